From an optimization exercise on the open Yosys and OpenROAD flow, aimed at small area; shortcuts taken in it are not production practice. Function was checked by simulation only, so behaviour that the tests miss may differ from the original. Runs are listed by start time; runs that overlapped did not see each other's results, and the first one shown may already differ from the original design. Some runs may be left out. An edit can pass the tests and still lose a function that they never use. No activity file was given, so power comes from the tool's default toggle rates.

`flow/constraint.sdc`:
```
create_clock -name core_clock -period 25.0 [get_ports {sysclk}]
set_input_delay 5.0000 -clock core_clock [delete_from_list [all_inputs] [get_ports {sysclk}]]
set_output_delay 5.0000 -clock core_clock [all_outputs]
set_load 0.01 [all_outputs]
```
`flow/design.v`:
```
module rtcClkDivider (
	input sys_clk,
	input rst,
	output tick_500Hz,  
	output tick_5s      
);
reg [10:0]counter1;
reg [128:0] counter2;
parameter KEYCHANGE_PERIOD = 5 ;   
localparam [128:0] ctrl = KEYCHANGE_PERIOD*10;
always @(posedge sys_clk) begin
	if (rst) begin
		counter1 <= 0;
		counter2 <= 0;
	end
	else begin
		if (counter1==999) begin
			counter1 <=counter1+1;
		end
		else if (counter1==1999) begin
			counter1 <=0;
		end
		else begin
			counter1<=counter1+1;
		end
		if (counter2==(ctrl/2-1)) begin
			counter2 <=counter2+1;
		end
		else if (counter2==(ctrl-1)) begin
			counter2 <=0;
		end
		else begin
			counter2 <=counter2+1;
		end
	end
end
assign tick_500Hz = !rst && (counter1==999) ;
assign tick_5s = !rst && (counter2==(ctrl/2-1)) ;
endmodule
module timekeeper (
	input clk,     
	input rst,
	input en,
	output[15:0] cur_time	
);
reg [15:0] ct;
always @(posedge clk) begin
	if (rst) begin
		ct <= 0;
	end
	else if (en) begin
		if (ct==16'b1111111111111111) begin
			ct<=0;
		end
		else begin
			ct<=ct+1;
		end
	end
end
assign cur_time =ct ;
endmodule
module hasher (
	input clk,     
	input rst,
	input en,
	input [15:0] cur_time,
	input [15:0] student_id,
	output [15:0] cur_hash	
);
reg [31:0] prev_hash;
reg [15:0] curhash;
always @(*) begin
	prev_hash=cur_hash;
	prev_hash=(cur_time^student_id)-prev_hash;
	prev_hash=prev_hash*prev_hash;
	prev_hash=prev_hash>>8;
	prev_hash=prev_hash & 16'b1111111111111111;
end
always @(posedge clk) begin
	if (rst) begin
		curhash <= 0;
	end
	else if (en) begin
		curhash <= prev_hash[15:0];
	end
end
assign cur_hash = curhash ;
endmodule
module buttonFsm (
	input clk,
	input rst,
	input en,
	input button,    
	output stateful_button
);
reg sb;
reg [1:0] state;
always @(posedge clk) begin
	if (rst) begin
		state <= 0;
	end
	else if (en) begin
	case(state)
	0:
	begin
		if (button) begin
			state <=3;
		end
		else begin
			state <=0;	
		end	
	end
	1:
	begin
		if (button) begin
			state <=2;
		end
		else begin
			state <=1;	
		end	
	end
	2:
	begin
		if (button) begin
			state <=2;
		end
		else begin
			state <=0;	
		end	
	end
	3:
	begin
		if (button) begin
			state <=3;
		end
		else begin
			state <=1;	
		end	
	end
	default: begin
	end
	endcase
	end
end
always @(state or button) begin
	sb=0;
	case(state)
	0:
	begin
		if (button) begin
			sb=1;
		end
		else begin
			sb=0;	
		end	
	end
	1:
	begin
		if (button) begin
			sb=0;
		end
		else begin
			sb=1;	
		end	
	end
	2:
	begin
		if (button) begin
			sb=0;
		end
		else begin
			sb=0;
		end	
	end
	3:
	begin
		if (button) begin
			sb=1;
		end
		else begin
			sb=1;
		end	
	end
	default:
	 begin
	end
	endcase
end
assign stateful_button = sb ;
endmodule
module b16toBCD (
	input [15:0] to_display,
	input enable,
	output [3:0] D5,	
	output [3:0] D4,	
	output [3:0] D3,	
	output [3:0] D2,	
	output [3:0] D1	
);
	reg [15:0] temp;
	reg [3:0] t5;	
	reg [3:0] t4;
	reg [3:0] t3;
	reg [3:0] t2;
	reg [3:0] t1;
	always @(enable or to_display) begin
		temp = to_display ;
		if (enable==0) begin
			t5 = 4'b1111 ;
			t4 = 4'b1111 ;
			t3 = 4'b1111 ;
			t2 = 4'b1111 ;
			t1 = 4'b1111 ;
		end	
		else begin
			t1 = temp % 10 ;
			temp =temp/10 ;
			t2 = temp % 10 ;
			temp =temp/10 ;
			t3 = temp % 10 ;
			temp =temp/10 ;
			t4 = temp % 10 ;
			temp =temp/10 ;
			t5 = temp % 10 ;
		end
	end
	assign D5 =t5 ;
	assign D4 = t4 ;
	assign D3 = t3 ;
	assign D2 =  t2;
	assign D1 = t1 ;
endmodule
module top (
	input sysclk,     
	input rst,        
	input button_in,
	input [15:0] student_id,
	output[3:0] D5_out,	
	output[3:0] D4_out,	
	output[3:0] D3_out,	
	output[3:0] D2_out,	
	output[3:0] D1_out		
);
wire tick500;
wire tick5s;
wire [15:0] curtime;
wire [15:0] curhash;
wire disp;
rtcClkDivider clkd(
	.sys_clk(sysclk),    
	.rst(rst),
	.tick_500Hz(tick500), 
	.tick_5s(tick5s)
	);
timekeeper timekep(
	.clk(sysclk),    
	.rst(rst),
	.en(tick5s),
	.cur_time(curtime)	
	);
hasher hs(
	.clk(sysclk),  
	.rst(rst),
	.en(tick5s),
	.cur_time(curtime),
	.student_id(student_id),
	.cur_hash(curhash)	
	);
buttonFsm button(
	.clk(sysclk),
	.rst(rst),
	.en(tick500),
	.button(button_in),    
	.stateful_button(disp)
	);
b16toBCD display(
	.to_display(curhash),
	.enable(disp),
	.D5(D5_out),	
	.D4(D4_out),
	.D3(D3_out),
	.D2(D2_out),
	.D1(D1_out)
	);
endmodule
```
`flow/config.mk`:
```
export PLATFORM = sky130hd
export DESIGN_NAME = top
export DESIGN_NICKNAME = top
export VERILOG_FILES = /design/flow/design.v
export SDC_FILE = /design/flow/constraint.sdc
export NUM_CORES = 4
export LEC_CHECK = 0
export CAP_MARGIN = 20
export CORE_MARGIN = 2
export CORE_UTILIZATION = 40
export SLEW_MARGIN = 20
```
`flow/run.sh`:
```
#!/bin/bash
# synth_recipe.tcl (not shown) runs the flow's synth.tcl, then flattens the netlist and writes it again
# the make line also repeats each setting of config.mk as NAME=value (left out here)
make -C /OpenROAD-flow-scripts/flow DESIGN_CONFIG=/design/flow/config.mk WORK_HOME=/design/flow/orfs CLKGATE_MAP_FILE= SYNTH_SCRIPT=/design/flow/synth_recipe.tcl finish
```
==> flow_summary.yaml, run 1 <==
outcome:
  outcome: "finished clean"
sta:
  relSlewSlack_pct: 29.15
  whs_ns: 0.4477
  fmax_ghz: 0.04504
  worst-slew-pin-transition_ns: 1.055
  clock-skew-final_ns: 0.02037
  report.final.hold_viol_count: 0
  finalMaxSlewViolations: 0
  final_period_minus_worst_setup_slack_ns: 22.20
  post-route-worst-setup-slack_ns: 2.798
  final.period_utilization_pct: 88.81
  summed_negative_setup_slack_over_all_endpoints_ns: 0
  rsz0062_at_grt: "no"
  number_of_setup_violations_in_the_final_report: 0
worst_setup_path:
  crit_arrival_ns: 17.20
  worstSetupPathType: "flip-flop to output pin"
  critical_path_peak_fanout: 19
  endpoint_kind: "output pin"
  setup_slack_reg_to_reg_ns: 13.41
  slowest_stage: "nor3_2"
  start_kind: "flip-flop"
  worst_path_dominant_cell_family: "simple AND/OR/NAND/NOR gates"
  slowest_delay_ns: 0.88
  timing.critical_path.buf_inv: 6
  ff_to_ff_path_depth: 44
  worstPathRequired_ns: 20.00
  regToRegStartpoint: "hs.curhash[2]"
  r2r_end: "hs.curhash[15]"
floorplan:
  starting_density_pct: 40.36
  core_area_mm2: 0.05748
  die_height_um: 244.8
  placement_rows: 88
  floorplan.die_area_mm2: 0.05993
  floorplan.io_pins: 39
  dieWidth_um: 244.8
cts:
  clk_path_buf_depth: 2
  post_cts_buffers: 0
  numCtsBuffers: 17
  cts_tree: "yes"
  clock-root-buffer: "clkbuf_16"
  postCtsResizedCells: 0
  clkTransAtPathRegs_ns: 0.08
  hold_buffers: 0
  cts_htree_levels: 4
  tritoncts_num_sinks: 174
  clk_latency_ns: 0.45
yosys:
  dominantRegCellSynth: "dfxtp_1"
  synthCells: 3013
  yosysTopAreaCellShare_pct: 16.31
  synthesis.yosys.warnings: 5
  synthesis.nets: 3336
  synth_edf_count: 0
  postSynthAreaPerCell_um2: 7.698
  synth.most_common_cell: "nor2_1"
  ranking_of_synthesized_cells_by_instance_count: "nor2_1 (389), inv_1 (308), nand2_1 (258), fa_1 (189), dfxtp_1 (174)"
  ys_seq_area_share_pct: 15.02
  synth_cell_types: 119
  ys_seq_elements: 174
  cell_taking_the_most_area_after_synthesis: "fa_1"
  synthesis.area_mm2: 0.02319
  synth_area_leaders: "fa_1 (16%), dfxtp_1 (15%), nor2_1 (6.3%)"
  synthArstFlopShare_pct: 0
worst_hold_path:
  hold_start: "clkd.counter1[0]"
  hold-path-cell-count: 1
  hold_path.class: "flip-flop to flip-flop"
  min_to: "clkd.counter1[0]"
placed_design:
  dp.final_hpwl_mm: 50.39
  placement.setup.worst_slack_ns: 3.556
  globalplace.congestion: 0.9290
  placement.io_buffers: 38
  dpl-instance-area_mm2: 0.02424
grt:
  grt_first_pass_wirelength_mm: 107.2
  largest_net_degree_at_the_start_of_global_routing: 78
  globalRoute.totalOverflow: 0
  antenna_found_initial: 2
  gr-usage-all-layers_pct: 21.50
  first_global_vias: 21287
cells_and_area:
  finalInstanceArea_mm2: 0.02483
  drive_gt1_share_pct: 4.813
  num-nets-final: 3302
  antennaDiodeCount: 0
  syn2layout_area_growth_pct: 7.034
drt:
  drt_iter0_markers: 1442
  routed-via-count: 21345
  drt-vias-per-instance: 5.681
  wirelength_mm: 63.78
  antenna_left: 0
  detailedRoute.firstPassIterationCount: 6
  wl_per_cell_um: 16.98
  remaining_drc_errors: 0
power_and_ir_drop:
  cellLeakagePower_nw: 10.91
  max-vdd-ir-drop_uv: 446.6
  power_density_mw_per_mm2: 122.0
job:
  cap_viol_max_count: 0
==> sequential cells by signal (all words and copies together), names as in the netlist <==
signal / cells
button.state: 2
hs.curhash: 16
clkd.counter2: 129
timekep.ct: 16
clkd.counter1: 11
==> metrics by stage <==
step | std cells | util (%) | power (mW)
2_1_floorplan | 3013 | - | 2.145
3_3_place_gp | 3724 | 42.12 | 2.768
3_5_place_dp | 3725 | 42.17 | 2.798
4_1_cts | 3757 | 43.19 | 3.092
5_1_grt | 3757 | 43.19 | 3.452
6_report | 3757 | 43.19 | 3.030
==> routing by layer <==
metal  global-route usage, %  vias up  wire (µm)
li1                        -    10341          -
met5                       0        -         26
met3                   2.056      100       2421
met4                   5.936        4       1365
met1                   27.87    10386      28680
met2                   37.96      514      31280
==> area by class of cell <==
type,count,area [µm²]
multi-input cells,2399,17980
clock inverters,14,147.6
flip-flops and latches,174,3483
inverters,322,1214
clock buffers,18,439.2
fillers,5790,32650
repair buffers,65,603.1
well taps,765,957.2
==> kinds of logic (layout without fill, tap and decap cells) <==
family,Yosys count,after routing,synth area share (%)
AOI/OAI and AO/OA,625,625,18.80
xor gates and xnor gates,249,249,9.402
adders and majority gates,314,314,22.95
buffers and inverters,440,419,7.520
DFF,174,174,15.02
muxes,29,29,1.305
and+or+nand+nor,1182,1182,25.00
==> power breakdown <==
part / internal, mW / switching (mW)
logic: 1.04 / 1.44
clock network: 0.136 / 0.130
registers: 0.278 / 0.000725
==> cells in the final DEF, fill, tap and decap left out, drive strengths merged, types with 17 or more instances in the layout <==
master / instances
nand3b: 17
o22ai: 19
nor2b: 25
a21oi: 147
nand4: 31
clkinv: 17
nor3: 66
a31oi: 27
nor2: 391
clkbuf: 18
clkdlybuf4s50: 38
dfxtp: 174
a21o: 46
nand3: 106
nor4: 53
a211oi: 23
and2: 23
ha: 115
nand2: 258
fa: 189
o21ai: 125
and3: 61
mux2i: 19
o211ai: 30
o31ai: 21
buf: 27
inv: 318
xor2: 139
or2: 18
nand2b: 41
or3: 50
o21a: 20
xnor2: 110
==> worst max-delay path by stage <==
stage | startpoint | to | slack, ns | cells past startpoint
floorplan | hs.curhash[13] | D4_out[2] | 7.68 | 54
global placement | hs.curhash[13] | D4_out[2] | 4.11 | 50
detailed placement | hs.curhash[13] | D4_out[2] | 3.56 | 50
CTS | hs.curhash[13] | D4_out[2] | 2.97 | 50
global route | hs.curhash[13] | D4_out[2] | 1.28 | 50
finish | hs.curhash[13] | D4_out[2] | 2.80 | 50
==> inputs of run 2 (changes only) <==
==> flow/design.v (replaced) <==
module rtcClkDivider (
	input rst,
	input [5:0] r,
	input [5:0] q,
	output [5:0] r_next,
	output [5:0] q_next,
	output tick_500Hz,  
	output tick_5s      
);
wire r_wrap = r[5] & r[4] & r[0];                   
wire q_wrap = r_wrap & q[5] & q[2] & q[1] & q[0];   
assign r_next = (rst | r_wrap) ? 6'd0 : r + 6'd1;
assign q_next = (rst | q_wrap) ? 6'd0 : q + {5'd0, r_wrap};
assign tick_500Hz = !rst && r_wrap && (q == 6'd19);
assign tick_5s = !rst && r[4] && r[3] && !r[2] && !r[1] && !r[0];  
endmodule
module timekeeper (
	input rst,
	input en,
	input [15:0] ct,
	output [15:0] ct_next
);
assign ct_next = rst ? 16'd0 : ct + {15'd0, en};
endmodule
module fa (input a, input b, input c, output s, output co);
	assign s = a ^ b ^ c;
	assign co = (a & b) | (a & c) | (b & c);
endmodule
module ha (input a, input b, output s, output co);
	assign s = a ^ b;
	assign co = a & b;
endmodule
module hasher (
	input [15:0] cur_time,
	input [15:0] student_id,
	input [15:0] h,
	output [15:0] nxt
);
wire [15:0] na = ~(cur_time ^ student_id);
wire s1, c2, s3, c4, s5, c6, s7, c8, s9, c10, s11, c12, s13, c14, s15, c16, s17, c18, s19, c20, s21, c22, s23, c24, s25, c26, s27, c28, s29, c30, s31, c32, c156, c158, s159, c160, c162, s163, c164, c166, s167, c168, s169, c170, c172, s173, c174, s175, c176, s177, c178, s179, c180, s181, c182, s183, c184, s185, c186, s187, c188, s189, c190, s191, c192, s193, c194, s195, c196, s197, c198, s199, c200, s201, c202, s203, c204, s205, c206, s207, c208, s209, c210, s211, c212, s213, c214, s215, c216, s217, c218, s219, c220, s221, c222, s223, c224, s225, c226, s227, c228, s229, c230, s231, c232, s233, c234, s235, c236, s237, c238, s239, c240, s241, c242, s243, c244, s245, c246, s247, c248, s249, c250, s251, c252, s253, c254, s255, c256, s257, c258, s259, c260, s261, c262, s263, c264, s265, c266, s267, c268, s269, c270, s271, c272, s273, c274, s275, c276, s277, c278, s279, c280, s281, c282, s283, c284, s285, c286, s287, c288, s289, c290, s291, c292, s293, c294, s295, c296, s297, c298, s299, c300, s301, c302, s303, c304, s305, c306, s307, c308, s309, c310, s311, c312, s313, c314, s315, c316, s317, c318, s319, c320, s321, c322, s323, c324, s325, c326, s327, c328, s329, c330, s331, c332, s333, c334, s335, c336, s337, c338, s339, c340, s341, c342, s343, c344, s345, c346, s347, c348, s349, c350, s351, c352, s353, c354;
wire p34 = ~(s3 | s1);
wire p35 = ~s5 & s3;
wire p36 = ~(s5 | s3);
wire p37 = ~s7 & s5;
wire p38 = ~(s7 | s5);
wire p39 = ~s9 & s7;
wire p40 = ~(s9 | s7);
wire p41 = ~s11 & s9;
wire p42 = ~(s11 | s9);
wire p43 = ~s13 & s11;
wire p44 = ~(s13 | s11);
wire p45 = ~s15 & s13;
wire p46 = ~(s15 | s13);
wire p47 = ~s17 & s15;
wire p48 = ~(s17 | s15);
wire p49 = ~s19 & s17;
wire p50 = ~(s19 | s17);
wire p51 = ~s21 & s19;
wire p52 = ~(s21 | s19);
wire p53 = ~s23 & s21;
wire p54 = ~(s23 | s21);
wire p55 = ~(s1 | s5);
wire p56 = ~(s1 | s7);
wire p57 = ~(s1 | s9);
wire p58 = ~(s1 | s11);
wire p59 = ~(s1 | s13);
wire p60 = ~(s1 | s15);
wire p61 = ~(s1 | s17);
wire p62 = ~(s1 | s19);
wire p63 = ~(s1 | s21);
wire p64 = ~(s1 | s23);
wire p65 = ~(s1 | s25);
wire p66 = ~(s1 | s27);
wire p67 = ~(s1 | s29);
wire p68 = ~(s1 | s31);
wire p69 = ~(s3 | s7);
wire p70 = ~(s3 | s9);
wire p71 = ~(s3 | s11);
wire p72 = ~(s3 | s13);
wire p73 = ~(s3 | s15);
wire p74 = ~(s3 | s17);
wire p75 = ~(s3 | s19);
wire p76 = ~(s3 | s21);
wire p77 = ~(s3 | s23);
wire p78 = ~(s3 | s25);
wire p79 = ~(s3 | s27);
wire p80 = ~(s3 | s29);
wire p81 = ~(s3 | s31);
wire p82 = ~(s5 | s9);
wire p83 = ~(s5 | s11);
wire p84 = ~(s5 | s13);
wire p85 = ~(s5 | s15);
wire p86 = ~(s5 | s17);
wire p87 = ~(s5 | s19);
wire p88 = ~(s5 | s21);
wire p89 = ~(s5 | s23);
wire p90 = ~(s5 | s25);
wire p91 = ~(s5 | s27);
wire p92 = ~(s5 | s29);
wire p93 = ~(s5 | s31);
wire p94 = ~(s7 | s11);
wire p95 = ~(s7 | s13);
wire p96 = ~(s7 | s15);
wire p97 = ~(s7 | s17);
wire p98 = ~(s7 | s19);
wire p99 = ~(s7 | s21);
wire p100 = ~(s7 | s23);
wire p101 = ~(s7 | s25);
wire p102 = ~(s7 | s27);
wire p103 = ~(s7 | s29);
wire p104 = ~(s7 | s31);
wire p105 = ~(s9 | s13);
wire p106 = ~(s9 | s15);
wire p107 = ~(s9 | s17);
wire p108 = ~(s9 | s19);
wire p109 = ~(s9 | s21);
wire p110 = ~(s9 | s23);
wire p111 = ~(s9 | s25);
wire p112 = ~(s9 | s27);
wire p113 = ~(s9 | s29);
wire p114 = ~(s9 | s31);
wire p115 = ~(s11 | s15);
wire p116 = ~(s11 | s17);
wire p117 = ~(s11 | s19);
wire p118 = ~(s11 | s21);
wire p119 = ~(s11 | s23);
wire p120 = ~(s11 | s25);
wire p121 = ~(s11 | s27);
wire p122 = ~(s11 | s29);
wire p123 = ~(s11 | s31);
wire p124 = ~(s13 | s17);
wire p125 = ~(s13 | s19);
wire p126 = ~(s13 | s21);
wire p127 = ~(s13 | s23);
wire p128 = ~(s13 | s25);
wire p129 = ~(s13 | s27);
wire p130 = ~(s13 | s29);
wire p131 = ~(s13 | s31);
wire p132 = ~(s15 | s19);
wire p133 = ~(s15 | s21);
wire p134 = ~(s15 | s23);
wire p135 = ~(s15 | s25);
wire p136 = ~(s15 | s27);
wire p137 = ~(s15 | s29);
wire p138 = ~(s15 | s31);
wire p139 = ~(s17 | s21);
wire p140 = ~(s17 | s23);
wire p141 = ~(s17 | s25);
wire p142 = ~(s17 | s27);
wire p143 = ~(s17 | s29);
wire p144 = ~(s19 | s23);
wire p145 = ~(s19 | s25);
wire p146 = ~(s19 | s27);
wire p147 = ~(s21 | s25);
wire p148 = c32 & s1;
wire p149 = c32 & s3;
wire p150 = c32 & s5;
wire p151 = c32 & s7;
wire p152 = c32 & s9;
wire p153 = c32 & s11;
wire p154 = c32 & s13;
wire x355 = p54 ^ p147;
wire x356 = x355 ^ p146;
wire x357 = x356 ^ p143;
wire x358 = c344 ^ p154;
wire x359 = x357 ^ p138;
wire x360 = c346 ^ x358;
wire x361 = x359 ^ c348;
wire x362 = x360 ^ x361;
wire x363 = c350 ^ x362;
wire x364 = x363 ^ c352;
wire x365 = x364 ^ c354;
ha u_s1 (.a(na[0]), .b(h[0]), .s(s1), .co(c2));
fa u_s3 (.a(na[1]), .b(h[1]), .c(c2), .s(s3), .co(c4));
fa u_s5 (.a(na[2]), .b(h[2]), .c(c4), .s(s5), .co(c6));
fa u_s7 (.a(na[3]), .b(h[3]), .c(c6), .s(s7), .co(c8));
fa u_s9 (.a(na[4]), .b(h[4]), .c(c8), .s(s9), .co(c10));
fa u_s11 (.a(na[5]), .b(h[5]), .c(c10), .s(s11), .co(c12));
fa u_s13 (.a(na[6]), .b(h[6]), .c(c12), .s(s13), .co(c14));
fa u_s15 (.a(na[7]), .b(h[7]), .c(c14), .s(s15), .co(c16));
fa u_s17 (.a(na[8]), .b(h[8]), .c(c16), .s(s17), .co(c18));
fa u_s19 (.a(na[9]), .b(h[9]), .c(c18), .s(s19), .co(c20));
fa u_s21 (.a(na[10]), .b(h[10]), .c(c20), .s(s21), .co(c22));
fa u_s23 (.a(na[11]), .b(h[11]), .c(c22), .s(s23), .co(c24));
fa u_s25 (.a(na[12]), .b(h[12]), .c(c24), .s(s25), .co(c26));
fa u_s27 (.a(na[13]), .b(h[13]), .c(c26), .s(s27), .co(c28));
fa u_s29 (.a(na[14]), .b(h[14]), .c(c28), .s(s29), .co(c30));
fa u_s31 (.a(na[15]), .b(h[15]), .c(c30), .s(s31), .co(c32));
assign c156 = p34 & p55;
assign c158 = (p35 & c156) | (p35 & p56) | (c156 & p56);
fa u_s159 (.a(p36), .b(p69), .c(p57), .s(s159), .co(c160));
assign c162 = c158 & s159;
fa u_s163 (.a(p37), .b(p70), .c(p58), .s(s163), .co(c164));
assign c166 = (c160 & c162) | (c160 & s163) | (c162 & s163);
fa u_s167 (.a(p38), .b(p82), .c(p71), .s(s167), .co(c168));
fa u_s169 (.a(p59), .b(c164), .c(s167), .s(s169), .co(c170));
assign c172 = c166 & s169;
fa u_s173 (.a(p39), .b(p83), .c(p72), .s(s173), .co(c174));
fa u_s175 (.a(c168), .b(p60), .c(c170), .s(s175), .co(c176));
fa u_s177 (.a(s173), .b(c172), .c(s175), .s(s177), .co(c178));
fa u_s179 (.a(p40), .b(p94), .c(p84), .s(s179), .co(c180));
fa u_s181 (.a(p73), .b(c174), .c(s179), .s(s181), .co(c182));
fa u_s183 (.a(p61), .b(c176), .c(s181), .s(s183), .co(c184));
ha u_s185 (.a(c178), .b(s183), .s(s185), .co(c186));
fa u_s187 (.a(p41), .b(p95), .c(p85), .s(s187), .co(c188));
fa u_s189 (.a(c180), .b(p74), .c(c182), .s(s189), .co(c190));
fa u_s191 (.a(s187), .b(p62), .c(c184), .s(s191), .co(c192));
fa u_s193 (.a(s189), .b(c186), .c(s191), .s(s193), .co(c194));
fa u_s195 (.a(p42), .b(p105), .c(p96), .s(s195), .co(c196));
fa u_s197 (.a(p86), .b(c188), .c(s195), .s(s197), .co(c198));
fa u_s199 (.a(p75), .b(c190), .c(s197), .s(s199), .co(c200));
fa u_s201 (.a(p63), .b(c192), .c(s199), .s(s201), .co(c202));
ha u_s203 (.a(c194), .b(s201), .s(s203), .co(c204));
fa u_s205 (.a(p43), .b(p106), .c(p97), .s(s205), .co(c206));
fa u_s207 (.a(c196), .b(p87), .c(c198), .s(s207), .co(c208));
fa u_s209 (.a(s205), .b(p76), .c(c200), .s(s209), .co(c210));
fa u_s211 (.a(s207), .b(p64), .c(c202), .s(s211), .co(c212));
fa u_s213 (.a(s209), .b(c204), .c(s211), .s(s213), .co(c214));
fa u_s215 (.a(p44), .b(p115), .c(p107), .s(s215), .co(c216));
fa u_s217 (.a(p98), .b(c206), .c(s215), .s(s217), .co(c218));
fa u_s219 (.a(p88), .b(c208), .c(s217), .s(s219), .co(c220));
fa u_s221 (.a(p77), .b(c210), .c(p65), .s(s221), .co(c222));
fa u_s223 (.a(s219), .b(c212), .c(s221), .s(s223), .co(c224));
ha u_s225 (.a(c214), .b(s223), .s(s225), .co(c226));
fa u_s227 (.a(p45), .b(p116), .c(p108), .s(s227), .co(c228));
fa u_s229 (.a(c216), .b(p99), .c(c218), .s(s229), .co(c230));
fa u_s231 (.a(s227), .b(p89), .c(c220), .s(s231), .co(c232));
fa u_s233 (.a(s229), .b(p78), .c(p66), .s(s233), .co(c234));
fa u_s235 (.a(c222), .b(s231), .c(c224), .s(s235), .co(c236));
fa u_s237 (.a(s233), .b(c226), .c(s235), .s(s237), .co(c238));
fa u_s239 (.a(p46), .b(p124), .c(p117), .s(s239), .co(c240));
fa u_s241 (.a(p109), .b(c228), .c(s239), .s(s241), .co(c242));
fa u_s243 (.a(p100), .b(c230), .c(s241), .s(s243), .co(c244));
fa u_s245 (.a(p90), .b(c232), .c(p79), .s(s245), .co(c246));
fa u_s247 (.a(s243), .b(p67), .c(c234), .s(s247), .co(c248));
fa u_s249 (.a(s245), .b(c236), .c(s247), .s(s249), .co(c250));
ha u_s251 (.a(c238), .b(s249), .s(s251), .co(c252));
fa u_s253 (.a(p47), .b(p125), .c(p118), .s(s253), .co(c254));
fa u_s255 (.a(c240), .b(p110), .c(c242), .s(s255), .co(c256));
fa u_s257 (.a(s253), .b(p101), .c(c244), .s(s257), .co(c258));
fa u_s259 (.a(s255), .b(p91), .c(p80), .s(s259), .co(c260));
fa u_s261 (.a(c246), .b(s257), .c(p68), .s(s261), .co(c262));
fa u_s263 (.a(c248), .b(s259), .c(c250), .s(s263), .co(c264));
fa u_s265 (.a(s261), .b(c252), .c(s263), .s(s265), .co(c266));
fa u_s267 (.a(p48), .b(p132), .c(p126), .s(s267), .co(c268));
fa u_s269 (.a(p119), .b(c254), .c(s267), .s(s269), .co(c270));
fa u_s271 (.a(p111), .b(c256), .c(s269), .s(s271), .co(c272));
fa u_s273 (.a(p102), .b(c258), .c(p92), .s(s273), .co(c274));
fa u_s275 (.a(c32), .b(s271), .c(p148), .s(s275), .co(c276));
fa u_s277 (.a(p81), .b(c260), .c(s273), .s(s277), .co(c278));
fa u_s279 (.a(c262), .b(s275), .c(s277), .s(s279), .co(c280));
fa u_s281 (.a(c264), .b(s279), .c(c266), .s(s281), .co(c282));
fa u_s283 (.a(p49), .b(p133), .c(p127), .s(s283), .co(c284));
fa u_s285 (.a(c268), .b(p120), .c(c270), .s(s285), .co(c286));
fa u_s287 (.a(s283), .b(p112), .c(c272), .s(s287), .co(c288));
fa u_s289 (.a(s285), .b(p103), .c(p149), .s(s289), .co(c290));
fa u_s291 (.a(p93), .b(c274), .c(s287), .s(s291), .co(c292));
fa u_s293 (.a(c276), .b(s289), .c(c278), .s(s293), .co(c294));
fa u_s295 (.a(s291), .b(c280), .c(s293), .s(s295), .co(c296));
ha u_s297 (.a(s295), .b(c282), .s(s297), .co(c298));
fa u_s299 (.a(p50), .b(p139), .c(p134), .s(s299), .co(c300));
fa u_s301 (.a(p128), .b(c284), .c(s299), .s(s301), .co(c302));
fa u_s303 (.a(p121), .b(c286), .c(s301), .s(s303), .co(c304));
fa u_s305 (.a(p113), .b(p150), .c(c288), .s(s305), .co(c306));
fa u_s307 (.a(p104), .b(s303), .c(c290), .s(s307), .co(c308));
fa u_s309 (.a(c292), .b(s305), .c(s307), .s(s309), .co(c310));
fa u_s311 (.a(c294), .b(s309), .c(c296), .s(s311), .co(c312));
ha u_s313 (.a(s311), .b(c298), .s(s313), .co(c314));
fa u_s315 (.a(p51), .b(p140), .c(p135), .s(s315), .co(c316));
fa u_s317 (.a(c300), .b(p129), .c(c302), .s(s317), .co(c318));
fa u_s319 (.a(s315), .b(p122), .c(p151), .s(s319), .co(c320));
fa u_s321 (.a(c304), .b(s317), .c(p114), .s(s321), .co(c322));
fa u_s323 (.a(c306), .b(s319), .c(s321), .s(s323), .co(c324));
fa u_s325 (.a(c308), .b(s323), .c(c310), .s(s325), .co(c326));
fa u_s327 (.a(s325), .b(c312), .c(c314), .s(s327), .co(c328));
fa u_s329 (.a(p52), .b(p144), .c(p141), .s(s329), .co(c330));
fa u_s331 (.a(p136), .b(c316), .c(s329), .s(s331), .co(c332));
fa u_s333 (.a(p130), .b(c318), .c(p152), .s(s333), .co(c334));
fa u_s335 (.a(s331), .b(p123), .c(c320), .s(s335), .co(c336));
fa u_s337 (.a(c322), .b(s333), .c(s335), .s(s337), .co(c338));
fa u_s339 (.a(c324), .b(s337), .c(c326), .s(s339), .co(c340));
ha u_s341 (.a(s339), .b(c328), .s(s341), .co(c342));
fa u_s343 (.a(p53), .b(p145), .c(p142), .s(s343), .co(c344));
fa u_s345 (.a(c330), .b(p137), .c(c332), .s(s345), .co(c346));
fa u_s347 (.a(s343), .b(p153), .c(p131), .s(s347), .co(c348));
fa u_s349 (.a(c334), .b(s345), .c(s347), .s(s349), .co(c350));
fa u_s351 (.a(c336), .b(s349), .c(c338), .s(s351), .co(c352));
fa u_s353 (.a(s351), .b(c340), .c(c342), .s(s353), .co(c354));
assign nxt = {x365, s353, s341, s327, s313, s297, s281, s265, s251, s237, s225, s213, s203, s193, s185, s177};
endmodule
module buttonFsm (
	input rst,
	input en,
	input button,
	input [1:0] state,
	output reg [1:0] state_next,
	output stateful_button
);
always @(*) begin
	if (rst) state_next = 2'd0;
	else if (!en) state_next = state;
	else begin
		case (state)
		2'd0: state_next = button ? 2'd3 : 2'd0;
		2'd1: state_next = button ? 2'd2 : 2'd1;
		2'd2: state_next = button ? 2'd2 : 2'd0;
		default: state_next = button ? 2'd3 : 2'd1;
		endcase
	end
end
assign stateful_button = (state == 2'd0 && button) || (state == 2'd1 && !button) || state == 2'd3;
endmodule
module add3 (input [3:0] d, output [3:0] q);
	assign q[3] = d[3] | (d[2] & (d[1] | d[0]));
	assign q[2] = (d[2] & ~d[1] & ~d[0]) | (d[3] & d[0]);
	assign q[1] = (d[1] & ~d[2]) | (d[1] & d[0]) | (d[3] & ~d[0]);
	assign q[0] = (d[0] & ~d[2] & ~d[3]) | (~d[0] & (d[3] | (d[2] & d[1])));
endmodule
module add3s (input [2:0] d, output [3:0] q);
	assign q[3] = d[2] & (d[1] | d[0]);
	assign q[2] = d[2] & ~d[1] & ~d[0];
	assign q[1] = (d[1] & ~d[2]) | (d[1] & d[0]);
	assign q[0] = (d[0] & ~d[2]) | (~d[0] & d[2] & d[1]);
endmodule
module b16toBCD (
	input [15:0] to_display,
	input enable,
	output [3:0] D5,
	output [3:0] D4,
	output [3:0] D3,
	output [3:0] D2,
	output [3:0] D1
);
wire b4, b3, b2, b1, b8, b7, b6, b5, b12, b11, b10, b9, b16, b15, b14, b13, b20, b19, b18, b17, b24, b23, b22, b21, b28, b27, b26, b25, b32, b31, b30, b29, b36, b35, b34, b33, b40, b39, b38, b37, b44, b43, b42, b41, b48, b47, b46, b45, b52, b51, b50, b49, b56, b55, b54, b53, b60, b59, b58, b57, b64, b63, b62, b61, b68, b67, b66, b65, b72, b71, b70, b69, b76, b75, b74, b73, b80, b79, b78, b77, b84, b83, b82, b81, b88, b87, b86, b85, b92, b91, b90, b89, b96, b95, b94, b93, b100, b99, b98, b97, b104, b103, b102, b101, b108, b107, b106, b105, b112, b111, b110, b109, b116, b115, b114, b113, b120, b119, b118, b117, b124, b123, b122, b121, b128, b127, b126, b125, b132, b131, b130, b129;
add3s u_b1 (.d({to_display[15], to_display[14], to_display[13]}), .q({b4, b3, b2, b1}));
add3 u_b5 (.d({b3, b2, b1, to_display[12]}), .q({b8, b7, b6, b5}));
add3 u_b9 (.d({b7, b6, b5, to_display[11]}), .q({b12, b11, b10, b9}));
add3 u_b13 (.d({b11, b10, b9, to_display[10]}), .q({b16, b15, b14, b13}));
add3s u_b17 (.d({b4, b8, b12}), .q({b20, b19, b18, b17}));
add3 u_b21 (.d({b15, b14, b13, to_display[9]}), .q({b24, b23, b22, b21}));
add3 u_b25 (.d({b19, b18, b17, b16}), .q({b28, b27, b26, b25}));
add3 u_b29 (.d({b23, b22, b21, to_display[8]}), .q({b32, b31, b30, b29}));
add3 u_b33 (.d({b27, b26, b25, b24}), .q({b36, b35, b34, b33}));
add3 u_b37 (.d({b31, b30, b29, to_display[7]}), .q({b40, b39, b38, b37}));
add3 u_b41 (.d({b35, b34, b33, b32}), .q({b44, b43, b42, b41}));
add3s u_b45 (.d({b20, b28, b36}), .q({b48, b47, b46, b45}));
add3 u_b49 (.d({b39, b38, b37, to_display[6]}), .q({b52, b51, b50, b49}));
add3 u_b53 (.d({b43, b42, b41, b40}), .q({b56, b55, b54, b53}));
add3 u_b57 (.d({b47, b46, b45, b44}), .q({b60, b59, b58, b57}));
add3 u_b61 (.d({b51, b50, b49, to_display[5]}), .q({b64, b63, b62, b61}));
add3 u_b65 (.d({b55, b54, b53, b52}), .q({b68, b67, b66, b65}));
add3 u_b69 (.d({b59, b58, b57, b56}), .q({b72, b71, b70, b69}));
add3 u_b73 (.d({b63, b62, b61, to_display[4]}), .q({b76, b75, b74, b73}));
add3 u_b77 (.d({b67, b66, b65, b64}), .q({b80, b79, b78, b77}));
add3 u_b81 (.d({b71, b70, b69, b68}), .q({b84, b83, b82, b81}));
add3 u_b85 (.d({b75, b74, b73, to_display[3]}), .q({b88, b87, b86, b85}));
add3 u_b89 (.d({b79, b78, b77, b76}), .q({b92, b91, b90, b89}));
add3 u_b93 (.d({b83, b82, b81, b80}), .q({b96, b95, b94, b93}));
add3 u_b97 (.d({b48, b60, b72, b84}), .q({b100, b99, b98, b97}));
add3 u_b101 (.d({b87, b86, b85, to_display[2]}), .q({b104, b103, b102, b101}));
add3 u_b105 (.d({b91, b90, b89, b88}), .q({b108, b107, b106, b105}));
add3 u_b109 (.d({b95, b94, b93, b92}), .q({b112, b111, b110, b109}));
add3 u_b113 (.d({b99, b98, b97, b96}), .q({b116, b115, b114, b113}));
add3 u_b117 (.d({b103, b102, b101, to_display[1]}), .q({b120, b119, b118, b117}));
add3 u_b121 (.d({b107, b106, b105, b104}), .q({b124, b123, b122, b121}));
add3 u_b125 (.d({b111, b110, b109, b108}), .q({b128, b127, b126, b125}));
add3 u_b129 (.d({b115, b114, b113, b112}), .q({b132, b131, b130, b129}));
assign D1 = enable ? {b119, b118, b117, to_display[0]} : 4'hF;
assign D2 = enable ? {b123, b122, b121, b120} : 4'hF;
assign D3 = enable ? {b127, b126, b125, b124} : 4'hF;
assign D4 = enable ? {b131, b130, b129, b128} : 4'hF;
assign D5 = enable ? {1'b0, b100, b116, b132} : 4'hF;
endmodule
module top (
	input sysclk,     
	input rst,        
	input button_in,
	input [15:0] student_id,
	output [3:0] D5_out,
	output [3:0] D4_out,
	output [3:0] D3_out,
	output [3:0] D2_out,
	output [3:0] D1_out
);
reg [5:0] r;         
reg [5:0] q;         
reg [15:0] curtime;
reg [15:0] curhash;
reg [1:0] state;
wire tick500;
wire tick5s;
wire [5:0] r_next, q_next;
wire [15:0] time_next;
wire [15:0] hash_next;
wire [1:0] state_next;
wire disp;
rtcClkDivider clkd (
	.rst(rst), .r(r), .q(q), .r_next(r_next), .q_next(q_next),
	.tick_500Hz(tick500), .tick_5s(tick5s)
);
timekeeper timekep (
	.rst(rst), .en(tick5s), .ct(curtime), .ct_next(time_next)
);
hasher hs (
	.cur_time(curtime), .student_id(student_id), .h(curhash), .nxt(hash_next)
);
buttonFsm button (
	.rst(rst), .en(tick500), .button(button_in), .state(state),
	.state_next(state_next), .stateful_button(disp)
);
wire hold = ~(tick5s | rst);
always @(posedge sysclk) begin
	r <= r_next;
	q <= q_next;
	curtime <= time_next;
	curhash <= (hash_next & {16{tick5s}}) | (curhash & {16{hold}});
	state <= state_next;
end
b16toBCD display (
	.to_display(curhash),
	.enable(disp),
	.D5(D5_out),
	.D4(D4_out),
	.D3(D3_out),
	.D2(D2_out),
	.D1(D1_out)
);
endmodule
--- a/flow/config.mk
+++ b/flow/config.mk
@@ -5,7 +5,9 @@
 export SDC_FILE = /design/flow/constraint.sdc
 export NUM_CORES = 4
 export LEC_CHECK = 0
+export ABC_AREA = 1
 export CAP_MARGIN = 20
 export CORE_MARGIN = 2
 export CORE_UTILIZATION = 40
 export SLEW_MARGIN = 20
+export SYNTH_HIERARCHICAL = 1
==> flow_summary.yaml, run 2 <==
cells_and_area:
  drive_gt1_share_pct: 11.47
  final_cell_mix: "nand2_1 (355), nor2_1 (191), inv_1 (109)"
  antennaDiodeCount: 0
  leading_cell_type_in_the_layout_fill_and_taps_excluded: "nand2_1"
  final.fill_count: 1944
  syn2layout_area_growth_pct: 7.034
  num-nets-final: 1285
  final_cells: 1385
  largestRegisters: "curhash (16), curtime (16)"
sta:
  rsz0062_at_grt: "no"
  number_of_setup_violations_in_the_final_report: 0
  finalMaxSlewViolations: 0
  clock-skew-final_ns: 0.005964
  report.final.hold_viol_count: 0
  relSlewSlack_pct: 43.95
  final.period_utilization_pct: 63.09
  final_period_minus_worst_setup_slack_ns: 15.77
  summed_negative_setup_slack_over_all_endpoints_ns: 0
  fmax_ghz: 0.06340
  worst-slew-pin-transition_ns: 0.8398
  post-route-worst-setup-slack_ns: 9.227
worst_hold_path:
  min_to: "r[5]"
  hold-path-cell-count: 2
  hold_path.class: "flip-flop to flip-flop"
  hold_start: "r[5]"
drt:
  wirelength_mm: 15.90
  detailedRoute.firstPassIterationCount: 4
  routed-via-count: 6495
  drt-vias-per-instance: 4.690
  remaining_drc_errors: 0
  antenna_left: 0
  wl_per_cell_um: 11.48
  drt_iter0_markers: 214
worst_setup_path:
  r2r_end: "curhash[15]"
  critical_path_peak_fanout: 13
  slowest_stage: "fa_1"
  path_common_cell: "fa_1"
  crit_arrival_ns: 15.96
  slowest_delay_ns: 0.86
  setup_slack_reg_to_reg_ns: 14.01
  start_kind: "primary input"
  worstPathRequired_ns: 25.18
  regToRegStartpoint: "curtime[0]"
  endpoint_kind: "flip-flop"
  worstSetupPathType: "primary input to flip-flop"
  ff_to_ff_path_depth: 39
floorplan:
  die_height_um: 141.3
  floorplan.io_pins: 39
  starting_density_pct: 40.59
  dieWidth_um: 141.3
  core_area_mm2: 0.01858
  floorplan.die_area_mm2: 0.01997
  placement_rows: 50
grt:
  gr-usage-all-layers_pct: 16.83
  use_met3_pct: 2.194
  first_global_vias: 6147
  largest_net_degree_at_the_start_of_global_routing: 21
  antenna_found_initial: 0
  top_usage_layer: "met2"
  met2_grt_util_pct: 30.58
  globalRoute.totalOverflow: 0
  grt_first_pass_wirelength_mm: 27.81
  globalRouteMet1Util_pct: 21.30
power_and_ir_drop:
  power.total_mw: 0.3026
  cellLeakagePower_nw: 3.747
  power_density_mw_per_mm2: 37.48
  max-vdd-ir-drop_uv: 28.13
placed_design:
  placement.io_buffers: 38
  placement.setup.worst_slack_ns: 8.899
  dpl.cell_count: 1377
  globalplace.congestion: 0.7977
  dp.final_hpwl_mm: 13.24
cts:
  clkTransAtPathRegs_ns: 0.07
  cts_tree: "yes"
  hold_buffers: 0
  clk_path_buf_depth: 2
  clock-root-buffer: "clkbuf_16"
  clk_latency_ns: 0.29
  postCtsResizedCells: 0
  tritoncts_num_sinks: 46
  numCtsBuffers: 5
  post_cts_buffers: 0
  cts_htree_levels: 2
yosys:
  synthesis.yosys.warnings: 8
  ys_seq_area_share_pct: 12.21
  postSynthAreaPerCell_um2: 6.564
  synthArstFlopShare_pct: 0
  ys_seq_elements: 46
  synthCells: 1149
  synthesis.nets: 1284
  yosysTopAreaCellShare_pct: 27.34
  synth_cell_types: 32
  synth_edf_count: 0
  dominantRegCellSynth: "dfxtp_1"
  ranking_of_synthesized_cells_by_instance_count: "nand2_1 (355), nor2_1 (191), inv_1 (109), fa_1 (103), inv_2 (67)"
  cell_taking_the_most_area_after_synthesis: "fa_1"
  synth.most_common_cell: "nand2_1"
  synth_area_leaders: "fa_1 (27%), nand2_1 (18%), dfxtp_1 (12%)"
  synthesis.area_mm2: 0.007542
job:
  cap_viol_max_count: 0
outcome:
  outcome: "finished clean"
[run 2: metal layers]
layer  vias to the layer above  wire length (µm)
met5                         -                 0
met1                      2949              7433
li1                       3452                 -
met2                        78              7751
met3                        16               438
met4                         0               279
[run 2: Yosys stat by module, one instance, submodules excluded]
| module | copies in the design | flops+latches | area, µm² | cells |
|---|---|---|---|---|
| fa | 103 | 0 | 20.02 | 1 |
| buttonFsm | 1 | 0 | 58.81 | 12 |
| add3s | 3 | 0 | 40.04 | 9 |
| top | 1 | 46 | 1157 | 98 |
| add3 | 30 | 0 | 65.06 | 15 |
| timekeeper | 1 | 0 | 498.0 | 107 |
| ha | 8 | 0 | 12.51 | 1 |
| rtcClkDivider | 1 | 0 | 301.5 | 60 |
| hasher | 1 | 0 | 1124 | 243 |
| b16toBCD | 1 | 0 | 168.9 | 41 |
[run 2: cell type report]
cell class              instances  area [µm²]  share of cell area (%)
repair buffers                 39       387.9                   4.805
clock inverters                 2       13.76                  0.1705
clock buffers                   6       128.9                   1.596
flip-flops and latches         46       920.9                   11.41
inverters                     176       660.6                   8.184
well taps                     234       292.8                   3.627
multi-input cells             882        5668                   70.21
[run 2: worst max-delay path by stage]
stage | from | endpoint | slack (ns) | cells past startpoint
4_1_cts | student_id[0] | curhash[15] | 9.19 | 39
5_1_grt | student_id[0] | curhash[15] | 8.75 | 39
3_5_place_dp | student_id[0] | curhash[15] | 8.90 | 39
3_3_place_gp | student_id[0] | curhash[15] | 9.01 | 39
6_report | student_id[0] | curhash[15] | 9.23 | 40
2_1_floorplan | student_id[0] | curhash[15] | 9.66 | 41
[run 2: power breakdown]
part / internal [mW] / switching (mW)
clock network: 0.0371 / 0.0290
registers: 0.0737 / 0.000452
logic: 0.0751 / 0.0872
[run 2: cell families after synthesis]
group	share of synthesized area [%]
AO/OA/AOI/OAI	9.456
XOR/XNOR	2.671
adder cells (fa/ha/maj)	29.50
buffers and inverters	12.71
flip-flops	12.21
AND/OR/NAND/NOR	33.46
[run 2: metrics by stage]
step | hold WS [ns] | area [µm²] | util [%]
2_1_floorplan | 0.4415 | 7542 | -
3_3_place_gp | 0.4560 | 7930 | 42.68
3_5_place_dp | 0.4536 | 7930 | 42.68
4_1_cts | 0.4643 | 8073 | 43.45
5_1_grt | 0.4808 | 8073 | 43.45
6_report | 0.4703 | 8073 | 43.45
[run 2: worst max-delay path, delay by kind of cell]
kind,cells,cell delay [ns]
xor gates and xnor gates,1,0.16
adders and majority gates,25,9.50
buffers and inverters,3,0.57
and+or+nand+nor,11,0.71
==> inputs of run 3 (changes only) <==
--- a/flow/design.v
+++ b/flow/design.v
@@ -7,11 +7,36 @@
 	output tick_500Hz,  
 	output tick_5s      
 );
-wire r_wrap = r[5] & r[4] & r[0];                   
-wire q_wrap = r_wrap & q[5] & q[2] & q[1] & q[0];   
-assign r_next = (rst | r_wrap) ? 6'd0 : r + 6'd1;
-assign q_next = (rst | q_wrap) ? 6'd0 : q + {5'd0, r_wrap};
-assign tick_500Hz = !rst && r_wrap && (q == 6'd19);
+wire wrap_n = ~(r[5] & r[4] & r[0]);                  
+wire r_clr = rst | ~wrap_n;
+wire q_clr = rst | (~wrap_n & q[5] & q[2] & q[1] & q[0]);   
+wire [5:0] rx, qx;    
+wire [6:0] rc, qc;    
+g_nor2 ur0 (.a(r_clr), .b(r[0]), .y(r_next[0]));
+assign rc[1] = r[0];
+genvar i;
+generate for (i = 1; i < 6; i = i + 1) begin : gr
+	if (i % 2 == 1) begin : odd
+		g_xnor2 ux (.a(r[i]), .b(rc[i]), .y(rx[i]));
+		if (i < 5) g_nand2 uc (.a(rc[i]), .b(r[i]), .y(rc[i+1]));
+	end else begin : even
+		g_xor2 ux (.a(r[i]), .b(rc[i]), .y(rx[i]));
+		if (i < 5) g_nor2b uc (.a(rc[i]), .b_n(r[i]), .y(rc[i+1]));
+	end
+	g_nor2 ur (.a(r_clr), .b(rx[i]), .y(r_next[i]));
+end endgenerate
+assign qc[0] = wrap_n;
+generate for (i = 0; i < 6; i = i + 1) begin : gq
+	if (i % 2 == 0) begin : even
+		g_xor2 ux (.a(q[i]), .b(qc[i]), .y(qx[i]));
+		if (i < 5) g_nor2b uc (.a(qc[i]), .b_n(q[i]), .y(qc[i+1]));
+	end else begin : odd
+		g_xnor2 ux (.a(q[i]), .b(qc[i]), .y(qx[i]));
+		if (i < 5) g_nand2 uc (.a(qc[i]), .b(q[i]), .y(qc[i+1]));
+	end
+	g_nor2 ur (.a(q_clr), .b(qx[i]), .y(q_next[i]));
+end endgenerate
+assign tick_500Hz = !rst && !wrap_n && q[4] && !q[3] && !q[2] && q[1] && q[0];  
 assign tick_5s = !rst && r[4] && r[3] && !r[2] && !r[1] && !r[0];  
 endmodule
 module timekeeper (
@@ -20,7 +45,20 @@
 	input [15:0] ct,
 	output [15:0] ct_next
 );
-assign ct_next = rst ? 16'd0 : ct + {15'd0, en};
+wire [16:0] c;    
+wire [15:0] xn;   
+assign c[0] = en;
+genvar i;
+generate for (i = 0; i < 16; i = i + 1) begin : g
+	if (i % 2 == 0) begin : even
+		g_xnor2 ux (.a(ct[i]), .b(c[i]), .y(xn[i]));
+		if (i < 15) g_nand2 uc (.a(c[i]), .b(ct[i]), .y(c[i+1]));
+	end else begin : odd
+		g_xor2 ux (.a(ct[i]), .b(c[i]), .y(xn[i]));
+		if (i < 15) g_nor2b uc (.a(c[i]), .b_n(ct[i]), .y(c[i+1]));
+	end
+	g_nor2 ur (.a(rst), .b(xn[i]), .y(ct_next[i]));
+end endgenerate
 endmodule
 module fa (input a, input b, input c, output s, output co);
 	assign s = a ^ b ^ c;
@@ -311,16 +349,46 @@
 assign stateful_button = (state == 2'd0 && button) || (state == 2'd1 && !button) || state == 2'd3;
 endmodule
 module add3 (input [3:0] d, output [3:0] q);
-	assign q[3] = d[3] | (d[2] & (d[1] | d[0]));
-	assign q[2] = (d[2] & ~d[1] & ~d[0]) | (d[3] & d[0]);
-	assign q[1] = (d[1] & ~d[2]) | (d[1] & d[0]) | (d[3] & ~d[0]);
-	assign q[0] = (d[0] & ~d[2] & ~d[3]) | (~d[0] & (d[3] | (d[2] & d[1])));
+	wire h1, m, f, n01;
+	g_a21oi u1 (.a1(d[2]), .a2(d[1]), .b1(d[3]), .y(h1));
+	g_nand2 u2 (.a(d[2]), .b(d[0]), .y(m));
+	g_nand2 u3 (.a(h1), .b(m), .y(q[3]));
+	g_nor2 u4 (.a(d[0]), .b(h1), .y(f));
+	g_xor2 u5 (.a(d[1]), .b(f), .y(q[1]));
+	g_xor2 u6 (.a(d[0]), .b(q[3]), .y(q[0]));
+	g_nor2 u7 (.a(d[1]), .b(d[0]), .y(n01));
+	g_a22o u8 (.a1(d[2]), .a2(n01), .b1(d[3]), .b2(d[0]), .y(q[2]));
 endmodule
 module add3s (input [2:0] d, output [3:0] q);
-	assign q[3] = d[2] & (d[1] | d[0]);
-	assign q[2] = d[2] & ~d[1] & ~d[0];
-	assign q[1] = (d[1] & ~d[2]) | (d[1] & d[0]);
-	assign q[0] = (d[0] & ~d[2]) | (~d[0] & d[2] & d[1]);
+	wire h1, m, f;
+	g_nand2 u1 (.a(d[2]), .b(d[1]), .y(h1));
+	g_nand2 u2 (.a(d[2]), .b(d[0]), .y(m));
+	g_nand2 u3 (.a(h1), .b(m), .y(q[3]));
+	g_nor2 u4 (.a(d[0]), .b(h1), .y(f));
+	g_xor2 u5 (.a(d[1]), .b(f), .y(q[1]));
+	g_xor2 u6 (.a(d[0]), .b(q[3]), .y(q[0]));
+	g_nor3b u7 (.a(d[1]), .b(d[0]), .c_n(d[2]), .y(q[2]));
+endmodule
+module add3n (input [3:0] d, output [3:0] qn);
+	wire h1, m, f, n01;
+	g_a21oi u1 (.a1(d[2]), .a2(d[1]), .b1(d[3]), .y(h1));
+	g_nand2 u2 (.a(d[2]), .b(d[0]), .y(m));
+	g_and2 u3 (.a(h1), .b(m), .y(qn[3]));
+	g_nor2 u4 (.a(d[0]), .b(h1), .y(f));
+	g_xnor2 u5 (.a(d[1]), .b(f), .y(qn[1]));
+	g_xor2 u6 (.a(d[0]), .b(qn[3]), .y(qn[0]));
+	g_nor2 u7 (.a(d[1]), .b(d[0]), .y(n01));
+	g_a22oi u8 (.a1(d[2]), .a2(n01), .b1(d[3]), .b2(d[0]), .y(qn[2]));
+endmodule
+module add3sn (input [2:0] d, output [3:0] qn);
+	wire h1, m, f;
+	g_nand2 u1 (.a(d[2]), .b(d[1]), .y(h1));
+	g_nand2 u2 (.a(d[2]), .b(d[0]), .y(m));
+	g_and2 u3 (.a(h1), .b(m), .y(qn[3]));
+	g_nor2 u4 (.a(d[0]), .b(h1), .y(f));
+	g_xnor2 u5 (.a(d[1]), .b(f), .y(qn[1]));
+	g_xor2 u6 (.a(d[0]), .b(qn[3]), .y(qn[0]));
+	g_or3b u7 (.a(d[1]), .b(d[0]), .c_n(d[2]), .y(qn[2]));
 endmodule
 module b16toBCD (
 	input [15:0] to_display,
@@ -361,15 +429,30 @@
 add3 u_b105 (.d({b91, b90, b89, b88}), .q({b108, b107, b106, b105}));
 add3 u_b109 (.d({b95, b94, b93, b92}), .q({b112, b111, b110, b109}));
 add3 u_b113 (.d({b99, b98, b97, b96}), .q({b116, b115, b114, b113}));
-add3 u_b117 (.d({b103, b102, b101, to_display[1]}), .q({b120, b119, b118, b117}));
-add3 u_b121 (.d({b107, b106, b105, b104}), .q({b124, b123, b122, b121}));
-add3 u_b125 (.d({b111, b110, b109, b108}), .q({b128, b127, b126, b125}));
-add3 u_b129 (.d({b115, b114, b113, b112}), .q({b132, b131, b130, b129}));
-assign D1 = enable ? {b119, b118, b117, to_display[0]} : 4'hF;
-assign D2 = enable ? {b123, b122, b121, b120} : 4'hF;
-assign D3 = enable ? {b127, b126, b125, b124} : 4'hF;
-assign D4 = enable ? {b131, b130, b129, b128} : 4'hF;
-assign D5 = enable ? {1'b0, b100, b116, b132} : 4'hF;
+add3n u_b117 (.d({b103, b102, b101, to_display[1]}), .qn({b120, b119, b118, b117}));
+add3n u_b121 (.d({b107, b106, b105, b104}), .qn({b124, b123, b122, b121}));
+add3n u_b125 (.d({b111, b110, b109, b108}), .qn({b128, b127, b126, b125}));
+add3n u_b129 (.d({b115, b114, b113, b112}), .qn({b132, b131, b130, b129}));
+assign D1[0] = ~(~to_display[0] & enable);
+assign D1[1] = ~(b117 & enable);
+assign D1[2] = ~(b118 & enable);
+assign D1[3] = ~(b119 & enable);
+assign D2[0] = ~(b120 & enable);
+assign D2[1] = ~(b121 & enable);
+assign D2[2] = ~(b122 & enable);
+assign D2[3] = ~(b123 & enable);
+assign D3[0] = ~(b124 & enable);
+assign D3[1] = ~(b125 & enable);
+assign D3[2] = ~(b126 & enable);
+assign D3[3] = ~(b127 & enable);
+assign D4[0] = ~(b128 & enable);
+assign D4[1] = ~(b129 & enable);
+assign D4[2] = ~(b130 & enable);
+assign D4[3] = ~(b131 & enable);
+assign D5[0] = ~(b132 & enable);
+assign D5[1] = ~(~b116 & enable);
+assign D5[2] = ~(~b100 & enable);
+assign D5[3] = ~enable;
 endmodule
 module top (
 	input sysclk,     
@@ -408,12 +491,18 @@
 	.rst(rst), .en(tick500), .button(button_in), .state(state),
 	.state_next(state_next), .stateful_button(disp)
 );
-wire hold = ~(tick5s | rst);
+wire hold;
+wire [15:0] hash_d;
+g_nor2 uhold (.a(tick5s), .b(rst), .y(hold));
+genvar i;
+generate for (i = 0; i < 16; i = i + 1) begin : gh
+	g_a22o um (.a1(hash_next[i]), .a2(tick5s), .b1(curhash[i]), .b2(hold), .y(hash_d[i]));
+end endgenerate
 always @(posedge sysclk) begin
 	r <= r_next;
 	q <= q_next;
 	curtime <= time_next;
-	curhash <= (hash_next & {16{tick5s}}) | (curhash & {16{hold}});
+	curhash <= hash_d;
 	state <= state_next;
 end
 b16toBCD display (
@@ -426,3 +515,14 @@
 	.D1(D1_out)
 );
 endmodule
+module g_nand2 (input a, input b, output y); assign y = ~(a & b); endmodule
+module g_nor2 (input a, input b, output y); assign y = ~(a | b); endmodule
+module g_nor2b (input a, input b_n, output y); assign y = ~a & b_n; endmodule
+module g_and2 (input a, input b, output y); assign y = a & b; endmodule
+module g_xor2 (input a, input b, output y); assign y = a ^ b; endmodule
+module g_xnor2 (input a, input b, output y); assign y = ~(a ^ b); endmodule
+module g_a21oi (input a1, input a2, input b1, output y); assign y = ~((a1 & a2) | b1); endmodule
+module g_a22o (input a1, input a2, input b1, input b2, output y); assign y = (a1 & a2) | (b1 & b2); endmodule
+module g_a22oi (input a1, input a2, input b1, input b2, output y); assign y = ~((a1 & a2) | (b1 & b2)); endmodule
+module g_nor3b (input a, input b, input c_n, output y); assign y = ~(a | b | ~c_n); endmodule
+module g_or3b (input a, input b, input c_n, output y); assign y = a | b | ~c_n; endmodule
--- a/flow/config.mk
+++ b/flow/config.mk
@@ -5,7 +5,8 @@
 export SDC_FILE = /design/flow/constraint.sdc
 export NUM_CORES = 4
 export LEC_CHECK = 0
-export ABC_AREA = 1
+export ABC_AREA = 0
+export ABC_CLOCK_PERIOD_IN_PS = 25000
 export CAP_MARGIN = 20
 export CORE_MARGIN = 2
 export CORE_UTILIZATION = 40
==> flow_summary.yaml, run 3 <==
outcome:
  outcome: "finished clean"
cells_and_area:
  finalInstanceArea_mm2: 0.007232
  drive_gt1_share_pct: 8.993
  post-route-util_pct: 44.08
  leading_cell_type_in_the_layout_fill_and_taps_excluded: "nor2_1"
  syn2layout_area_growth_pct: 8.954
  num-nets-final: 874
  final_cell_mix: "nor2_1 (191), fa_1 (103), nand2_1 (96)"
  largestRegisters: "curhash (16), curtime (16)"
  seqCellArea_um2: 920.9
  antennaDiodeCount: 0
  final.fill_count: 1549
  multi_input_comb_area_mm2: 0.005489
cts:
  tritoncts_num_sinks: 46
  clk_latency_ns: 0.29
  postCtsResizedCells: 0
  cts_tree: "yes"
  hold_buffers: 0
  clkTransAtPathRegs_ns: 0.06
  cts_htree_levels: 2
  clock-root-buffer: "clkbuf_16"
  post_cts_buffers: 0
  numCtsBuffers: 5
  clk_path_buf_depth: 2
floorplan:
  placement_rows: 47
  die_height_um: 132.8
  floorplan.io_pins: 39
  floorplan.die_area_mm2: 0.01764
  core_area_mm2: 0.01641
  starting_density_pct: 40.46
  dieWidth_um: 132.8
yosys:
  yosysTopAreaCellShare_pct: 31.07
  ranking_of_synthesized_cells_by_instance_count: "nor2_1 (192), fa_1 (103), nand2_1 (96), xor2_1 (77), dfxtp_1 (46)"
  synth_area_leaders: "fa_1 (31%), dfxtp_1 (14%), nor2_1 (11%)"
  synth.most_common_cell: "nor2_1"
  synthCells: 736
  ys_seq_elements: 46
  synthArstFlopShare_pct: 0
  postSynthAreaPerCell_um2: 9.019
  synth_edf_count: 0
  dominantRegCellSynth: "dfxtp_1"
  synth_cell_types: 38
  ys_seq_area_share_pct: 13.87
  synthesis.nets: 866
  cell_taking_the_most_area_after_synthesis: "fa_1"
  synthesis.area_mm2: 0.006638
  synthesis.yosys.warnings: 8
worst_setup_path:
  regToRegStartpoint: "curtime[0]"
  slowest_delay_ns: 0.80
  r2r_end: "curhash[15]"
  worstSetupPathType: "primary input to flip-flop"
  crit_arrival_ns: 16.34
  start_kind: "primary input"
  setup_slack_reg_to_reg_ns: 13.63
  endpoint_kind: "flip-flop"
  path_common_cell: "fa_1"
  critical_path_peak_fanout: 11
  slowest_stage: "fa_1"
  ff_to_ff_path_depth: 32
  worstPathRequired_ns: 25.18
worst_hold_path:
  hold_path.class: "flip-flop to flip-flop"
  hold_start: "r[0]"
  hold-path-cell-count: 1
  min_to: "r[0]"
sta:
  fmax_ghz: 0.06188
  worst-slew-pin-transition_ns: 0.8114
  relSlewSlack_pct: 45.64
  rsz0062_at_grt: "no"
  clock-skew-final_ns: 0.006707
  number_of_setup_violations_in_the_final_report: 0
  finalMaxSlewViolations: 0
  final.period_utilization_pct: 64.64
  whs_ns: 0.5048
  final_period_minus_worst_setup_slack_ns: 16.16
  summed_negative_setup_slack_over_all_endpoints_ns: 0
  report.final.hold_viol_count: 0
grt:
  gr-usage-all-layers_pct: 15.33
  first_global_vias: 4938
  globalRoute.totalOverflow: 0
  largest_net_degree_at_the_start_of_global_routing: 25
  grt_first_pass_wirelength_mm: 22.49
  antenna_found_initial: 0
placed_design:
  dp.final_hpwl_mm: 10.21
  placement.io_buffers: 38
  globalplace.congestion: 0.8501
  dpl-instance-area_mm2: 0.007086
power_and_ir_drop:
  max-vdd-ir-drop_uv: 22.20
  power_density_mw_per_mm2: 41.30
  cellLeakagePower_nw: 3.239
drt:
  wl_per_cell_um: 12.63
  detailedRoute.firstPassIterationCount: 4
  routed-via-count: 4701
  drt_iter0_markers: 178
  wirelength_mm: 12.19
  remaining_drc_errors: 0
  drt-vias-per-instance: 4.872
  antenna_left: 0
job:
  cap_viol_max_count: 0
## run 3: changes by cell type after synthesis, sizes merged, moves of 5 or more
cell	previous run	this run
ha	13	8
nand2	367	96
nor2b	0	21
nand3	53	1
and2	0	10
xnor2	18	42
a21oi	9	30
nor2	201	194
inv	176	2
a22o	0	42
xor2	5	77
buf	34	24
o21ai	99	0
## run 3: per-layer routing
metal	vias up	global-route usage, %	routed length [µm]
li1	2350	-	-
met1	2283	19.49	5487
met2	64	28.24	6348
met3	4	2.184	315
met4	0	2.210	34
met5	-	0	0
## run 3: power by group
| part | switching, mW | internal (mW) |
|---|---|---|
| combinational | 0.0812 | 0.0787 |
| sequential | 0.000501 | 0.0737 |
| clock | 0.0276 | 0.0370 |
| total | 0.109 | 0.189 |
## run 3: how the worst max path moves through the flow
stage	cells after the start	slack [ns]	startpoint	endpoint
floorplan	34	9.28	student_id[0]	curhash[15]
global placement	33	8.72	student_id[0]	curhash[15]
detailed placement	33	8.47	student_id[0]	curhash[15]
CTS	33	8.77	student_id[0]	curhash[15]
global route	33	8.53	student_id[0]	curhash[15]
finish	33	8.84	student_id[0]	curhash[15]
## run 3: per-module statistics from Yosys, one instance, submodules excluded, a selection
module     copies in the design  cells  flip-flops and latches
g_nor2                       92      1                       0
g_xnor2                      18      1                       0
g_a22o                       42      1                       0
g_nor2b                      12      1                       0
ha                            8      1                       0
buttonFsm                     1      8                       0
g_xor2                       75      1                       0
## run 3: worst max-delay path: cells and delay by family
| family | cells | cell delay [ns] |
|---|---|---|
| AO/OA/AOI/OAI | 1 | 0.23 |
| XOR/XNOR | 5 | 1.01 |
| adder cells (fa/ha/maj) | 25 | 9.52 |
| buffers and inverters | 1 | 0.42 |
| AND/OR/NAND/NOR | 1 | 0.11 |
## run 3: layout make-up
class,count,area share [%]
clock buffer,5,1.730
clock inverter,3,0.2595
sequential,46,12.73
timing repair buffer,40,5.467
multi-input combinational,649,75.90
inverter,2,0.1038
tap,220,3.806
## run 3: stage by stage
step / total power [mW] / setup WS (ns) / instances
after floorplan: 0.2568 / 9.275 / 736
after global placement: 0.2350 / 8.719 / 957
after detailed placement: 0.2400 / 8.466 / 957
after CTS: 0.3061 / 8.772 / 965
after global routing: 0.3305 / 8.531 / 965
final: 0.2987 / 8.840 / 965
## run 3: cell families after synthesis
kind of cell,count (synthesis),synth area share [%]
muxes,2,0.3769
and+or+nand+nor,337,22.75
AOI/OAI and AO/OA,79,10.61
DFF,46,13.87
adders and majority gates,111,32.57
xor gates and xnor gates,120,16.15
buffers and inverters,41,3.657
==> inputs of run 4 (changes only) <==
==> flow/flow/run.sh (new file) <==
#!/bin/bash
# Standard synthesis, then every combinational cell swapped to its smallest
# size (downsize.tcl), then the standard layout with 1x port buffers.
set -euo pipefail
HERE=$PWD
bash standard.sh synth > synth.log 2>&1
ODB=$HERE/orfs/results/sky130hd/top/base/1_synth.odb openroad -no_init -exit flow/downsize.tcl > downsize.log 2>&1
bash standard.sh BUFFER_PORTS_ARGS="-buffer_cell sky130_fd_sc_hd__buf_1" finish > finish.log 2>&1
==> flow/flow/downsize.tcl (new file) <==
# Swap every combinational cell of the synthesized netlist to the smallest cell
# of the same function (same name but the drive-strength suffix); later repair
# steps upsize or buffer where slew, capacitance or timing need it.
read_db $::env(ODB)
set db [ord::get_db]
set block [ord::get_db_block]
foreach lib [$db getLibs] {
  foreach m [$lib getMasters] {
    set n [$m getName]
    if {[regexp {^(sky130_fd_sc_hd__[a-z0-9]+)_([0-9]+)$} $n -> base drv]} {
      set area [expr {[$m getWidth] * [$m getHeight]}]
      lappend cands($base) [list $m $area $drv]
    }
  }
}
set skip {^sky130_fd_sc_hd__(df|dl|sdf|edf|sedf|conb|tap|fill|decap|clk|probe|buf|dlygate|dlymetal)}
set n 0
foreach inst [$block getInsts] {
  set m [$inst getMaster]
  set name [$m getName]
  if {[regexp $skip $name]} continue
  if {![regexp {^(sky130_fd_sc_hd__[a-z0-9]+)_([0-9]+)$} $name -> base drv]} continue
  set best ""; set barea 0; set bdrv 0
  foreach c $cands($base) {
    lassign $c cm ca cd
    if {$best eq "" || $ca < $barea || ($ca == $barea && $cd > $bdrv)} {
      set best $cm; set barea $ca; set bdrv $cd
    }
  }
  if {$best ne "" && [$best getName] ne $name} {
    puts "swap [$inst getName] $name -> [$best getName]"
    $inst swapMaster $best
    incr n
  }
}
puts "swapped $n cells"
write_db $::env(ODB)
==> flow/standard.sh (new file) <==
#!/bin/bash
# synth_recipe.tcl (not shown) runs the flow's synth.tcl, then flattens the netlist and writes it again
# the make line also repeats each setting of config.mk as NAME=value (left out here)
make -C /OpenROAD-flow-scripts/flow DESIGN_CONFIG=/design/flow/config.mk WORK_HOME=/design/flow/orfs CLKGATE_MAP_FILE= SYNTH_SCRIPT=/design/flow/synth_recipe.tcl "${@:-finish}"
removed: flow/run.sh
==> flow_summary.yaml, run 4 <==
grt:
  grt_first_pass_wirelength_mm: 21.05
  gr-usage-all-layers_pct: 15.29
  largest_net_degree_at_the_start_of_global_routing: 25
  first_global_vias: 4543
  globalRoute.totalOverflow: 0
  antenna_found_initial: 0
drt:
  wl_per_cell_um: 12.20
  drt_iter0_markers: 177
  top_signal_layer_used: "met4"
  routed-wl-met2_mm: 5.586
  wirelength_mm: 11.72
  routed-via-count: 4613
  remaining_drc_errors: 0
  detailedRoute.firstPassIterationCount: 4
  drt-vias-per-instance: 4.800
  antenna_left: 0
  dr_wl_met3_um: 378
  met1_length_mm: 5.710
cells_and_area:
  final.fill_count: 1596
  final_cell_mix: "nor2_1 (193), fa_1 (103), nand2_1 (96)"
  syn2layout_area_growth_pct: 5.512
  leading_cell_type_in_the_layout_fill_and_taps_excluded: "nor2_1"
  seqCellArea_um2: 920.9
  multi_input_comb_area_mm2: 0.005230
  drive_gt1_share_pct: 2.282
  finalInstanceArea_mm2: 0.006730
  antennaDiodeCount: 0
  largestRegisters: "curhash (16), curtime (16)"
  post-route-util_pct: 42.83
  num-nets-final: 874
sta:
  fmax_ghz: 0.06379
  report.final.hold_viol_count: 0
  final.period_utilization_pct: 62.70
  whs_ns: 0.4890
  rsz0062_at_grt: "no"
  final_period_minus_worst_setup_slack_ns: 15.68
  relSlewSlack_pct: 44.91
  number_of_setup_violations_in_the_final_report: 0
  finalMaxSlewViolations: 0
  worst-slew-pin-transition_ns: 0.8223
  clock-skew-final_ns: 0.008663
  summed_negative_setup_slack_over_all_endpoints_ns: 0
cts:
  post_cts_buffers: 0
  clkTransAtPathRegs_ns: 0.07
  numCtsBuffers: 5
  postCtsResizedCells: 0
  cts_htree_levels: 2
  cts_tree: "yes"
  tritoncts_num_sinks: 46
  clk_latency_ns: 0.29
  hold_buffers: 0
  clock-root-buffer: "clkbuf_16"
  clk_path_buf_depth: 2
power_and_ir_drop:
  power.total_mw: 0.2911
  cellLeakagePower_nw: 3.092
  max-vdd-ir-drop_uv: 25.97
  power_density_mw_per_mm2: 43.25
floorplan:
  die_height_um: 130.3
  dieWidth_um: 130.3
  floorplan.die_area_mm2: 0.01697
  floorplan.io_pins: 39
  placement_rows: 46
  core_area_mm2: 0.01571
  starting_density_pct: 40.60
job:
  cap_viol_max_count: 0
yosys:
  synthesis.yosys.warnings: 8
  synthesis.nets: 866
  synthCells: 736
  postSynthAreaPerCell_um2: 8.667
  synthesis.area_mm2: 0.006379
worst_setup_path:
  ff_to_ff_path_depth: 31
  crit_arrival_ns: 15.86
  slowest_delay_ns: 0.99
  critical_path_peak_fanout: 17
  worstPathRequired_ns: 25.18
  worstSetupPathType: "primary input to flip-flop"
  start_kind: "primary input"
  endpoint_kind: "flip-flop"
  path_common_cell: "fa_1"
  slowest_stage: "fa_1"
placed_design:
  dpl-instance-area_mm2: 0.006584
  dp.final_hpwl_mm: 9.448
  placement.io_buffers: 38
  globalplace.congestion: 0.7773
worst_hold_path:
  hold-path-cell-count: 1
  hold_path.class: "flip-flop to flip-flop"
outcome:
  outcome: "finished clean"
-- run 4: worst max-delay path, delay by kind of cell --
family | cells | cell delay, ns
XOR/XNOR | 5 | 0.99
AND/OR/NAND/NOR | 1 | 0.11
AO/OA/AOI/OAI | 1 | 0.22
adder cells (fa/ha/maj) | 24 | 9.43
buffers and inverters | 1 | 0.08
-- run 4: cell type report --
cell class	count	share of cell area, %
Clock buffer	5	1.859
Sequential cell	46	13.68
Timing Repair Buffer	40	2.342
Multi-Input combinational cell	649	77.71
Clock inverter	3	0.2789
Tap cell	216	4.016
Inverter	2	0.1115
-- run 4: where the power goes --
| group | internal, mW | switching (mW) |
|---|---|---|
| registers | 0.0737 | 0.000462 |
| logic | 0.0734 | 0.0786 |
| clock network | 0.0370 | 0.0279 |
| total | 0.184 | 0.107 |
-- run 4: layer usage --
layer  vias up  track usage [%]
li1       2347                -
met1      2206            20.77
met2        56            26.92
met3         4            2.173
met4         0            1.581
met5         -                0
-- run 4: through the flow --
step           cells  worst slack [ns]
2_1_floorplan    736             9.275
3_3_place_gp     953             9.016
3_5_place_dp     953             8.927
4_1_cts          961             9.228
5_1_grt          961             8.834
6_report         961             9.324
-- run 4: worst paths after layout --
path	startpoint	endpoint	slack [ns]
min reg2reg	r[0]	r[0]	0.49
max reg2reg	curtime[0]	curhash[15]	13.76
min	r[0]	r[0]	0.49
max	student_id[0]	curhash[15]	9.32
==> inputs of run 5 (changes only) <==
--- a/flow/flow/run.sh
+++ b/flow/flow/run.sh
@@ -5,4 +5,4 @@
 HERE=$PWD
 bash standard.sh synth > synth.log 2>&1
 ODB=$HERE/orfs/results/sky130hd/top/base/1_synth.odb openroad -no_init -exit flow/downsize.tcl > downsize.log 2>&1
-bash standard.sh BUFFER_PORTS_ARGS="-buffer_cell sky130_fd_sc_hd__buf_1" finish > finish.log 2>&1
+bash standard.sh BUFFER_PORTS_ARGS="-buffer_cell sky130_fd_sc_hd__buf_1" CTS_ARGS="-sink_clustering_enable -repair_clock_nets -buf_list sky130_fd_sc_hd__clkbuf_8 -root_buf sky130_fd_sc_hd__clkbuf_8 -dont_use_dummy_load" finish > finish.log 2>&1
==> flow_summary.yaml, run 5 <==
worst_setup_path:
  worstSetupPathType: "primary input to flip-flop"
  crit_arrival_ns: 15.85
  slowest_delay_ns: 0.99
  worstPathRequired_ns: 25.21
  path_common_cell: "fa_1"
  endpoint_kind: "flip-flop"
  start_kind: "primary input"
  slowest_stage: "fa_1"
  critical_path_peak_fanout: 17
drt:
  remaining_drc_errors: 0
  drt-vias-per-instance: 4.841
  routed-via-count: 4638
  antenna_left: 0
  drt_iter0_markers: 157
  wirelength_mm: 11.74
  wl_per_cell_um: 12.26
  detailedRoute.firstPassIterationCount: 4
cells_and_area:
  syn2layout_area_growth_pct: 4.335
  num-nets-final: 874
  antennaDiodeCount: 0
  leading_cell_type_in_the_layout_fill_and_taps_excluded: "nor2_1"
  multi_input_comb_area_mm2: 0.005230
  largestRegisters: "curhash (16), curtime (16)"
  final_cell_mix: "nor2_1 (193), fa_1 (103), nand2_1 (96)"
  drive_gt1_share_pct: 1.887
  seqCellArea_um2: 920.9
  final.fill_count: 1608
floorplan:
  core_area_mm2: 0.01571
  die_height_um: 130.3
  floorplan.io_pins: 39
  starting_density_pct: 40.60
  dieWidth_um: 130.3
  placement_rows: 46
  floorplan.die_area_mm2: 0.01697
grt:
  antenna_found_initial: 0
  top_usage_layer: "met2"
  use_met3_pct: 2.173
  grt_first_pass_wirelength_mm: 20.98
  first_global_vias: 4525
  met2_grt_util_pct: 26.79
  largest_net_degree_at_the_start_of_global_routing: 25
  gr-usage-all-layers_pct: 15.28
  globalRouteMet1Util_pct: 20.69
  globalRoute.totalOverflow: 0
yosys:
  synthesis.yosys.warnings: 8
  synthesis.nets: 866
  postSynthAreaPerCell_um2: 8.667
  synthesis.area_mm2: 0.006379
  synthCells: 736
sta:
  summed_negative_setup_slack_over_all_endpoints_ns: 0
  finalMaxSlewViolations: 0
  clock-skew-final_ns: 0.03025
  worst-slew-pin-transition_ns: 0.8220
  relSlewSlack_pct: 44.93
  fmax_ghz: 0.06392
  final.period_utilization_pct: 62.58
  rsz0062_at_grt: "no"
  final_period_minus_worst_setup_slack_ns: 15.64
  whs_ns: 0.4922
  report.final.hold_viol_count: 0
  number_of_setup_violations_in_the_final_report: 0
cts:
  numCtsBuffers: 5
  post_cts_buffers: 0
  clock-root-buffer: "clkbuf_8"
  clk_path_buf_depth: 2
  cts_htree_levels: 2
  cts_tree: "yes"
  hold_buffers: 0
  clk_latency_ns: 0.31
  postCtsResizedCells: 0
  clkTransAtPathRegs_ns: 0.09
  tritoncts_num_sinks: 46
job:
  cap_viol_max_count: 0
placed_design:
  placement.io_buffers: 38
  globalplace.congestion: 0.7773
  dp.final_hpwl_mm: 9.448
power_and_ir_drop:
  max-vdd-ir-drop_uv: 23.54
  cellLeakagePower_nw: 3.054
  power_density_mw_per_mm2: 40.06
outcome:
  outcome: "finished clean"
worst_hold_path:
  hold_path.class: "flip-flop to flip-flop"
==> run 5: where the power goes <==
| part | internal (mW) | switching (mW) | total, mW |
|---|---|---|---|
| registers | 0.0736 | 0.000462 | 0.0741 |
| logic | 0.0734 | 0.0785 | 0.152 |
| clock network | 0.0180 | 0.0226 | 0.0407 |
==> run 5: worst paths after layout <==
check / from / end / slack [ns] / depth (start not counted)
worst max-delay path: student_id[0] / curhash[15] / 9.36 / 32
worst min-delay path: r[0] / r[0] / 0.49 / 1
worst max register to register: curtime[0] / curhash[15] / 13.77 / 31
worst min register to register: r[0] / r[0] / 0.49 / 1
==> run 5: through the flow <==
| stage | cell area [µm²] | worst slack (ns) | std cells | power [mW] | utilization, % |
|---|---|---|---|---|---|
| 2_1_floorplan | 6379 | 9.275 | 736 | 0.2565 | - |
| 3_3_place_gp | 6584 | 9.016 | 953 | 0.2302 | 41.90 |
| 3_5_place_dp | 6584 | 8.927 | 953 | 0.2316 | 41.90 |
| 4_1_cts | 6653 | 9.262 | 958 | 0.2741 | 42.34 |
| 5_1_grt | 6655 | 8.868 | 958 | 0.3027 | 42.36 |
| 6_report | 6655 | 9.356 | 958 | 0.2666 | 42.36 |
==> run 5: layout make-up <==
cell class,instances,area share (%)
timing repair buffer,40,2.369
tap,216,4.061
inverter,2,0.1128
clock buffer,5,1.034
sequential,46,13.84
multi-input combinational,649,78.59
==> run 5: metal layers <==
metal / wire length (µm) / vias to the layer above / part of all wire [%]
met5: 0 / - / 0
met4: 45 / 0 / 0.38
met3: 345 / 4 / 2.9
met2: 5595 / 54 / 48
met1: 5755 / 2236 / 49
li1: - / 2344 / -
==> run 5: critical path: cells and delay by family <==
family | cells | cell delay, ns
buf+inv | 1 | 0.08
compound gates | 1 | 0.22
fa+ha+maj | 24 | 9.43
xor+xnor | 5 | 0.99
simple gates | 1 | 0.11
==> inputs of run 6 (changes only) <==
--- a/flow/design.v
+++ b/flow/design.v
@@ -7,23 +7,17 @@
 	output tick_500Hz,  
 	output tick_5s      
 );
-wire wrap_n = ~(r[5] & r[4] & r[0]);                  
+wire wrap_n = ~(~r[4] & r[3] & r[2] & r[1] & ~r[0]);      
 wire r_clr = rst | ~wrap_n;
 wire q_clr = rst | (~wrap_n & q[5] & q[2] & q[1] & q[0]);   
-wire [5:0] rx, qx;    
-wire [6:0] rc, qc;    
-g_nor2 ur0 (.a(r_clr), .b(r[0]), .y(r_next[0]));
-assign rc[1] = r[0];
+wire [5:0] qx;        
+wire [6:0] qc;        
+wire fbn;
+g_xnor2 ufb (.a(r[4]), .b(r[5]), .y(fbn));
+g_nor2 ur0 (.a(r_clr), .b(fbn), .y(r_next[0]));
 genvar i;
 generate for (i = 1; i < 6; i = i + 1) begin : gr
-	if (i % 2 == 1) begin : odd
-		g_xnor2 ux (.a(r[i]), .b(rc[i]), .y(rx[i]));
-		if (i < 5) g_nand2 uc (.a(rc[i]), .b(r[i]), .y(rc[i+1]));
-	end else begin : even
-		g_xor2 ux (.a(r[i]), .b(rc[i]), .y(rx[i]));
-		if (i < 5) g_nor2b uc (.a(rc[i]), .b_n(r[i]), .y(rc[i+1]));
-	end
-	g_nor2 ur (.a(r_clr), .b(rx[i]), .y(r_next[i]));
+	g_nor2 ur (.a(r_clr), .b(r[i-1]), .y(r_next[i]));
 end endgenerate
 assign qc[0] = wrap_n;
 generate for (i = 0; i < 6; i = i + 1) begin : gq
@@ -37,7 +31,7 @@
 	g_nor2 ur (.a(q_clr), .b(qx[i]), .y(q_next[i]));
 end endgenerate
 assign tick_500Hz = !rst && !wrap_n && q[4] && !q[3] && !q[2] && q[1] && q[0];  
-assign tick_5s = !rst && r[4] && r[3] && !r[2] && !r[1] && !r[0];  
+assign tick_5s = !rst && r[4] && r[3] && r[2] && r[1] && r[0];  
 endmodule
 module timekeeper (
 	input rst,
@@ -349,15 +343,14 @@
 assign stateful_button = (state == 2'd0 && button) || (state == 2'd1 && !button) || state == 2'd3;
 endmodule
 module add3 (input [3:0] d, output [3:0] q);
-	wire h1, m, f, n01;
+	wire h1, m, f;
 	g_a21oi u1 (.a1(d[2]), .a2(d[1]), .b1(d[3]), .y(h1));
 	g_nand2 u2 (.a(d[2]), .b(d[0]), .y(m));
 	g_nand2 u3 (.a(h1), .b(m), .y(q[3]));
 	g_nor2 u4 (.a(d[0]), .b(h1), .y(f));
 	g_xor2 u5 (.a(d[1]), .b(f), .y(q[1]));
 	g_xor2 u6 (.a(d[0]), .b(q[3]), .y(q[0]));
-	g_nor2 u7 (.a(d[1]), .b(d[0]), .y(n01));
-	g_a22o u8 (.a1(d[2]), .a2(n01), .b1(d[3]), .b2(d[0]), .y(q[2]));
+	g_a32o u8 (.a1(d[2]), .a2(h1), .a3(m), .b1(d[3]), .b2(d[0]), .y(q[2]));
 endmodule
 module add3s (input [2:0] d, output [3:0] q);
 	wire h1, m, f;
@@ -370,15 +363,14 @@
 	g_nor3b u7 (.a(d[1]), .b(d[0]), .c_n(d[2]), .y(q[2]));
 endmodule
 module add3n (input [3:0] d, output [3:0] qn);
-	wire h1, m, f, n01;
+	wire h1, m, f;
 	g_a21oi u1 (.a1(d[2]), .a2(d[1]), .b1(d[3]), .y(h1));
 	g_nand2 u2 (.a(d[2]), .b(d[0]), .y(m));
 	g_and2 u3 (.a(h1), .b(m), .y(qn[3]));
 	g_nor2 u4 (.a(d[0]), .b(h1), .y(f));
 	g_xnor2 u5 (.a(d[1]), .b(f), .y(qn[1]));
 	g_xor2 u6 (.a(d[0]), .b(qn[3]), .y(qn[0]));
-	g_nor2 u7 (.a(d[1]), .b(d[0]), .y(n01));
-	g_a22oi u8 (.a1(d[2]), .a2(n01), .b1(d[3]), .b2(d[0]), .y(qn[2]));
+	g_a32oi u8 (.a1(d[2]), .a2(h1), .a3(m), .b1(d[3]), .b2(d[0]), .y(qn[2]));
 endmodule
 module add3sn (input [2:0] d, output [3:0] qn);
 	wire h1, m, f;
@@ -526,3 +518,5 @@
 module g_a22oi (input a1, input a2, input b1, input b2, output y); assign y = ~((a1 & a2) | (b1 & b2)); endmodule
 module g_nor3b (input a, input b, input c_n, output y); assign y = ~(a | b | ~c_n); endmodule
 module g_or3b (input a, input b, input c_n, output y); assign y = a | b | ~c_n; endmodule
+module g_a32o (input a1, input a2, input a3, input b1, input b2, output y); assign y = (a1 & a2 & a3) | (b1 & b2); endmodule
+module g_a32oi (input a1, input a2, input a3, input b1, input b2, output y); assign y = ~((a1 & a2 & a3) | (b1 & b2)); endmodule
==> flow/flow/run.sh (replaced) <==
#!/bin/bash
# Standard synthesis, then every combinational cell swapped to its smallest
# size (downsize.tcl), then the standard layout with 1x port buffers.
set -euo pipefail
HERE=$PWD
bash standard.sh synth > synth.log 2>&1
ODB=$HERE/orfs/results/sky130hd/top/base/1_synth.odb openroad -no_init -exit flow/downsize.tcl > downsize.log 2>&1
bash standard.sh BUFFER_PORTS_ARGS="-buffer_cell sky130_fd_sc_hd__buf_1" CTS_ARGS="-sink_clustering_enable -repair_clock_nets -buf_list sky130_fd_sc_hd__clkbuf_16 -root_buf sky130_fd_sc_hd__clkbuf_16 -dont_use_dummy_load -sink_clustering_size 50 -sink_clustering_max_diameter 500" finish > finish.log 2>&1
==> flow_summary.yaml, run 6 <==
outcome:
  outcome: "finished clean"
placed_design:
  globalplace.congestion: 0.8247
  dpl.cell_count: 913
  placement.io_buffers: 38
  dpl-instance-area_mm2: 0.006456
  dp.final_hpwl_mm: 9.511
sta:
  final.period_utilization_pct: 63.50
  rsz0062_at_grt: "no"
  whs_ns: 0.4201
  finalMaxSlewViolations: 0
  number_of_setup_violations_in_the_final_report: 0
  summed_negative_setup_slack_over_all_endpoints_ns: 0
  final_period_minus_worst_setup_slack_ns: 15.87
  relSlewSlack_pct: 47.40
  clock-skew-final_ns: 0.02208
  worst-slew-pin-transition_ns: 0.7881
  fmax_ghz: 0.06299
  report.final.hold_viol_count: 0
drt:
  remaining_drc_errors: 0
  detailedRoute.firstPassIterationCount: 5
  drt-vias-per-instance: 5.062
  wirelength_mm: 11.80
  wl_per_cell_um: 12.85
  drt_iter0_markers: 290
  routed-via-count: 4647
  antenna_left: 0
floorplan:
  floorplan.io_pins: 39
  core_area_mm2: 0.01526
  die_height_um: 129.1
  placement_rows: 45
  starting_density_pct: 41.01
  dieWidth_um: 129.1
  floorplan.die_area_mm2: 0.01666
power_and_ir_drop:
  max-vdd-ir-drop_uv: 34.79
  power_density_mw_per_mm2: 60.99
  cellLeakagePower_nw: 3.019
  power.total_mw: 0.4016
cts:
  cts_htree_levels: 2
  numCtsBuffers: 5
  postCtsResizedCells: 0
  clk_path_buf_depth: 2
  clk_latency_ns: 0.29
  post_cts_buffers: 0
  clock-root-buffer: "clkbuf_16"
  clkTransAtPathRegs_ns: 0.06
  hold_buffers: 0
  tritoncts_num_sinks: 46
  cts_tree: "yes"
cells_and_area:
  syn2layout_area_growth_pct: 5.219
  largestRegisters: "curhash (16), curtime (16)"
  seqCellArea_um2: 920.9
  final.fill_count: 1469
  final_cells: 918
  multi_input_comb_area_mm2: 0.005097
  drive_gt1_share_pct: 2.122
  leading_cell_type_in_the_layout_fill_and_taps_excluded: "nor2_1"
  num-nets-final: 839
  final_cell_mix: "nor2_1 (163), fa_1 (103), nand2_1 (95)"
  antennaDiodeCount: 0
  finalInstanceArea_mm2: 0.006584
worst_setup_path:
  endpoint_kind: "flip-flop"
  crit_arrival_ns: 16.06
  path_common_cell: "fa_1"
  critical_path_peak_fanout: 17
  slowest_stage: "fa_1"
  start_kind: "primary input"
  worstPathRequired_ns: 25.18
  slowest_delay_ns: 0.99
  worstSetupPathType: "primary input to flip-flop"
  ff_to_ff_path_depth: 31
worst_hold_path:
  hold-path-cell-count: 1
  hold_path.class: "flip-flop to flip-flop"
grt:
  globalRoute.totalOverflow: 0
  largest_net_degree_at_the_start_of_global_routing: 24
  antenna_found_initial: 0
  gr-usage-all-layers_pct: 15.78
  grt_first_pass_wirelength_mm: 21.60
  first_global_vias: 4783
job:
  cap_viol_max_count: 0
yosys:
  synthesis.area_mm2: 0.006257
  synthesis.yosys.warnings: 8
  synthesis.nets: 830
  synthCells: 700
  postSynthAreaPerCell_um2: 8.939
## run 6: per-stage QoR
step	setup slack, ns	utilization (%)
2_1_floorplan	9.275	-
3_3_place_gp	9.082	42.31
3_5_place_dp	8.797	42.31
4_1_cts	9.097	43.13
5_1_grt	8.695	43.15
6_report	9.125	43.15
## run 6: worst max-delay path: cells and delay by family
kind | cells | cell delay, ns
and+or+nand+nor | 1 | 0.13
AOI/OAI and AO/OA | 1 | 0.22
buffers and inverters | 1 | 0.08
adders and majority gates | 24 | 9.51
xor gates and xnor gates | 5 | 1.10
## run 6: area by class of cell
type	instances	share of cell area (%)
flip-flops and latches	46	13.99
inverters	3	0.1710
well taps	211	4.010
multi-input cells	612	77.42
clock buffers	5	1.900
repair buffers	41	2.509
## run 6: worst paths after layout
kind | start | to | slack [ns]
setup / recovery | student_id[0] | curhash[15] | 9.13
hold / removal | r[3] | r[4] | 0.42
setup reg to reg | curtime[0] | curhash[15] | 13.58
hold reg to reg | r[3] | r[4] | 0.42
## run 6: metal layers
layer / GRT usage [%] / share of wire, % / vias to the layer above
li1: - / - / 2279
met1: 21.03 / 47 / 2262
met2: 28.04 / 49 / 93
met3: 2.106 / 3.3 / 13
met4: 2.558 / 1.3 / 0
met5: 0 / 0 / -
## run 6: power by group
part | internal, mW | switching (mW) | leakage (nW)
sequential | 0.0746 | 0.00118 | 0.372
clock | 0.0352 | 0.0235 | 0.0616
combinational | 0.124 | 0.143 | 2.58
total | 0.234 | 0.167 | 3.02
==> inputs of run 7 (changes only) <==
==> flow/flow/run.sh (replaced) <==
#!/bin/bash
# Standard synthesis, then every combinational cell swapped to its smallest
# size (downsize.tcl), then the standard layout with 1x port buffers.
set -euo pipefail
HERE=$PWD
bash standard.sh synth > synth.log 2>&1
ODB=$HERE/orfs/results/sky130hd/top/base/1_synth.odb openroad -no_init -exit flow/downsize.tcl > downsize.log 2>&1
bash standard.sh BUFFER_PORTS_ARGS="-buffer_cell sky130_fd_sc_hd__buf_1" CTS_ARGS="-sink_clustering_enable -repair_clock_nets -buf_list sky130_fd_sc_hd__clkbuf_8 -root_buf sky130_fd_sc_hd__clkbuf_8 -dont_use_dummy_load -sink_clustering_size 24 -sink_clustering_max_diameter 500" finish > finish.log 2>&1
==> flow_summary.yaml, run 7 <==
outcome:
  outcome: "finished clean"
cts:
  hold_buffers: 0
  post_cts_buffers: 0
  postCtsResizedCells: 0
  tritoncts_num_sinks: 46
  clk_latency_ns: 0.29
  clkTransAtPathRegs_ns: 0.09
  clk_path_buf_depth: 2
  clock-root-buffer: "clkbuf_8"
  cts_htree_levels: 2
  numCtsBuffers: 5
  cts_tree: "yes"
sta:
  whs_ns: 0.4230
  relSlewSlack_pct: 46.82
  final.period_utilization_pct: 63.38
  clock-skew-final_ns: 0.02784
  summed_negative_setup_slack_over_all_endpoints_ns: 0
  final_period_minus_worst_setup_slack_ns: 15.85
  number_of_setup_violations_in_the_final_report: 0
  report.final.hold_viol_count: 0
  post-route-worst-setup-slack_ns: 9.154
  worst-slew-pin-transition_ns: 0.7968
  finalMaxSlewViolations: 0
  rsz0062_at_grt: "no"
  fmax_ghz: 0.06311
grt:
  antenna_found_initial: 0
  first_global_vias: 4777
  globalRoute.totalOverflow: 0
  gr-usage-all-layers_pct: 15.77
  grt_first_pass_wirelength_mm: 21.58
  largest_net_degree_at_the_start_of_global_routing: 24
floorplan:
  starting_density_pct: 41.01
  placement_rows: 45
  floorplan.die_area_mm2: 0.01666
  floorplan.io_pins: 39
  dieWidth_um: 129.1
  die_height_um: 129.1
  core_area_mm2: 0.01526
drt:
  drt_iter0_markers: 288
  wirelength_mm: 11.80
  drt-vias-per-instance: 5.059
  routed-via-count: 4644
  antenna_left: 0
  wl_per_cell_um: 12.85
  detailedRoute.firstPassIterationCount: 5
  remaining_drc_errors: 0
worst_hold_path:
  hold_path.class: "flip-flop to flip-flop"
  hold_start: "r[3]"
  min_to: "r[4]"
  hold-path-cell-count: 1
placed_design:
  dpl.cell_count: 913
  globalplace.congestion: 0.8247
  placement.setup.worst_slack_ns: 8.797
  dp.final_hpwl_mm: 9.511
  placement.io_buffers: 38
worst_setup_path:
  worstSetupPathType: "primary input to flip-flop"
  worstPathRequired_ns: 25.20
  worst_path_dominant_cell_family: "adder cells"
  endpoint_kind: "flip-flop"
  regToRegStartpoint: "curtime[0]"
  r2r_end: "curhash[15]"
  setup_slack_reg_to_reg_ns: 13.59
  slowest_delay_ns: 0.84
  timing.critical_path.buf_inv: 1
  start_kind: "primary input"
  crit_arrival_ns: 16.04
  path_common_cell: "fa_1"
  ff_to_ff_path_depth: 32
  slowest_stage: "fa_1"
  critical_path_peak_fanout: 11
power_and_ir_drop:
  max-vdd-ir-drop_uv: 34.85
  power_density_mw_per_mm2: 58.46
  cellLeakagePower_nw: 2.993
yosys:
  synthCells: 700
  synthesis.nets: 830
  synthesis.yosys.warnings: 8
  synthesis.area_mm2: 0.006257
  postSynthAreaPerCell_um2: 8.939
cells_and_area:
  drive_gt1_share_pct: 2.122
  largestRegisters: "curhash (16), curtime (16)"
  syn2layout_area_growth_pct: 4.319
  final_cells: 918
  final_cell_mix: "nor2_1 (163), fa_1 (103), nand2_1 (95)"
  num-nets-final: 839
  post-route-util_pct: 42.78
  leading_cell_type_in_the_layout_fill_and_taps_excluded: "nor2_1"
  antennaDiodeCount: 0
  final.fill_count: 1476
job:
  cap_viol_max_count: 0
-- run 7: cell count changes in the layout (fill, tap and decap cells not counted) --
| cell | previous run | this run |
|---|---|---|
| clkbuf_16 | 5 | 0 |
| clkbuf_8 | 0 | 5 |
-- run 7: layout make-up --
cell class | instances | area [µm²] | area share [%]
clock buffers | 5 | 68.82 | 1.054
inverters | 3 | 11.26 | 0.1725
multi-input cells | 612 | 5097 | 78.09
flip-flops and latches | 46 | 920.9 | 14.11
well taps | 211 | 264.0 | 4.044
repair buffers | 41 | 165.2 | 2.530
-- run 7: worst max-delay path by stage --
stage	start	to	slack (ns)	depth (start not counted)
5_1_grt	student_id[0]	curhash[15]	8.73	32
3_5_place_dp	student_id[0]	curhash[15]	8.80	32
3_3_place_gp	student_id[0]	curhash[15]	9.08	33
4_1_cts	student_id[0]	curhash[15]	9.12	32
2_1_floorplan	student_id[0]	curhash[15]	9.28	34
6_report	student_id[0]	curhash[15]	9.15	33
-- run 7: layer usage --
| metal | vias up | share of wire, % | GRT usage [%] |
|---|---|---|---|
| li1 | 2278 | - | - |
| met1 | 2269 | 46 | 21.01 |
| met2 | 87 | 49 | 28.01 |
| met3 | 10 | 3.3 | 2.106 |
| met4 | 0 | 1.1 | 2.558 |
| met5 | - | 0 | 0 |
-- run 7: report_power, final --
group | leakage (nW) | internal (mW) | switching (mW)
clock network | 0.0359 | 0.0180 | 0.0213
logic | 2.58 | 0.124 | 0.142
registers | 0.372 | 0.0744 | 0.00118
-- run 7: metrics by stage --
step           power, mW  cell area [µm²]
6_report          0.3816             6528
5_1_grt           0.4330             6528
4_1_cts           0.3901             6525
3_5_place_dp      0.3480             6456
3_3_place_gp      0.3441             6456
2_1_floorplan     0.3727             6257
==> inputs of run 8 (changes only) <==
==> flow/flow/run.sh (replaced) <==
#!/bin/bash
# Standard synthesis, then every combinational cell swapped to its smallest
# size (downsize.tcl), then the standard layout with 1x port buffers.
set -euo pipefail
HERE=$PWD
bash standard.sh synth > synth.log 2>&1
ODB=$HERE/orfs/results/sky130hd/top/base/1_synth.odb openroad -no_init -exit flow/downsize.tcl > downsize.log 2>&1
bash standard.sh BUFFER_PORTS_ARGS="-buffer_cell sky130_fd_sc_hd__buf_1" CTS_ARGS="-sink_clustering_enable -repair_clock_nets -buf_list sky130_fd_sc_hd__clkbuf_8 -root_buf sky130_fd_sc_hd__clkbuf_8 -dont_use_dummy_load" finish > finish.log 2>&1
==> flow_summary.yaml, run 8 <==
cells_and_area:
  largestRegisters: "curhash (16), curtime (16)"
  final_cells: 918
  syn2layout_area_growth_pct: 4.319
  num-nets-final: 839
  leading_cell_type_in_the_layout_fill_and_taps_excluded: "nor2_1"
  drive_gt1_share_pct: 2.122
  final.fill_count: 1476
  post-route-util_pct: 42.78
  final_cell_mix: "nor2_1 (163), fa_1 (103), nand2_1 (95)"
  antennaDiodeCount: 0
drt:
  wirelength_mm: 11.80
  wl_per_cell_um: 12.85
  drt-vias-per-instance: 5.059
  routed-via-count: 4644
  antenna_left: 0
  remaining_drc_errors: 0
  drt_iter0_markers: 288
  detailedRoute.firstPassIterationCount: 5
cts:
  clk_path_buf_depth: 2
  clock-root-buffer: "clkbuf_8"
  post_cts_buffers: 0
  numCtsBuffers: 5
  clk_latency_ns: 0.29
  clkTransAtPathRegs_ns: 0.09
  tritoncts_num_sinks: 46
  postCtsResizedCells: 0
  cts_htree_levels: 2
  hold_buffers: 0
  cts_tree: "yes"
sta:
  fmax_ghz: 0.06311
  relSlewSlack_pct: 46.82
  clock-skew-final_ns: 0.02784
  rsz0062_at_grt: "no"
  post-route-worst-setup-slack_ns: 9.154
  final.period_utilization_pct: 63.38
  finalMaxSlewViolations: 0
  number_of_setup_violations_in_the_final_report: 0
  worst-slew-pin-transition_ns: 0.7968
  summed_negative_setup_slack_over_all_endpoints_ns: 0
  report.final.hold_viol_count: 0
  final_period_minus_worst_setup_slack_ns: 15.85
grt:
  first_global_vias: 4777
  globalRoute.totalOverflow: 0
  antenna_found_initial: 0
  grt_first_pass_wirelength_mm: 21.58
  largest_net_degree_at_the_start_of_global_routing: 24
  gr-usage-all-layers_pct: 15.77
floorplan:
  core_area_mm2: 0.01526
  floorplan.io_pins: 39
  floorplan.die_area_mm2: 0.01666
  dieWidth_um: 129.1
  die_height_um: 129.1
  placement_rows: 45
  starting_density_pct: 41.01
yosys:
  synthesis.yosys.warnings: 8
  synthesis.nets: 830
  synthesis.area_mm2: 0.006257
  postSynthAreaPerCell_um2: 8.939
  synthCells: 700
placed_design:
  placement.setup.worst_slack_ns: 8.797
  dp.final_hpwl_mm: 9.511
  globalplace.congestion: 0.8247
  placement.io_buffers: 38
  dpl.cell_count: 913
power_and_ir_drop:
  switching_power_mw: 0.1648
  power_density_mw_per_mm2: 58.46
  cellLeakagePower_nw: 2.993
  clock_power_share_pct: 10.3
  power.total_mw: 0.3816
  power.switching_fraction_pct: 43.18
  pwr-share-comb_pct: 69.9
  power.internal_mw: 0.2168
  power.sequential.fraction_pct: 19.8
  max-vdd-ir-drop_uv: 34.85
worst_setup_path:
  endpoint_kind: "flip-flop"
  setup_slack_reg_to_reg_ns: 13.59
  worstPathRequired_ns: 25.20
  start_kind: "primary input"
  critical_path_peak_fanout: 11
  slowest_delay_ns: 0.84
  path_common_cell: "fa_1"
  slowest_stage: "fa_1"
  crit_arrival_ns: 16.04
  worstSetupPathType: "primary input to flip-flop"
worst_hold_path:
  hold_path.class: "flip-flop to flip-flop"
job:
  cap_viol_max_count: 0
outcome:
  outcome: "finished clean"
==> run 8: routing by layer <==
layer | share of wire (%) | GRT usage, % | vias to the layer above
met5 | 0 | 0 | -
met4 | 1.1 | 2.558 | 0
met3 | 3.3 | 2.106 | 10
met2 | 49 | 28.01 | 87
met1 | 46 | 21.01 | 2269
li1 | - | - | 2278
==> run 8: per-stage QoR <==
stage / cell area [µm²] / hold WS (ns)
finish: 6528 / 0.4230
global route: 6528 / 0.4652
CTS: 6525 / 0.4258
detailed placement: 6456 / 0.4154
global placement: 6456 / 0.3957
floorplan: 6257 / 0.3921
==> run 8: worst paths after layout <==
path / from / cells past startpoint / endpoint
max: student_id[0] / 33 / curhash[15]
min: r[3] / 1 / r[4]
max reg2reg: curtime[0] / 32 / curhash[15]
min reg2reg: r[3] / 1 / r[4]
==> run 8: power by group through the flow <==
stage | Clock [mW] | Combinational [mW] | Sequential [mW]
after floorplan | 0 | 0.296 | 0.0771
final | 0.0394 | 0.267 | 0.0756
after detailed placement | 0 | 0.271 | 0.0774
after CTS | 0.0419 | 0.273 | 0.0756
after global placement | 0 | 0.267 | 0.0773
after global routing | 0.0451 | 0.312 | 0.0759
==> run 8: area by class of cell <==
class	instances	area [µm²]	share of cell area [%]
clock buffer	5	68.82	1.054
inverter	3	11.26	0.1725
multi-input combinational	612	5097	78.09
sequential	46	920.9	14.11
tap	211	264.0	4.044
timing repair buffer	41	165.2	2.530
==> run 8: worst max-delay path, delay by kind of cell <==
kind | cells | cell delay, ns
buffers and inverters | 1 | 0.08
xor gates and xnor gates | 5 | 1.10
adders and majority gates | 25 | 9.49
and+or+nand+nor | 1 | 0.13
AOI/OAI and AO/OA | 1 | 0.22
==> inputs of run 9 (changes only) <==
--- a/flow/config.mk
+++ b/flow/config.mk
@@ -5,7 +5,7 @@
 export SDC_FILE = /design/flow/constraint.sdc
 export NUM_CORES = 4
 export LEC_CHECK = 0
-export ABC_AREA = 0
+export ABC_AREA = 1
 export ABC_CLOCK_PERIOD_IN_PS = 25000
 export CAP_MARGIN = 20
 export CORE_MARGIN = 2
==> flow_summary.yaml, run 9 <==
yosys:
  synthesis.area_mm2: 0.007471
  synthCells: 1248
  synthesis.yosys.warnings: 8
  postSynthAreaPerCell_um2: 5.986
  synthesis.nets: 1378
power_and_ir_drop:
  max-vdd-ir-drop_uv: 29.17
  power_density_mw_per_mm2: 51.46
  cellLeakagePower_nw: 3.899
grt:
  first_global_vias: 5801
  antenna_found_initial: 0
  gr-usage-all-layers_pct: 15.75
  grt_first_pass_wirelength_mm: 26.15
  globalRoute.totalOverflow: 0
  largest_net_degree_at_the_start_of_global_routing: 22
sta:
  number_of_setup_violations_in_the_final_report: 0
  report.final.hold_viol_count: 0
  clock-skew-final_ns: 0.02693
  final_period_minus_worst_setup_slack_ns: 15.32
  rsz0062_at_grt: "no"
  relSlewSlack_pct: 47.97
  fmax_ghz: 0.06529
  final.period_utilization_pct: 61.26
  whs_ns: 0.4120
  summed_negative_setup_slack_over_all_endpoints_ns: 0
  finalMaxSlewViolations: 0
  worst-slew-pin-transition_ns: 0.7796
floorplan:
  core_area_mm2: 0.01815
  floorplan.die_area_mm2: 0.01979
  placement_rows: 49
  dieWidth_um: 140.7
  floorplan.io_pins: 39
  die_height_um: 140.7
  starting_density_pct: 41.17
cts:
  cts_htree_levels: 2
  hold_buffers: 0
  postCtsResizedCells: 0
  tritoncts_num_sinks: 46
  clk_path_buf_depth: 2
  cts_tree: "yes"
  post_cts_buffers: 0
  clk_latency_ns: 0.33
  clock-root-buffer: "clkbuf_8"
  clkTransAtPathRegs_ns: 0.10
  numCtsBuffers: 5
worst_setup_path:
  path_common_cell: "fa_1"
  worstSetupPathType: "primary input to flip-flop"
  endpoint_kind: "flip-flop"
  critical_path_peak_fanout: 19
  slowest_stage: "fa_1"
  crit_arrival_ns: 15.55
  worstPathRequired_ns: 25.23
  slowest_delay_ns: 1.01
  start_kind: "primary input"
cells_and_area:
  drive_gt1_share_pct: 19.66
  leading_cell_type_in_the_layout_fill_and_taps_excluded: "nand2_1"
  final.fill_count: 1942
  num-nets-final: 1383
  largestRegisters: "curhash (16), curtime (16)"
  syn2layout_area_growth_pct: 3.366
  antennaDiodeCount: 0
  final_cell_mix: "nand2_1 (519), inv_2 (238), nor2_1 (198)"
drt:
  drt-vias-per-instance: 4.349
  remaining_drc_errors: 0
  detailedRoute.firstPassIterationCount: 8
  drt_iter0_markers: 304
  wl_per_cell_um: 9.785
  routed-via-count: 6437
  antenna_left: 0
  wirelength_mm: 14.48
placed_design:
  placement.io_buffers: 38
  dp.final_hpwl_mm: 12.00
  globalplace.congestion: 0.7948
worst_hold_path:
  hold_path.class: "flip-flop to flip-flop"
job:
  cap_viol_max_count: 0
outcome:
  outcome: "finished clean"
-- run 9: worst max-delay path: cells and delay by family --
kind	cells	cell delay, ns
adders and majority gates	24	9.49
and+or+nand+nor	11	0.76
buffers and inverters	3	0.17
xor gates and xnor gates	1	0.13
-- run 9: area by class of cell --
class	count	area [µm²]	share of cell area, %
multi-input cells	922	5395	69.86
flip-flops and latches	46	920.9	11.92
inverters	238	893.4	11.57
well taps	229	286.5	3.710
repair buffers	40	157.7	2.041
clock buffers	5	68.82	0.8911
-- run 9: worst paths after layout --
path | start | end | slack, ns | cells after the start
worst min-delay path | r[2] | r[3] | 0.41 | 1
worst max register to register | curtime[0] | curhash[15] | 14.07 | 38
worst max-delay path | student_id[0] | curhash[15] | 9.68 | 39
worst min register to register | r[2] | r[3] | 0.41 | 1
-- run 9: metal layers --
layer | track usage, % | vias up | part of all wire (%)
li1 | - | 3576 | -
met1 | 22.36 | 2792 | 51
met2 | 25.91 | 57 | 45
met3 | 2.378 | 12 | 3.3
met4 | 2.789 | 0 | 0.71
met5 | 0 | - | 0
-- run 9: power by group --
part / switching, mW / total (mW) / internal (mW)
logic: 0.160 / 0.277 / 0.116
clock network: 0.0271 / 0.0452 / 0.0181
registers: 0.00128 / 0.0756 / 0.0744
-- run 9: through the flow --
stage	total power, mW	setup slack, ns	cells	util (%)	instance area (µm²)
6_report	0.3974	9.684	1480	42.55	7722
5_1_grt	0.4531	9.158	1480	42.55	7722
4_1_cts	0.4104	9.611	1480	42.54	7720
3_5_place_dp	0.3627	9.250	1475	42.16	7651
3_3_place_gp	0.3612	9.344	1475	42.16	7651
2_1_floorplan	0.3810	9.620	1248	-	7471
==> inputs of run 10 (changes only) <==
--- a/flow/design.v
+++ b/flow/design.v
@@ -322,25 +322,18 @@
 endmodule
 module buttonFsm (
 	input rst,
-	input en,
+	input en,             
 	input button,
-	input [1:0] state,
-	output reg [1:0] state_next,
+	input [1:0] state,    
+	output [1:0] state_next,
 	output stateful_button
 );
-always @(*) begin
-	if (rst) state_next = 2'd0;
-	else if (!en) state_next = state;
-	else begin
-		case (state)
-		2'd0: state_next = button ? 2'd3 : 2'd0;
-		2'd1: state_next = button ? 2'd2 : 2'd1;
-		2'd2: state_next = button ? 2'd2 : 2'd0;
-		default: state_next = button ? 2'd3 : 2'd1;
-		endcase
-	end
-end
-assign stateful_button = (state == 2'd0 && button) || (state == 2'd1 && !button) || state == 2'd3;
+wire s1 = state[1];
+wire u = state[0];
+wire hold = ~(en | rst);
+assign state_next[1] = (en & button) | (hold & s1);
+assign state_next[0] = ~rst & (u ^ (en & s1 & ~button));
+assign stateful_button = u ^ (s1 | button);
 endmodule
 module add3 (input [3:0] d, output [3:0] q);
 	wire h1, m, f;
--- a/flow/config.mk
+++ b/flow/config.mk
@@ -5,7 +5,7 @@
 export SDC_FILE = /design/flow/constraint.sdc
 export NUM_CORES = 4
 export LEC_CHECK = 0
-export ABC_AREA = 1
+export ABC_AREA = 0
 export ABC_CLOCK_PERIOD_IN_PS = 25000
 export CAP_MARGIN = 20
 export CORE_MARGIN = 2
==> flow_summary.yaml, run 10 <==
yosys:
  postSynthAreaPerCell_um2: 8.923
  synthesis.area_mm2: 0.006255
  synthCells: 701
  synthesis.yosys.warnings: 7
  synthesis.nets: 831
grt:
  globalRoute.totalOverflow: 0
  antenna_found_initial: 0
  largest_net_degree_at_the_start_of_global_routing: 24
  gr-usage-all-layers_pct: 15.90
  first_global_vias: 4815
  grt_first_pass_wirelength_mm: 21.87
drt:
  wirelength_mm: 11.87
  remaining_drc_errors: 0
  routed-via-count: 4622
  detailedRoute.firstPassIterationCount: 4
  drt-vias-per-instance: 5.029
  antenna_left: 0
  wl_per_cell_um: 12.92
  drt_iter0_markers: 237
floorplan:
  floorplan.die_area_mm2: 0.01665
  floorplan.io_pins: 39
  placement_rows: 45
  starting_density_pct: 40.99
  core_area_mm2: 0.01526
  dieWidth_um: 129.0
  die_height_um: 129.0
job:
  cap_viol_max_count: 0
sta:
  finalMaxSlewViolations: 0
  rsz0062_at_grt: "no"
  clock-skew-final_ns: 0.02233
  worst-slew-pin-transition_ns: 0.7557
  final.period_utilization_pct: 63.13
  report.final.hold_viol_count: 0
  summed_negative_setup_slack_over_all_endpoints_ns: 0
  number_of_setup_violations_in_the_final_report: 0
  relSlewSlack_pct: 49.56
  final_period_minus_worst_setup_slack_ns: 15.78
  fmax_ghz: 0.06336
power_and_ir_drop:
  clock_power_share_pct: 10.5
  cellLeakagePower_nw: 2.988
  power_density_mw_per_mm2: 58.79
  max-vdd-ir-drop_uv: 38.50
  power.sequential.fraction_pct: 19.7
  switching_power_mw: 0.1665
  power.internal_mw: 0.2171
  pwr-share-comb_pct: 69.8
  power.switching_fraction_pct: 43.41
cells_and_area:
  antennaDiodeCount: 0
  final_cell_mix: "nor2_1 (163), fa_1 (103), nand2_1 (96)"
  syn2layout_area_growth_pct: 4.321
  leading_cell_type_in_the_layout_fill_and_taps_excluded: "nor2_1"
  final_cells: 919
  num-nets-final: 840
  drive_gt1_share_pct: 2.119
  largestRegisters: "curhash (16), curtime (16)"
worst_setup_path:
  crit_arrival_ns: 15.98
  cp-startpoint: "student_id[0]"
  critical_path_peak_fanout: 11
  start_kind: "primary input"
  worst_path_dominant_cell_family: "adder cells"
  slowest_delay_ns: 0.84
  regToRegStartpoint: "curtime[0]"
  path_common_cell: "fa_1"
  worstSetupPathType: "primary input to flip-flop"
  worstPathRequired_ns: 25.20
  slowest_stage: "fa_1"
  timing.critical_path.buf_inv: 1
  endpoint_kind: "flip-flop"
cts:
  postCtsResizedCells: 0
  numCtsBuffers: 5
  clk_latency_ns: 0.30
  tritoncts_num_sinks: 46
  cts_htree_levels: 2
  cts_tree: "yes"
  clock-root-buffer: "clkbuf_8"
  clkTransAtPathRegs_ns: 0.09
  hold_buffers: 0
  clk_path_buf_depth: 2
  post_cts_buffers: 0
placed_design:
  dp.final_hpwl_mm: 9.638
  dpl.cell_count: 914
  placement.io_buffers: 38
  globalplace.congestion: 0.8244
worst_hold_path:
  hold_start: "r[2]"
  hold_path.class: "flip-flop to flip-flop"
outcome:
  outcome: "finished clean"
run 10: metal layers:
metal | track usage [%] | part of all wire (%) | vias up
met3 | 2.601 | 3.0 | 8
met5 | 0 | 0 | -
met2 | 28.20 | 50 | 71
met4 | 2.238 | 0.67 | 0
met1 | 21.06 | 47 | 2259
li1 | - | - | 2284
run 10: area by class of cell:
cell class	count	area, µm²
Timing Repair Buffer	41	165.2
Multi-Input combinational cell	613	5095
Inverter	3	11.26
Tap cell	211	264.0
Clock buffer	5	68.82
Sequential cell	46	920.9
Fill cell	1539	8733
run 10: worst paths after layout:
kind | cells past startpoint | slack [ns] | to
setup reg to reg | 32 | 13.65 | curhash[15]
hold reg to reg | 1 | 0.42 | r[3]
hold / removal | 1 | 0.42 | r[3]
setup / recovery | 33 | 9.22 | curhash[15]
run 10: power groups by stage:
stage	Sequential (mW)	Combinational (mW)	Clock, mW
2_1_floorplan	0.0771	0.296	0
5_1_grt	0.0759	0.315	0.0451
3_3_place_gp	0.0773	0.267	0
3_5_place_dp	0.0774	0.272	0
6_report	0.0756	0.268	0.0403
4_1_cts	0.0756	0.274	0.0423
run 10: through the flow:
step / utilization (%) / area, µm² / setup WS [ns] / power (mW) / hold WS, ns
6_report: 42.76 / 6525 / 9.218 / 0.3836 / 0.4247
5_1_grt: 42.76 / 6525 / 8.844 / 0.4359 / 0.4513
4_1_cts: 42.75 / 6523 / 9.164 / 0.3920 / 0.4235
3_5_place_dp: 42.30 / 6454 / 8.848 / 0.3494 / 0.4025
3_3_place_gp: 42.30 / 6454 / 9.081 / 0.3443 / 0.3957
2_1_floorplan: - / 6255 / 9.275 / 0.3727 / 0.3921
==> inputs of run 11 (changes only) <==
==> flow/flow/run.sh (replaced) <==
#!/bin/bash
# Standard synthesis, then every combinational cell swapped to its smallest
# size (downsize.tcl), then the standard layout with 1x port buffers.
set -euo pipefail
HERE=$PWD
bash standard.sh synth > synth.log 2>&1
ODB=$HERE/orfs/results/sky130hd/top/base/1_synth.odb openroad -no_init -exit flow/downsize.tcl > downsize.log 2>&1
bash standard.sh BUFFER_PORTS_ARGS="-buffer_cell sky130_fd_sc_hd__buf_1" CTS_ARGS="-repair_clock_nets -buf_list sky130_fd_sc_hd__clkbuf_16 -root_buf sky130_fd_sc_hd__clkbuf_16 -dont_use_dummy_load" finish > finish.log 2>&1
==> flow_summary.yaml, run 11 <==
outcome:
  outcome: "finished clean"
grt:
  first_global_vias: 4823
  largest_net_degree_at_the_start_of_global_routing: 24
  grt_first_pass_wirelength_mm: 21.92
  gr-usage-all-layers_pct: 15.92
  antenna_found_initial: 0
  globalRoute.totalOverflow: 0
drt:
  antenna_left: 0
  drt-vias-per-instance: 5.029
  wirelength_mm: 11.92
  drt_iter0_markers: 264
  remaining_drc_errors: 0
  routed-via-count: 4622
  detailedRoute.firstPassIterationCount: 4
  wl_per_cell_um: 12.97
sta:
  finalMaxSlewViolations: 0
  rsz0062_at_grt: "no"
  worst-slew-pin-transition_ns: 0.7498
  final.period_utilization_pct: 63.21
  report.final.hold_viol_count: 0
  post-route-worst-setup-slack_ns: 9.197
  fmax_ghz: 0.06328
  summed_negative_setup_slack_over_all_endpoints_ns: 0
  final_period_minus_worst_setup_slack_ns: 15.80
  whs_ns: 0.4184
  relSlewSlack_pct: 49.96
  clock-skew-final_ns: 0.01757
  number_of_setup_violations_in_the_final_report: 0
cells_and_area:
  drive_gt1_share_pct: 2.119
  syn2layout_area_growth_pct: 5.221
  leading_cell_type_in_the_layout_fill_and_taps_excluded: "nor2_1"
  seqCellArea_um2: 920.9
  antennaDiodeCount: 0
  num-nets-final: 840
  final_cell_mix: "nor2_1 (163), fa_1 (103), nand2_1 (96)"
  post-route-util_pct: 43.13
  final_cells: 919
  final.fill_count: 1525
  finalInstanceArea_mm2: 0.006581
  multi_input_comb_area_mm2: 0.005095
  largestRegisters: "curhash (16), curtime (16)"
floorplan:
  starting_density_pct: 40.99
  die_height_um: 129.0
  floorplan.io_pins: 39
  dieWidth_um: 129.0
  core_area_mm2: 0.01526
  placement_rows: 45
  floorplan.die_area_mm2: 0.01665
power_and_ir_drop:
  max-vdd-ir-drop_uv: 38.39
  switching_power_mw: 0.1693
  cellLeakagePower_nw: 3.013
  pwr-share-comb_pct: 66.4
  clock_power_share_pct: 14.9
  power.total_mw: 0.4040
  power.internal_mw: 0.2347
  power.sequential.fraction_pct: 18.7
  power.switching_fraction_pct: 41.91
  power_density_mw_per_mm2: 61.38
placed_design:
  dpl.cell_count: 914
  dpl-instance-area_mm2: 0.006454
  placement.setup.worst_slack_ns: 8.848
  dp.final_hpwl_mm: 9.638
  placement.io_buffers: 38
  globalplace.congestion: 0.8244
worst_hold_path:
  hold-path-cell-count: 1
  hold_path.class: "flip-flop to flip-flop"
worst_setup_path:
  worstSetupPathType: "primary input to flip-flop"
  path_common_cell: "fa_1"
  slowest_delay_ns: 0.84
  worstPathRequired_ns: 25.18
  critical_path_peak_fanout: 11
  crit_arrival_ns: 15.98
  slowest_stage: "fa_1"
  endpoint_kind: "flip-flop"
  ff_to_ff_path_depth: 32
  start_kind: "primary input"
yosys:
  synthCells: 701
  synthesis.nets: 831
  synthesis.yosys.warnings: 7
  synthesis.area_mm2: 0.006255
  postSynthAreaPerCell_um2: 8.923
cts:
  numCtsBuffers: 5
  clk_latency_ns: 0.29
  clock-root-buffer: "clkbuf_16"
  cts_tree: "yes"
  post_cts_buffers: 0
  tritoncts_num_sinks: 46
  clkTransAtPathRegs_ns: 0.06
  cts_htree_levels: 2
  hold_buffers: 0
  postCtsResizedCells: 0
  clk_path_buf_depth: 2
job:
  cap_viol_max_count: 0
-- run 11: cell types whose count changed in the layout (fill, tap and decap cells not counted) --
cell | before | now
clkbuf_8 | 5 | 0
clkbuf_16 | 0 | 5
-- run 11: path summary, 6_finish.rpt --
kind | startpoint | to | slack (ns)
worst min-delay path | r[3] | r[4] | 0.42
worst max-delay path | student_id[0] | curhash[15] | 9.20
worst max register to register | curtime[0] | curhash[15] | 13.65
worst min register to register | r[3] | r[4] | 0.42
-- run 11: power groups by stage --
stage	registers (mW)	logic [mW]	clock network, mW
floorplan	0.0771	0.296	0
global placement	0.0773	0.267	0
detailed placement	0.0774	0.272	0
CTS	0.0757	0.274	0.0618
global route	0.0759	0.315	0.0643
finish	0.0757	0.268	0.0600
-- run 11: metal layers --
layer	up-vias	track usage, %	share of wire (%)	routed length, µm
li1	2283	-	-	-
met1	2257	20.97	46	5510
met2	72	28.38	50	5946
met3	10	2.477	3.2	377
met4	0	2.430	0.75	89
met5	-	0	0	0
-- run 11: critical path: cells and delay by family --
kind	cells	cell delay (ns)
fa+ha+maj	25	9.52
xor+xnor	5	1.02
compound gates	1	0.23
simple gates	1	0.12
buf+inv	1	0.08
-- run 11: area by class of cell --
| cell class | instances | share of cell area (%) |
|---|---|---|
| Tap cell | 211 | 4.011 |
| Sequential cell | 46 | 13.99 |
| Clock buffer | 5 | 1.901 |
| Timing Repair Buffer | 41 | 2.510 |
| Inverter | 3 | 0.1711 |
| Multi-Input combinational cell | 613 | 77.41 |
==> inputs of run 12 (changes only) <==
==> flow/flow/run.sh (replaced) <==
#!/bin/bash
# Standard synthesis, then every combinational cell swapped to its smallest
# size (downsize.tcl), then the standard layout with 1x port buffers.
set -euo pipefail
HERE=$PWD
bash standard.sh synth > synth.log 2>&1
ODB=$HERE/orfs/results/sky130hd/top/base/1_synth.odb openroad -no_init -exit flow/downsize.tcl > downsize.log 2>&1
bash standard.sh BUFFER_PORTS_ARGS="-buffer_cell sky130_fd_sc_hd__buf_1" CTS_ARGS="-repair_clock_nets -buf_list sky130_fd_sc_hd__clkbuf_8 -root_buf sky130_fd_sc_hd__clkbuf_8 -dont_use_dummy_load" finish > finish.log 2>&1
==> flow_summary.yaml, run 12 <==
outcome:
  outcome: "finished clean"
worst_setup_path:
  ff_to_ff_path_depth: 32
  r2r_end: "curhash[15]"
  path_common_cell: "fa_1"
  slowest_delay_ns: 0.84
  endpoint_kind: "flip-flop"
  start_kind: "primary input"
  timing.critical_path.buf_inv: 1
  worstPathRequired_ns: 25.20
  worstSetupPathType: "primary input to flip-flop"
  slowest_stage: "fa_1"
  crit_arrival_ns: 15.98
  path_depth: 33
  regToRegStartpoint: "curtime[0]"
  worst_path_dominant_cell_family: "adder cells"
  crit_end: "curhash[15]"
  critical_path_peak_fanout: 11
  cp-startpoint: "student_id[0]"
  setup_slack_reg_to_reg_ns: 13.65
placed_design:
  dpl-instance-area_mm2: 0.006454
  placement.io_buffers: 38
  globalplace.congestion: 0.8244
  dp.final_hpwl_mm: 9.638
sta:
  worst-slew-pin-transition_ns: 0.7557
  final_period_minus_worst_setup_slack_ns: 15.78
  clock-skew-final_ns: 0.02233
  report.final.hold_viol_count: 0
  summed_negative_setup_slack_over_all_endpoints_ns: 0
  relSlewSlack_pct: 49.56
  final.period_utilization_pct: 63.13
  finalMaxSlewViolations: 0
  rsz0062_at_grt: "no"
  whs_ns: 0.4247
  fmax_ghz: 0.06336
  number_of_setup_violations_in_the_final_report: 0
cells_and_area:
  final_cell_mix: "nor2_1 (163), fa_1 (103), nand2_1 (96)"
  finalInstanceArea_mm2: 0.006525
  num-nets-final: 840
  syn2layout_area_growth_pct: 4.321
  largestRegisters: "curhash (16), curtime (16)"
  leading_cell_type_in_the_layout_fill_and_taps_excluded: "nor2_1"
  antennaDiodeCount: 0
  post-route-util_pct: 42.76
  drive_gt1_share_pct: 2.119
worst_hold_path:
  hold_path.class: "flip-flop to flip-flop"
  hold_start: "r[2]"
grt:
  largest_net_degree_at_the_start_of_global_routing: 24
  antenna_found_initial: 0
  globalRoute.totalOverflow: 0
  first_global_vias: 4815
  gr-usage-all-layers_pct: 15.90
  grt_first_pass_wirelength_mm: 21.87
cts:
  clock-root-buffer: "clkbuf_8"
  clk_path_buf_depth: 2
  numCtsBuffers: 5
  cts_tree: "yes"
  clkTransAtPathRegs_ns: 0.09
  post_cts_buffers: 0
  clk_latency_ns: 0.30
  tritoncts_num_sinks: 46
  cts_htree_levels: 2
  hold_buffers: 0
  postCtsResizedCells: 0
drt:
  detailedRoute.firstPassIterationCount: 4
  antenna_left: 0
  wirelength_mm: 11.87
  wl_per_cell_um: 12.92
  drt_iter0_markers: 237
  drt-vias-per-instance: 5.029
  remaining_drc_errors: 0
  routed-via-count: 4622
floorplan:
  floorplan.die_area_mm2: 0.01665
  die_height_um: 129.0
  placement_rows: 45
  starting_density_pct: 40.99
  floorplan.io_pins: 39
  dieWidth_um: 129.0
  core_area_mm2: 0.01526
yosys:
  synthesis.area_mm2: 0.006255
  postSynthAreaPerCell_um2: 8.923
  synthesis.yosys.warnings: 7
  synthesis.nets: 831
  synthCells: 701
power_and_ir_drop:
  cellLeakagePower_nw: 2.988
  power_density_mw_per_mm2: 58.79
  max-vdd-ir-drop_uv: 38.50
job:
  cap_viol_max_count: 0
==> run 12: cell types whose count changed in the layout (fill, tap and decap cells not counted) <==
cell,delta
clkbuf_8,+5
clkbuf_16,-5
==> run 12: layout make-up <==
class | instances | area (µm²)
clock buffers | 5 | 68.82
fillers | 1539 | 8733
inverters | 3 | 11.26
multi-input cells | 613 | 5095
flip-flops and latches | 46 | 920.9
well taps | 211 | 264.0
repair buffers | 41 | 165.2
==> run 12: through the flow <==
stage | total power, mW | setup WS [ns] | cells
final | 0.3836 | 9.218 | 919
after global routing | 0.4359 | 8.844 | 919
after CTS | 0.3920 | 9.164 | 919
after detailed placement | 0.3494 | 8.848 | 914
after global placement | 0.3443 | 9.081 | 914
after floorplan | 0.3727 | 9.275 | 701
==> run 12: where the power goes <==
| part | leakage [nW] | switching [mW] | internal [mW] |
|---|---|---|---|
| Combinational | 2.58 | 0.143 | 0.125 |
| Sequential | 0.372 | 0.00118 | 0.0744 |
| Clock | 0.0359 | 0.0222 | 0.0180 |
==> run 12: worst min-delay path by stage <==
stage / depth (start not counted) / endpoint
CTS: 1 / r[3]
detailed placement: 1 / r[4]
finish: 1 / r[3]
global route: 1 / r[3]
global placement: 1 / r[4]
floorplan: 1 / r[2]
==> run 12: routing by layer <==
layer	wire length, µm	up-vias	global-route usage (%)	part of all wire, %
met5	0	-	0	0
met4	79	0	2.238	0.67
met2	5895	71	28.20	50
met1	5539	2259	21.06	47
met3	357	8	2.601	3.0
li1	-	2284	-	-

## afterwards: timing with drivers on the ports
No port has a modelled driver above. Below, the same layouts with a new extraction and two added sets of constraints.
Step 1 assumes that a clkbuf_16 drives the clock port and a buf_2 every other input.
Step 2, shift: input delay + t, output delay - t, t = (earliest + latest rising clock arrival at the registers) / 2. This alone moves slack from input paths to output paths.
Slacks: ideal / step 1 / step 2; pairs: ideal / step 1.
run	t, ns	slack for setup (ns)	worst data-port slew with drivers (ns)
run 1	0.496	2.798 / 2.742 / 3.238	0.09
run 2	0.322	9.227 / 9.243 / 8.921	0.04
run 3	0.318	8.840 / 8.843 / 8.526	0.04
run 4	0.319	9.324 / 9.340 / 9.022	0.04
run 5	0.323	9.356 / 9.367 / 9.044	0.04
run 6	0.308	9.125 / 9.136 / 8.828	0.04
run 7	0.310	9.154 / 9.160 / 8.850	0.04
run 8	0.310	9.154 / 9.160 / 8.850	0.04
run 9	0.351	9.684 / 9.695 / 9.344	0.04
run 10	0.315	9.218 / 9.227 / 8.912	0.04
run 11	0.310	9.197 / 9.211 / 8.901	0.04
run 12	0.315	9.218 / 9.227 / 8.912	0.04
After both steps setup and hold are still met in every run listed. For run 9, which loses most, drivers alone change the setup slack by +0.011 ns; drivers and shift together by -0.340 ns.
